Background: an optimization exercise with open tools, aiming at a short achievable clock period and few clock cycles. Do not read the settings as production practice. Where RTL was checked, it was by simulation tests only, not by an equivalence proof against the original. Runs are listed by start time; runs that overlapped did not see each other's results, and the first one shown may already differ from the original design. The series may have gaps, and a smaller design here may also do less where the tests do not look. The RTL of runs 2 and 3 was laid out without a check of its function. Power figures rest on the tool's default switching activity, not on a simulated workload.

<file path="flow/design.v">
`timescale 1ns / 1ps
module ALU_OP(clk,rst,en,aluopcode,immed,data_A,data_B,data_result,shldBranch);
	input en,clk,rst;
	input      [15:0]data_A,data_B;       
	input      [8:0] immed;
	input      [4:0] aluopcode;
	output reg shldBranch;
	output     [17:0]data_result;         
	wire [3:0]opcode;
	reg  [17:0]result;                    
	wire op_lsb;                          
	assign opcode = aluopcode[4:1];
	assign op_lsb = aluopcode[0];
	localparam ADD = 0, 
	           OR = 1, 
	           AND = 2, 
	           XOR = 3, 
	           NOT = 4, 
	           RDMem = 5, 
	           WRMem = 6, 
	           LOAD = 8, 
	           COMP = 9, 
	           ShftL = 10, 
	           ShftR = 11, 
	           JumpA = 12, 
	           JumpR = 13;
	always @(posedge clk)                                  
		begin
			if(rst) begin
				result     <= 0;
				shldBranch <= 0;
			end
			else if(en) begin
				case(opcode)
					ADD : begin
					   result <= (op_lsb ? ($signed(data_A)+$signed(data_B)) : (data_A + data_B));
					   shldBranch <= 0;
					end
					OR  : begin
					   result <= data_A | data_B;
					   shldBranch <=0;
					end
					AND : begin
					   result <= data_A & data_B;
					   shldBranch <= 0;
					end
					XOR : begin
					   result <= data_A ^ data_B;
					   shldBranch <= 0;
					end
					NOT : begin
					   result <= ~data_A;
					   shldBranch <= 0;
					end
					LOAD: begin
					   result <= (op_lsb ? ({immed, 8'h00}) : ({8'h00, immed}));
					   shldBranch <= 0;
					end
					COMP: begin
						if(op_lsb)begin
							result[0] <= ($signed(data_A) == $signed(data_B)) ? 1 : 0;
							result[1] <= ($signed(data_A) == 0)               ? 1 : 0;
							result[2] <= ($signed(data_B) == 0)               ? 1 : 0;
							result[3] <= ($signed(data_A) > $signed(data_B))  ? 1 : 0;
							result[4] <= ($signed(data_A) < $signed(data_B))  ? 1 : 0;
						end
						else begin
							result[0] <= (data_A == data_B) ? 1 : 0;
							result[1] <= (data_A == 0)      ? 1 : 0;
							result[2] <= (data_B == 0)      ? 1 : 0;
							result[3] <= (data_A > data_B)  ? 1 : 0;
							result[4] <= (data_A < data_B)  ? 1 : 0;
						end
					end
					ShftL : result <= data_A << (data_B[2:0]);
					ShftR : result <= data_B >> (data_B[2:0]);
					JumpA : begin
						result     <= (op_lsb ? data_A : immed);
						shldBranch <= 1;
					end
					JumpR : begin
						result     <= data_A;
						shldBranch <= data_B [{op_lsb, immed[1:0]}];
					end
				endcase
			end 
		end
	assign data_result = result;
endmodule
`timescale 1ns / 1ps
module Control_Unit(clk, rst,enfetch,endecode,enregrd,enregwr,enalu,enmem);
	input clk,rst;
	output enfetch,endecode,enregrd,enregwr,enalu,enmem;
	reg [2:0] state;
	parameter FETCH  = 3'b000,
		      DECODE = 3'b001,
			  REGRD  = 3'b010,
			  ALU    = 3'b011,
			  REGWR  = 3'b100,
			  MEM    = 3'b101;
	always @(posedge clk)
		begin
			if (rst)
				state <= FETCH;
			else begin
				case(state)
					FETCH : state <= DECODE;
					DECODE: state <= REGRD;
					REGRD : state <= ALU;
					ALU   : state <= REGWR;
					REGWR : state <= MEM;
					MEM   : state <= FETCH;
				endcase
			end
		end
	assign enfetch  = (state == FETCH);
	assign endecode = (state == DECODE);
	assign enregrd  = (state == REGRD | state == REGWR);
	assign enregwr  = (state == REGWR);
	assign enalu    = (state == ALU);
	assign enmem    = (state == MEM);
endmodule
`timescale 1ns / 1ps
module Instruction_decode(clk,rst,en,instr,readreg1,readreg2,writereg,regen,aluopcode,imme);
	input en,clk,rst;
	input      [15:0]instr;
	output reg [2:0]readreg1, readreg2;
	output reg [2:0]writereg;
	output reg [4:0]aluopcode;
	output reg [8:0] imme;
	output reg regen;
	always @(posedge clk)
		begin
			if(rst) begin
				readreg1 <= 0;
				readreg2 <= 0;
				writereg <= 0;
				regen    <= 0;
				imme     <= 0;
				aluopcode<= 0;
			end
			else if(en) begin
				readreg1 <= instr[4:2];
				readreg2 <= instr[7:5];
				aluopcode<= instr[15:11];
				imme     <= instr[7:0];
				writereg <= instr[10:8];
				case(instr[15:12])            
					4'b0111: regen <= 0;
					4'b1100: regen <= 0;
					4'b1101: regen <= 0;
					default: regen <= 1;
				endcase
			end
		end
endmodule
`timescale 1ns / 1ps
module PC_unit(clk, counter, pc_in, pc_out);
	input             clk;
	input      [1:0]  counter;
	input      [15:0] pc_in;
	output reg [15:0] pc_out;
	always@(posedge clk)
		begin
			case(counter)
				2'b00 : pc_out <= pc_out;
				2'b01 : pc_out <= pc_out + 1;     
				2'b10 : pc_out <= pc_in;          
				2'b11 : pc_out <= 0;
			endcase
		end
endmodule
`timescale 1ns / 1ps
module Reg_File(clk,rst,en,regen,readreg1,readreg2, writereg, data_A, data_B, data_result);
	input            clk,rst,en,regen;
	input      [2:0] readreg1,readreg2,writereg;
	input      [15:0] data_result;
	output reg [15:0]data_A, data_B;
	reg [15:0] registers [7:0];
	integer i;                      
	always @(posedge clk) 
		begin
			if(rst) begin
				data_A <= 0;
				data_B <= 0;
				for (i=0; i<8; i=i+1)
					registers[i] <= 0;                   
			end
			else if(en) begin
				data_A <= registers[readreg1];             
				data_B <= registers[readreg2];             
				if(regen)
					registers[writereg] <= data_result;    
			end
		end
endmodule
`timescale 1ns / 1ps
module risc16(clk, rst, imem_addr, imem_data, wb_en, wb_reg, wb_data);
	input         clk, rst;
	output [15:0] imem_addr;
	input  [15:0] imem_data;
	output        wb_en;
	output [2:0]  wb_reg;
	output [15:0] wb_data;
	wire [2:0] readreg1;
	wire [2:0] readreg2;
	wire [2:0] writereg;
	wire [4:0] aluopcode;
	wire [8:0] imme;
	wire [15:0]data_A;
	wire [15:0]data_B;
	wire [17:0]data_result;
	wire [1:0] counter;
	wire [15:0]pc_out;
	wire enfetch,endecode,enregrd,enregwr,enalu,enmem;
	wire shldBranch;
	wire update;
	wire regen;
	Instruction_decode main_instr (clk,rst,endecode,imem_data,readreg1,readreg2,writereg,regen,aluopcode,imme);    
	Control_Unit main_ctrl (clk, rst,enfetch,endecode,enregrd,update,enalu,enmem);
	ALU_OP main_alu (clk,rst,enalu,aluopcode,imme,data_A,data_B,data_result,shldBranch);
	PC_unit main_PC (clk, counter, data_result[15:0], pc_out);
	Reg_File main_reg (clk,rst,enregrd,enregwr,readreg1,readreg2, writereg, data_A, data_B, data_result[15:0]);
	assign enregwr = regen & update ;
	assign counter = (rst) ? 2'b11 : ((shldBranch) ? 2'b10 : ((update) ? 2'b01 : 2'b00));       
	assign imem_addr = pc_out;
	assign wb_en     = enregwr;
	assign wb_reg    = writereg;
	assign wb_data   = data_result[15:0];
endmodule
</file>
<file path="flow/run.sh">
#!/bin/bash
# synth_recipe.tcl (not shown) runs the flow's synth.tcl, then flattens the netlist and writes it again
# the make line also repeats each setting of config.mk as NAME=value (left out here)
make -C /OpenROAD-flow-scripts/flow DESIGN_CONFIG=/design/flow/config.mk WORK_HOME=/design/flow/orfs CLKGATE_MAP_FILE= SYNTH_SCRIPT=/design/flow/synth_recipe.tcl finish
</file>
<file path="flow/config.mk">
export PLATFORM = sky130hd
export DESIGN_NAME = risc16
export DESIGN_NICKNAME = risc16
export VERILOG_FILES = /design/flow/design.v
export SDC_FILE = /design/flow/constraint.sdc
export NUM_CORES = 4
export LEC_CHECK = 0
export CAP_MARGIN = 20
export CORE_MARGIN = 2
export CORE_UTILIZATION = 40
export SLEW_MARGIN = 20
</file>
<file path="flow/constraint.sdc">
create_clock -name core_clock -period 8.0 [get_ports {clk}]
set_input_delay 1.6000 -clock core_clock [delete_from_list [all_inputs] [get_ports {clk}]]
set_output_delay 1.6000 -clock core_clock [all_outputs]
set_load 0.01 [all_outputs]
</file>
==> results.yml, run 1 <==
detailed_routing:
  routedWlPerCell_um: 24.2
  via_per_inst: 5.97
  postRouteAntennaNets: 0
  drt_iter0_markers: 1185
  dr.pass1.iters: 6
  wirelength_um: 42800
  vias: 10600
  drc: 0
layout:
  syn_to_final_growth_pct: 12.3
  layout-drive-gt1-share_pct: 13.4
  layout_commonest_cell: "edfxtp_1"
  final_nets: 1376
  diodes: 0
  fillers: 3116
  mostFrequentLayoutCells: "edfxtp_1, and2_1, nor2_1, nand2_1, a21oi_1"
floorplanning:
  io-pin-count: 54
  die-height_um: 189
  initial_core_util_pct: 40.7
  design.die.area_mm2: 0.0357
  die_x_um: 189
  rows: 67
  core_area_mm2: 0.0336
pwr:
  peakVddDrop_v: 0.000134
  netSwitchingPower_mw: 1.27
  p_leak_nw: 5.24
  pwr-share-clk_pct: 29.7
  combPwrFrac_pct: 31.0
  internal_power_mw: 2.38
  seqPwrFrac_pct: 39.3
  p_sw_share_pct: 34.9
  powerDensity_mw_per_mm2: 238
yosys:
  yosys_warnings: 5
  ys_seq_area_share_pct: 41.7
  synth_seq_cells: 213
  synth_edf_count: 144
  ys.flop_type: "edfxtp_1"
  syn_nets: 1367
  synth_area_per_cell_um2: 10.5
  syn_area_mm2: 0.0137
  syn_inst: 1297
  ys_types: 73
  synthArstFlopShare_pct: 0
clock_tree:
  clock-root-buffer: "clkbuf_16"
  clockBufferDepth: 3
  cts_sinks: 213
  cts.clk_slew.worst_paths_ns: 0.06
  cts_made_buffers: 22
  cts.htree.levels: 1
  cts_resized: 0
  cts_setup_buffers: 0
  cts_tree: "built"
  clock_latency_ns: 0.51
  holdBufCountCts: 0
timing:
  fmax_ghz: 0.270
  skew_ns: 0.00982
  worstMarginPinSlew_ns: 1.06
  setup_violations: 0
  rsz0062_at_grt: "no"
  fin_crit_ns: 3.70
  fin_hold_ws_ns: 0.456
  slew_headroom_pct: 29.3
  fin_setup_tns_ns: 0
  hold_viol: 0
  fin_crit_sh_pct: 46.2
  drv_slew: 0
grt:
  gr-usage-all-layers_pct: 23.9
  grt_pass1_wl_um: 64900
  grt_pass1_vias: 10400
  antenna_found_initial: 0
  globalRouteOverflowTotal: 0
  grt_max_degree: 65
worst_setup_path:
  crit_chain: "buf_2 -> inv_1 -> nand3_1 -> nor2_1 -> and2_1"
  arrival_ns: 4.07
  cp_slowest_cell: "nor2_1"
  worstPathMaxFanout: 31
  slowest_delay_ns: 0.90
  crit_required_ns: 8.37
  cp-start-kind: "primary input"
  path_class: "in -> reg"
  crit_path_end_kind: "register"
flow_run:
  maxCapViolCount: 0
worst_hold_path:
  hold_path.class: "reg -> reg"
placement:
  gp_congestion: 0.938
  dp_hpwl_um: 29400
  io_buffers: 53
outcome:
  status: "finished clean"
registers in the layout, indices dropped and copies added, names as in the netlist:
register and count:
main_instr.writereg 3, main_reg.data_A 16, main_instr.aluopcode 5, main_PC.pc_out 16, main_instr.regen 1, main_reg.registers 128
main_instr.imme 4, main_ctrl.state 3, main_instr.readreg2 2, main_reg.data_B 16, main_alu.shldBranch 1, main_alu.result 16
main_instr.readreg1 2
synth_stat cells (all sizes together), types with 9 or more instances:
library cell / n / share of area [%]
o21ai: 47 / 1.7
buf: 38 / 1.4
clkbuf: 59 / 1.6
a32oi: 12 / 0.77
a21oi: 83 / 3.0
nand3: 21 / 0.77
edfxtp: 144 / 32
and3: 9 / 0.41
a31oi: 9 / 0.41
a22oi: 10 / 0.55
dfxtp: 69 / 10
xnor2: 17 / 1.1
mux4: 81 / 13
nor2: 126 / 3.5
nand2: 92 / 2.5
mux2i: 57 / 4.2
ha: 51 / 4.7
a211oi: 39 / 2.2
inv: 46 / 1.3
nand2b: 9 / 0.41
and2: 126 / 5.8
xor2: 9 / 0.58
nor3: 21 / 0.77
nor4: 15 / 0.73
cells by family after synthesis:
logic type / after synthesis / synth area share [%]
AND/OR/NAND/NOR: 453 / 16.8
AO/OA/AOI/OAI: 265 / 12.7
flip-flops: 213 / 41.7
buffers and inverters: 144 / 4.28
multiplexers: 144 / 18.0
adder cells (fa/ha/maj): 52 / 4.81
XOR/XNOR: 26 / 1.67
per-stage QoR:
| stage | setup slack (ns) | power, mW | instances | utilization [%] | area [um^2] |
|---|---|---|---|---|---|
| after floorplan | 4.04 | 2.17 | 1297 | - | 13700 |
| final | 4.30 | 3.65 | 1770 | 45.7 | 15400 |
| after global routing | 4.02 | 3.81 | 1770 | 45.7 | 15400 |
| after global placement | 3.87 | 2.56 | 1729 | 43.4 | 14600 |
| after CTS | 4.31 | 3.65 | 1769 | 45.7 | 15400 |
| after detailed placement | 3.78 | 2.56 | 1729 | 43.4 | 14600 |
critical path: cells and delay by family:
kind / cells / cell delay (ns)
buffers and inverters: 2 / 0.86
AND/OR/NAND/NOR: 3 / 1.60
cell type report:
type	instances	area, um^2	share of cell area (%)
tap	448	561	3.65
clock inverter	9	121	0.790
inverter	47	176	1.15
timing repair buffer	82	743	4.84
clock buffer	31	652	4.24
sequential	213	5710	37.2
multi-input combinational	940	7400	48.2
power groups by stage:
stage	combinational (mW)	clock (mW)	sequential, mW
after floorplan	0.804	0	1.36
after global placement	1.11	0	1.45
after detailed placement	1.11	0	1.46
after CTS	1.11	1.10	1.43
after global routing	1.22	1.14	1.45
final	1.13	1.08	1.44
path summary, 6_finish.rpt:
check	startpoint	to	slack (ns)	depth (start not counted)
worst max register to register	main_reg.data_A[4]$_SDFFE_PP0P_	main_alu.result[15]$_SDFFE_PP0P_	4.76	9
worst max-delay path	rst	main_reg.registers[3][6]$_SDFFCE_PN0P_	4.30	5
worst min-delay path	main_instr.aluopcode[3]$_SDFFE_PP0P_	main_instr.aluopcode[3]$_SDFFE_PP0P_	0.46	2
worst min register to register	main_instr.aluopcode[3]$_SDFFE_PP0P_	main_instr.aluopcode[3]$_SDFFE_PP0P_	0.46	2
metal layers:
| layer | share of wire (%) | vias up | track usage, % |
|---|---|---|---|
| met1 | 44 | 5203 | 33.7 |
| met4 | 3.3 | 0 | 8.68 |
| li1 | - | 4850 | - |
| met5 | 0 | - | 0 |
| met3 | 6.5 | 81 | 2.61 |
| met2 | 47 | 439 | 38.2 |
Testbench counts, summed over its fixed seeds: cycles 79,624.
==> run 2, diff against run 1 <==
==> flow/design.v (replaced) <==
`timescale 1ns / 1ps
module risc16(clk, rst, imem_addr, imem_data, wb_en, wb_reg, wb_data);
	input         clk, rst;
	output [15:0] imem_addr;
	input  [15:0] imem_data;
	output        wb_en;
	output [2:0]  wb_reg;
	output [15:0] wb_data;
	localparam NBTB = 16;
	reg [15:0] R [0:7];
	reg [15:0] res_q;
	reg        br_q;
	reg [15:0] fpc_q;
	reg        btb_v   [0:NBTB-1];
	reg [15:0] btb_tag [0:NBTB-1];
	reg [15:0] btb_tgt [0:NBTB-1];
	reg [3:0]  btb_ptr;
	wire [15:0] fpc_inc = fpc_q + 16'd1;
	reg  [15:0] btb_pred;
	reg         btb_hit;
	integer i;
	always @(*) begin
		btb_pred = 16'd0;
		btb_hit  = 1'b0;
		for (i = 0; i < NBTB; i = i + 1)
			if (btb_v[i] && btb_tag[i] == fpc_q) begin
				btb_pred = btb_pred | btb_tgt[i];
				btb_hit  = 1'b1;
			end
	end
	wire [15:0] pred_next = btb_hit ? btb_pred : fpc_inc;
	reg        f2_v;
	reg [15:0] f2_pc1;            
	reg [15:0] f2_pred;           
	reg        f2_seq;            
	reg        ex_v;
	reg [15:0] ex_ir;
	reg [15:0] ex_pc1;
	reg [15:0] ex_pred;
	reg        ex_seq;
	reg [15:0] ex_a, ex_b;        
	reg        ex_fa, ex_fb;      
	wire [3:0]  op  = ex_ir[15:12];
	wire        L   = ex_ir[11];
	wire [2:0]  wr  = ex_ir[10:8];
	wire [7:0]  imm = ex_ir[7:0];
	wire [15:0] A   = ex_fa ? res_q : ex_a;
	wire [15:0] B   = ex_fb ? res_q : ex_b;
	wire writes = ~(op == 4'd7 || op == 4'd12 || op == 4'd13);
	wire        a_eq_b = (A == B);
	wire        a_lt_u = (A < B);
	wire        a_gt_u = (A > B);
	wire        a_lt_s = ($signed(A) < $signed(B));
	wire        a_gt_s = ($signed(A) > $signed(B));
	wire [4:0]  cmp = {L ? a_lt_s : a_lt_u, L ? a_gt_s : a_gt_u,
	                   (B == 16'd0), (A == 16'd0), a_eq_b};
	reg [15:0] res_n;
	reg        br_n;
	always @(*) begin
		res_n = res_q;
		br_n  = br_q;
		case (op)
			4'd0:  begin res_n = A + B; br_n = 1'b0; end
			4'd1:  begin res_n = A | B; br_n = 1'b0; end
			4'd2:  begin res_n = A & B; br_n = 1'b0; end
			4'd3:  begin res_n = A ^ B; br_n = 1'b0; end
			4'd4:  begin res_n = ~A;    br_n = 1'b0; end
			4'd8:  begin res_n = L ? {imm, 8'h00} : {8'h00, imm}; br_n = 1'b0; end
			4'd9:  res_n = {res_q[15:5], cmp};
			4'd10: res_n = A << B[2:0];
			4'd11: res_n = B >> B[2:0];
			4'd12: begin res_n = L ? A : {8'h00, imm}; br_n = 1'b1; end
			4'd13: begin res_n = A; br_n = B[{L, ex_ir[1:0]}]; end
			default: ;
		endcase
	end
	wire [15:0] next_pc = br_n ? res_n : ex_pc1;
	wire        mispred = ex_v & (br_n ? (res_n != ex_pred) : ~ex_seq);
	reg        up_v;
	reg [15:0] up_pc;             
	reg [15:0] up_tgt;
	reg        up_seq;
	wire [15:0] up_pcm1 = up_pc - 16'd1;
	reg         up_hit;
	reg  [NBTB-1:0] up_match;
	always @(*) begin
		up_hit = 1'b0;
		for (i = 0; i < NBTB; i = i + 1) begin
			up_match[i] = btb_v[i] && btb_tag[i] == up_pcm1;
			if (up_match[i]) up_hit = 1'b1;
		end
	end
	always @(posedge clk) begin
		if (rst) begin
			fpc_q <= 16'd0;
			f2_v  <= 1'b0;
			ex_v  <= 1'b0;
			up_v  <= 1'b0;
			btb_ptr <= 4'd0;
			for (i = 0; i < NBTB; i = i + 1) btb_v[i] <= 1'b0;
		end else begin
			fpc_q   <= mispred ? next_pc : pred_next;
			f2_v    <= ~mispred;
			f2_pc1  <= fpc_inc;
			f2_pred <= pred_next;
			f2_seq  <= ~btb_hit;
			ex_v    <= f2_v & ~mispred;
			up_v    <= ex_v;
			up_pc   <= ex_pc1;
			up_tgt  <= next_pc;
			up_seq  <= ~br_n | (res_n == ex_pc1);
			if (up_v) begin
				if (up_hit) begin
					for (i = 0; i < NBTB; i = i + 1)
						if (up_match[i]) begin
							btb_tgt[i] <= up_tgt;
							if (up_seq) btb_v[i] <= 1'b0;
						end
				end else if (!up_seq) begin
					btb_v[btb_ptr]   <= 1'b1;
					btb_tag[btb_ptr] <= up_pcm1;
					btb_tgt[btb_ptr] <= up_tgt;
					btb_ptr <= btb_ptr + 4'd1;
				end
			end
		end
	end
	always @(posedge clk) begin
		ex_ir   <= imem_data;
		ex_pc1  <= f2_pc1;
		ex_pred <= f2_pred;
		ex_seq  <= f2_seq;
		ex_a    <= R[imem_data[4:2]];
		ex_b    <= R[imem_data[7:5]];
		ex_fa   <= ex_v & writes & (wr == imem_data[4:2]);
		ex_fb   <= ex_v & writes & (wr == imem_data[7:5]);
	end
	reg        wb_en_q;
	reg [2:0]  wb_reg_q;
	reg [15:0] wb_data_q;
	always @(posedge clk) begin
		if (rst) begin
			res_q   <= 16'd0;
			br_q    <= 1'b0;
			wb_en_q <= 1'b0;
			for (i = 0; i < 8; i = i + 1) R[i] <= 16'd0;
		end else begin
			wb_en_q <= ex_v & writes;
			if (ex_v) begin
				res_q <= res_n;
				br_q  <= br_n;
				if (writes) R[wr] <= res_n;
			end
		end
		wb_reg_q  <= wr;
		wb_data_q <= res_n;
	end
	assign imem_addr = fpc_q;
	assign wb_en     = wb_en_q;
	assign wb_reg    = wb_reg_q;
	assign wb_data   = wb_data_q;
endmodule
==> results.yml, run 2 <==
clock_tree:
  clock-root-buffer: "clkbuf_16"
  cts_resized: 0
  clockBufferDepth: 3
  clock_latency_ns: 0.70
  cts_sinks: 865
  cts_made_buffers: 94
  cts.htree.levels: 3
  cts_tree: "built"
  cts_setup_buffers: 0
  cts.clk_slew.worst_paths_ns: 0.06
  holdBufCountCts: 0
detailed_routing:
  drt_iter0_markers: 4024
  wirelength_um: 153000
  drc: 0
  vias: 30400
  via_per_inst: 6.19
  routedWlPerCell_um: 31.1
  postRouteAntennaNets: 0
  dr.pass1.iters: 6
yosys:
  synth_top_area_cell: "edfxtp_1"
  syn_inst: 3345
  syn_nets: 3419
  yosys_warnings: 1
  yosysMostFrequentCell: "edfxtp_1"
  ys_types: 95
  synth_area_leaders: "edfxtp_1, dfxtp_1, xnor2_1"
  synth_edf_count: 706
  synthArstFlopShare_pct: 0
  ys.flop_type: "edfxtp_1"
  yosys-top-cells-count: "edfxtp_1, xnor2_1, xor2_1, nor2_1, dfxtp_1"
  syn_area_mm2: 0.0431
  yosysTopAreaCellShare_pct: 49.2
  synth_area_per_cell_um2: 12.9
  ys_seq_area_share_pct: 56.6
  synth_seq_cells: 865
layout:
  final_nets: 3499
  layout-drive-gt1-share_pct: 14.9
  layout_commonest_cell: "edfxtp_1"
  reg_top3: "btb_tag (256), btb_tgt (256), R (128)"
  mostFrequentLayoutCells: "edfxtp_1, xnor2_1, xor2_1, nor2_1, dfxtp_1"
  syn_to_final_growth_pct: 13.8
worst_setup_path:
  crit_path_start: "ex_fb$_DFF_P_"
  slowest_delay_ns: 0.86
  cp_slowest_cell: "clkinv_1"
  timing.rr.start: "ex_fb$_DFF_P_"
  arrival_ns: 7.18
  worstPathMaxFanout: 27
  crit_path_end_kind: "register"
  crit_family: "compound AO/OA/AOI/OAI gates"
  crit_chain: "buf_4 -> mux2i_2 -> buf_4 -> clkinv_1 -> ha_1 -> a211o_1 -> a211oi_1 -> nor2_1 -> mux2i_1 -> or4_1 -> o21ai_2 -> inv_2 -> a222oi_1 -> and4_1 -> nand4b_1 -> a21oi_1 -> nor3_1"
  path_class: "reg -> reg"
  cpMostUsedCell: "buf_4"
  cp-start-kind: "register"
  critPathBufInv: 4
  crit_required_ns: 8.52
grt:
  grt_pass1_vias: 29100
  grt_max_degree: 50
  globalRouteOverflowTotal: 0
  grt_pass1_wl_um: 216000
  antenna_found_initial: 5
  gr-usage-all-layers_pct: 27.1
timing:
  hold_viol: 0
  fin_crit_sh_pct: 83.3
  setup_violations: 0
  fin_crit_ns: 6.66
  fin_setup_tns_ns: 0
  skew_ns: 0.0523
  worstMarginPinSlew_ns: 1.23
  drv_slew: 0
  fmax_ghz: 0.150
  slew_headroom_pct: 18.1
  rsz0062_at_grt: "no"
  setup_slack_ns: 1.34
pwr:
  seqPwrFrac_pct: 47.8
  powerDensity_mw_per_mm2: 219
  p_leak_nw: 16.9
  combPwrFrac_pct: 12.0
  power_mw: 10.7
  pwr-share-clk_pct: 40.2
  internal_power_mw: 7.89
  netSwitchingPower_mw: 2.86
  peakVddDrop_v: 0.000171
  p_sw_share_pct: 26.6
flow_run:
  maxCapViolCount: 0
floorplanning:
  die-height_um: 332
  design.die.area_mm2: 0.110
  die_x_um: 332
  initial_core_util_pct: 40.3
  core_area_mm2: 0.107
  io-pin-count: 54
  rows: 120
outcome:
  status: "finished clean"
placement:
  dp_slack_ns: 1.47
  gp_congestion: 0.981
  dp_hpwl_um: 97900
  io_buffers: 53
worst_hold_path:
  holdCritStartpoint: "f2_pc1[5]$_DFFE_PN_"
  hold_path.class: "reg -> reg"
==> run 2: metal layers <==
layer	part of all wire, %	track usage, %
met4	4.6	11.2
met2	46	42.8
met3	9.3	4.66
met5	0.018	0
met1	40	36.9
==> run 2: metrics by stage <==
stage / instance area, um^2 / utilization (%) / instances / hold WS [ns]
3_3_place_gp: 45800 / 42.9 / 4729 / 0.325
2_1_floorplan: 43100 / - / 3345 / 0.323
3_5_place_dp: 45900 / 42.9 / 4731 / 0.327
6_report: 49000 / 45.9 / 4910 / 0.341
5_1_grt: 49000 / 45.9 / 4908 / 0.343
4_1_cts: 49000 / 45.8 / 4907 / 0.340
==> run 2: power by group through the flow <==
stage          Sequential [mW]  Clock, mW  Combinational (mW)
6_report                  5.14       4.32                1.29
5_1_grt                   5.14       4.53                1.35
4_1_cts                   5.13       4.36                1.26
3_5_place_dp              5.23          0                1.25
3_3_place_gp              5.23          0                1.25
2_1_floorplan             5.15          0               0.773
==> run 2: worst paths after layout <==
kind | depth (start not counted) | slack, ns | end
worst max-delay path | 17 | 1.34 | fpc_q[2]$_SDFF_PP0_
worst min-delay path | 0 | 0.34 | ex_pc1[5]$_DFF_P_
worst max register to register | 17 | 1.34 | fpc_q[2]$_SDFF_PP0_
worst min register to register | 0 | 0.34 | ex_pc1[5]$_DFF_P_
==> run 2: logic make-up after synthesis <==
kind of cell	Yosys count	share of synthesized area, %
muxes	237	7.68
DFF	865	56.6
xor gates and xnor gates	571	12.8
buffers and inverters	312	2.91
adders and majority gates	56	1.64
and+or+nand+nor	823	10.2
AOI/OAI and AO/OA	481	8.21
==> run 2: cell type report <==
| type | instances | area, um^2 |
|---|---|---|
| fillers | 9602 | 57900 |
| flip-flops and latches | 865 | 24400 |
| multi-input cells | 2168 | 17800 |
| clock buffers | 128 | 2580 |
| well taps | 1403 | 1760 |
| repair buffers | 191 | 1570 |
| clock inverters | 48 | 484 |
| inverters | 105 | 397 |
| diodes | 2 | 5.00 |
==> run 3, diff against run 2 <==
--- a/flow/config.mk
+++ b/flow/config.mk
@@ -6,6 +6,8 @@
 export NUM_CORES = 4
 export LEC_CHECK = 0
+export ABC_CLOCK_PERIOD_IN_PS = 2500
 export CAP_MARGIN = 20
 export CORE_MARGIN = 2
 export CORE_UTILIZATION = 40
+export SETUP_SLACK_MARGIN = 5
 export SLEW_MARGIN = 20
==> results.yml, run 3 <==
yosys:
  synth_edf_count: 706
  synth_area_leaders: "edfxtp_1, dfxtp_1, xnor2_1"
  ys.flop_type: "edfxtp_1"
  ys_types: 95
  syn_inst: 3345
  synth_area_per_cell_um2: 12.9
  syn_nets: 3419
  ys_seq_area_share_pct: 56.6
  yosysMostFrequentCell: "edfxtp_1"
  synthArstFlopShare_pct: 0
  syn_area_mm2: 0.0431
  synth_top_area_cell: "edfxtp_1"
  yosys-top-cells-count: "edfxtp_1, xnor2_1, xor2_1, nor2_1, dfxtp_1"
  yosysTopAreaCellShare_pct: 49.2
  synth_seq_cells: 865
  yosys_warnings: 1
grt:
  globalRouteOverflowTotal: 0
  grt_pass1_vias: 32500
  grt_pass1_wl_um: 247000
  antenna_found_initial: 9
  met1_usage_pct: 40.6
  gr-usage-all-layers_pct: 31.3
  grt_use_met3_pct: 7.88
  grt_util_met2_pct: 48.5
  grt_busiest_layer: "met2"
  grt_max_degree: 62
detailed_routing:
  dr.pass1.iters: 6
  wirelength_um: 180000
  postRouteAntennaNets: 0
  via_per_inst: 6.31
  vias: 34200
  drt_iter0_markers: 4656
  routedWlPerCell_um: 33.3
  drc: 0
floorplanning:
  core_area_mm2: 0.107
  rows: 120
  die-height_um: 332
  initial_core_util_pct: 40.3
  die_x_um: 332
  design.die.area_mm2: 0.110
  io-pin-count: 54
worst_hold_path:
  hold_path.class: "reg -> reg"
  whs_path_depth: 0
  holdCritStartpoint: "f2_seq$_DFFE_PN_"
  min_to: "ex_seq$_DFF_P_"
clock_tree:
  cts.clk_slew.worst_paths_ns: 0.06
  cts_made_buffers: 93
  cts_tree: "built"
  clockBufferDepth: 3
  cts.htree.levels: 3
  cts_sinks: 865
  clock-root-buffer: "clkbuf_16"
  clock_latency_ns: 0.70
timing:
  fin_crit_sh_pct: 56.7
  hold_viol: 0
  worstMarginPinSlew_ns: 1.39
  rsz0062_at_grt: "yes"
  fin_crit_ns: 4.54
  drv_slew: 0
  fin_hold_ws_ns: 0.332
  fmax_ghz: 0.220
  skew_ns: 0.0486
  setup_violations: 0
  fin_setup_tns_ns: 0
  slew_headroom_pct: 7.51
pwr:
  combPwrFrac_pct: 17.1
  internal_power_mw: 8.31
  p_leak_nw: 21.2
  powerDensity_mw_per_mm2: 193
  peakVddDrop_v: 0.000173
  p_sw_share_pct: 27.3
  pwr-share-clk_pct: 38.0
  seqPwrFrac_pct: 45.0
  netSwitchingPower_mw: 3.12
worst_setup_path:
  crit_required_ns: 8.44
  r2r_slack_ns: 3.46
  path_class: "reg -> reg"
  crit_path_end_kind: "register"
  worstPathMaxFanout: 13
  timing.rr.start: "up_pc[0]$_DFFE_PN_"
  arrival_ns: 4.98
  cp-start-kind: "register"
  rr_worst_depth: 18
  r2r-end: "btb_tgt[11][12]$_DFFE_PP_"
flow_run:
  maxCapViolCount: 0
placement:
  dp_hpwl_um: 99400
  gp_congestion: 0.953
  io_buffers: 53
  dpl-instance-area_mm2: 0.0466
  placedCellCount: 4694
layout:
  instances_no_fill: 5419
  layout-drive-gt1-share_pct: 35.8
  syn_to_final_growth_pct: 37.5
  fillers: 8455
  final_nets: 4014
  layout_commonest_cell: "edfxtp_1"
  final-seq-area_mm2: 0.0245
  multi_input_area_mm2: 0.0209
  mostFrequentLayoutCells: "edfxtp_1, buf_4, xnor2_1, xor2_1, nor2_1"
  reg_top3: "btb_tag (256), btb_tgt (256), R (128)"
  fin_area_mm2: 0.0592
  final_util_pct: 55.4
outcome:
  status: "finished clean"
[run 3: kinds of logic after synthesis]
kind of cell,share of synthesized area (%)
AND/OR/NAND/NOR,10.2
buffers and inverters,2.91
flip-flops,56.6
XOR/XNOR,12.8
adder cells (fa/ha/maj),1.64
multiplexers,7.68
AO/OA/AOI/OAI,8.21
[run 3: power groups by stage]
stage	logic, mW	clock network, mW	registers [mW]
after floorplan	0.879	0	5.15
final	1.95	4.34	5.14
after CTS	1.76	4.37	5.13
after global placement	1.30	0	5.23
after global routing	2.00	4.55	5.14
after detailed placement	1.30	0	5.24
[run 3: layer usage]
| layer | part of all wire, % | vias to the layer above |
|---|---|---|
| met5 | 0.015 | - |
| met4 | 7.0 | 4 |
| met3 | 12 | 683 |
| met2 | 44 | 2531 |
| met1 | 37 | 17100 |
| li1 | - | 13900 |
[run 3: worst max-delay path, stage by stage, from the launching register on]
cell and delay [ns]:
edfxtp_1 0.38, buf_6 0.17, inv_12 0.08, ha_4 0.13, or4b_4 0.58, nor2_1 0.13, buf_4 0.18, xnor2_2 0.13
buf_6 0.32, xor2_1 0.28, nand3_1 0.14, or4_4 0.57, o31ai_1 0.12, and4bb_4 0.30, buf_6 0.15, nand3_4 0.13
buf_8 0.16, o22ai_4 0.12, buf_16 0.22
[run 3: how the worst max path moves through the flow]
| stage | startpoint | end | slack [ns] | depth (start not counted) |
|---|---|---|---|---|
| final | up_pc[0]$_DFFE_PN_ | btb_tgt[11][12]$_DFFE_PP_ | 3.46 | 18 |
| after global routing | up_pc[0]$_DFFE_PN_ | btb_tgt[7][12]$_DFFE_PP_ | 3.47 | 19 |
| after CTS | up_pc[0]$_DFFE_PN_ | btb_tgt[1][13]$_DFFE_PP_ | 3.63 | 20 |
| after detailed placement | ex_fb$_DFF_P_ | fpc_q[4]$_SDFF_PP0_ | 1.67 | 16 |
| after global placement | ex_fb$_DFF_P_ | fpc_q[4]$_SDFF_PP0_ | 1.73 | 16 |
| after floorplan | up_pc[0]$_DFFE_PN_ | btb_tgt[13][0]$_DFFE_PP_ | 3.70 | 17 |
[run 3: per-stage QoR]
| step | power (mW) | setup slack [ns] |
|---|---|---|
| 2_1_floorplan | 6.03 | 3.70 |
| 4_1_cts | 11.3 | 3.63 |
| 3_5_place_dp | 6.54 | 1.67 |
| 3_3_place_gp | 6.54 | 1.73 |
| 5_1_grt | 11.7 | 3.47 |
| 6_report | 11.4 | 3.46 |
[run 3: timing repair]
item | in CTS | in global routing
gates resized for setup | 660 | 266
gates cloned | 37 | 11
pin swaps | 148 | 124
buffers inserted | 378 | 127
endpoints found under the setup margin | 1147 | 912
hold buffers | 0 | 0
[run 3: final cells by class]
class / count / area share, %
flip-flops and latches: 865 / 41.3
clock inverters: 40 / 0.818
repair inverters: 1 / 0.0275
repair buffers: 701 / 14.4
inverters: 105 / 0.947
well taps: 1403 / 2.97
clock buffers: 128 / 4.29
multi-input cells: 2173 / 35.3
diodes: 3 / 0.0127
==> run 4, diff against run 3 <==
==> flow/design.v (replaced) <==
`timescale 1ns / 1ps
module risc16(clk, rst, imem_addr, imem_data, wb_en, wb_reg, wb_data);
	input         clk, rst;
	output [15:0] imem_addr;
	input  [15:0] imem_data;
	output        wb_en;
	output [2:0]  wb_reg;
	output [15:0] wb_data;
	localparam NB = 16;    
	localparam PW = 4;     
	integer i;
	function [17:0] exec1;
		input [15:0] ins;
		input [15:0] A, B;
		input [15:0] rin;
		input        bin;
		reg   [15:0] r;
		reg          b;
		reg   [4:0]  cmp;
		reg          l;
		begin
			l   = ins[11];
			cmp = {l ? ($signed(A) < $signed(B)) : (A < B),
			       l ? ($signed(A) > $signed(B)) : (A > B),
			       (B == 16'd0), (A == 16'd0), (A == B)};
			r = rin;
			b = bin;
			case (ins[15:12])
				4'd0:  begin r = A + B; b = 1'b0; end
				4'd1:  begin r = A | B; b = 1'b0; end
				4'd2:  begin r = A & B; b = 1'b0; end
				4'd3:  begin r = A ^ B; b = 1'b0; end
				4'd4:  begin r = ~A;    b = 1'b0; end
				4'd8:  begin r = l ? {ins[7:0], 8'h00} : {8'h00, ins[7:0]}; b = 1'b0; end
				4'd9:  r = {rin[15:5], cmp};
				4'd10: r = A << B[2:0];
				4'd11: r = B >> B[2:0];
				4'd12: begin r = l ? A : {8'h00, ins[7:0]}; b = 1'b1; end
				4'd13: begin r = A; b = B[{l, ins[1:0]}]; end
				default: ;
			endcase
			exec1 = {~(ins[15:12] == 4'd7 || ins[15:12] == 4'd12 || ins[15:12] == 4'd13), b, r};
		end
	endfunction
	function [16:0] jump1;
		input [15:0] ins;
		input [15:0] A, B;
		input [15:0] rin;
		input        bin;
		reg   [15:0] r;
		reg          b;
		reg   [4:0]  cmp;
		reg          l;
		begin
			l   = ins[11];
			cmp = {l ? ($signed(A) < $signed(B)) : (A < B),
			       l ? ($signed(A) > $signed(B)) : (A > B),
			       (B == 16'd0), (A == 16'd0), (A == B)};
			r = rin;
			b = bin;
			case (ins[15:12])
				4'd0, 4'd1, 4'd2, 4'd3, 4'd4, 4'd8: b = 1'b0;
				4'd9:  r = {rin[15:5], cmp};
				4'd10: r = A << B[2:0];
				4'd11: r = B >> B[2:0];
				4'd12: begin r = l ? A : {8'h00, ins[7:0]}; b = 1'b1; end
				4'd13: begin r = A; b = B[{l, ins[1:0]}]; end
				default: ;
			endcase
			jump1 = {b, r};
		end
	endfunction
	reg [15:0] R [0:7];
	reg [15:0] res_q;
	reg        br_q;
	reg        bv   [0:NB-1];    
	reg [15:0] btag [0:NB-1];    
	reg [15:0] btgt [0:NB-1];    
	reg        bfz  [0:NB-1];    
	reg [15:0] bwin [0:NB-1];    
	reg [15:0] bwpc [0:NB-1];    
	reg [PW-1:0] bptr;
	reg  [15:0] fpc_q;
	wire [15:0] fpc_inc = fpc_q + 16'd1;
	reg  [15:0] l_tgt, l_win, l_wpc;
	reg         l_hit, l_fz;
	always @(*) begin
		l_tgt = 16'd0; l_win = 16'd0; l_wpc = 16'd0;
		l_hit = 1'b0;  l_fz = 1'b0;
		for (i = 0; i < NB; i = i + 1)
			if (bv[i] && btag[i] == fpc_q) begin
				l_tgt = l_tgt | btgt[i];
				l_win = l_win | bwin[i];
				l_wpc = l_wpc | bwpc[i];
				l_fz  = l_fz  | bfz[i];
				l_hit = 1'b1;
			end
	end
	wire [15:0] pred_next = l_hit ? l_tgt : fpc_inc;
	reg        f2_v;
	reg [15:0] f2_pc, f2_pc1, f2_pred;
	reg        f2_fz;
	reg [15:0] f2_win, f2_wpc;
	wire [15:0] f2_wpc1 = f2_wpc + 16'd1;
	reg        ex_v;
	reg [15:0] ex_ir, ex_pc, ex_pc1, ex_pred;
	reg        ex_seq0, ex_seq1;    
	reg        ex_fz;
	reg        ex_pc1_is_wpc;
	reg [15:0] ex_win, ex_wpc, ex_wpc1;
	reg [15:0] ex_a0, ex_b0, ex_a1, ex_b1;
	reg        ex_fa0, ex_fb0, ex_fa1, ex_fb1;
	wire [15:0] A0 = ex_fa0 ? res_q : ex_a0;
	wire [15:0] B0 = ex_fb0 ? res_q : ex_b0;
	wire [15:0] A1 = ex_fa1 ? res_q : ex_a1;
	wire [15:0] B1 = ex_fb1 ? res_q : ex_b1;
	wire [17:0] x0 = exec1(ex_ir, A0, B0, res_q, br_q);
	wire        w0 = x0[17];
	wire [15:0] res0 = x0[15:0];
	wire [3:0]  op0 = ex_ir[15:12];
	wire [15:0] imm0 = {8'h00, ex_ir[7:0]};
	wire [15:0] res0j = (op0 == 4'd12) ? (ex_ir[11] ? A0 : imm0) :
	                    (op0 == 4'd13) ? A0 : res_q;
	wire        br0j  = (op0 == 4'd12) ? 1'b1 :
	                    (op0 == 4'd13) ? B0[{ex_ir[11], ex_ir[1:0]}] : br_q;
	wire [17:0] x1 = exec1(ex_win, A1, B1, res0j, br0j);
	wire        w1 = x1[17];
	wire [15:0] res1 = x1[15:0];
	wire [16:0] j0 = jump1(ex_ir, A0, B0, res_q, br_q);
	wire [16:0] j1 = jump1(ex_win, A1, B1, res0j, br0j);
	wire        br0 = j0[16], br1 = j1[16];
	wire [15:0] next0 = br0 ? j0[15:0] : ex_pc1;
	wire [15:0] next1 = br1 ? j1[15:0] : ex_wpc1;
	wire        use1 = ex_fz & ~w0 & (br0j ? (res0j == ex_wpc) : ex_pc1_is_wpc);
	wire [15:0] res_f  = use1 ? res1 : res0;
	wire        br_f   = use1 ? br1 : br0;
	wire        wen_f  = ex_v & (use1 ? w1 : w0);
	wire [2:0]  wreg_f = use1 ? ex_win[10:8] : ex_ir[10:8];
	wire [15:0] next_f = use1 ? next1 : next0;
	wire m0 = br0 ? (j0[15:0] != ex_pred) : ~ex_seq0;
	wire m1 = br1 ? (j1[15:0] != ex_pred) : ~ex_seq1;
	wire mispred = ex_v & (use1 ? m1 : m0);
	reg        lj_v;
	reg [15:0] lj_pc;
	reg        ua_v;
	reg [15:0] ua_key, ua_win, ua_wpc, ua_tgt;
	reg        ub_v;
	reg [15:0] ub_key, ub_tgt, ub_lpc1;
	reg        ub_fz;       
	reg        ub_jfail;    
	reg [NB-1:0] ma, mb;
	reg          ha, hb, hb_fz;
	always @(*) begin
		ha = 1'b0; hb = 1'b0; hb_fz = 1'b0;
		for (i = 0; i < NB; i = i + 1) begin
			ma[i] = bv[i] && btag[i] == ua_key;
			mb[i] = bv[i] && btag[i] == ub_key;
			if (ma[i]) ha = 1'b1;
			if (mb[i]) begin hb = 1'b1; hb_fz = hb_fz | bfz[i]; end
		end
	end
	wire ub_seq  = (ub_tgt == ub_lpc1);
	wire a_do    = ua_v;
	wire b_do    = ub_v & ~(ua_v && ua_key == ub_key);
	wire a_alloc = a_do & ~ha;
	wire b_skip  = ~ub_fz & ~ub_jfail & hb & hb_fz;
	wire b_alloc = b_do & ~hb & ~ub_seq;
	wire [PW-1:0] pa = bptr;
	wire [PW-1:0] pb = a_alloc ? bptr + 1'b1 : bptr;
	always @(posedge clk) begin
		if (rst) begin
			fpc_q <= 16'd0;
			f2_v  <= 1'b0;
			ex_v  <= 1'b0;
			ua_v  <= 1'b0;
			ub_v  <= 1'b0;
			lj_v  <= 1'b0;
			bptr  <= {PW{1'b0}};
			for (i = 0; i < NB; i = i + 1) bv[i] <= 1'b0;
		end else begin
			fpc_q   <= mispred ? next_f : pred_next;
			f2_v    <= ~mispred;
			ex_v    <= f2_v & ~mispred;
			if (ex_v) begin
				lj_v  <= use1 ? ~w1 : ~w0;
				lj_pc <= use1 ? ex_wpc : ex_pc;
			end
			ua_v <= ex_v & lj_v & ~ex_fz;
			ub_v <= ex_v;
			for (i = 0; i < NB; i = i + 1) begin
				if ((a_do && ma[i]) || (a_alloc && pa == i)) begin
					bv[i]   <= 1'b1;
					btag[i] <= ua_key;
					bfz[i]  <= 1'b1;
					bwin[i] <= ua_win;
					bwpc[i] <= ua_wpc;
					btgt[i] <= ua_tgt;
				end else if (b_do && mb[i] && !b_skip) begin
					btgt[i] <= ub_tgt;
					if (!ub_fz) begin
						bfz[i] <= 1'b0;
						if (ub_seq) bv[i] <= 1'b0;
					end
				end else if (b_alloc && pb == i) begin
					bv[i]   <= 1'b1;
					btag[i] <= ub_key;
					bfz[i]  <= 1'b0;
					btgt[i] <= ub_tgt;
				end
			end
			bptr <= bptr + a_alloc + b_alloc;
		end
	end
	always @(posedge clk) begin
		f2_pc   <= fpc_q;
		f2_pc1  <= fpc_inc;
		f2_pred <= pred_next;
		f2_fz   <= l_hit & l_fz;
		f2_win  <= l_win;
		f2_wpc  <= l_wpc;
		ex_ir   <= imem_data;
		ex_pc   <= f2_pc;
		ex_pc1  <= f2_pc1;
		ex_pred <= f2_pred;
		ex_seq0 <= (f2_pc1 == f2_pred);
		ex_seq1 <= (f2_wpc1 == f2_pred);
		ex_fz   <= f2_fz;
		ex_win  <= f2_win;
		ex_wpc  <= f2_wpc;
		ex_wpc1 <= f2_wpc1;
		ex_pc1_is_wpc <= (f2_pc1 == f2_wpc);
		ex_a0   <= R[imem_data[4:2]];
		ex_b0   <= R[imem_data[7:5]];
		ex_a1   <= R[f2_win[4:2]];
		ex_b1   <= R[f2_win[7:5]];
		ex_fa0  <= wen_f & (wreg_f == imem_data[4:2]);
		ex_fb0  <= wen_f & (wreg_f == imem_data[7:5]);
		ex_fa1  <= wen_f & (wreg_f == f2_win[4:2]);
		ex_fb1  <= wen_f & (wreg_f == f2_win[7:5]);
		ua_key  <= lj_pc;
		ua_win  <= ex_ir;
		ua_wpc  <= ex_pc;
		ua_tgt  <= next0;
		ub_key  <= ex_pc;
		ub_tgt  <= next_f;
		ub_lpc1 <= use1 ? ex_wpc1 : ex_pc1;
		ub_fz   <= use1;
		ub_jfail <= ex_fz & ~use1;
	end
	reg        wb_en_q;
	reg [2:0]  wb_reg_q;
	reg [15:0] wb_data_q;
	always @(posedge clk) begin
		if (rst) begin
			res_q   <= 16'd0;
			br_q    <= 1'b0;
			wb_en_q <= 1'b0;
			for (i = 0; i < 8; i = i + 1) R[i] <= 16'd0;
		end else begin
			wb_en_q <= wen_f;
			if (ex_v) begin
				res_q <= res_f;
				br_q  <= br_f;
			end
			if (wen_f) R[wreg_f] <= res_f;
		end
		wb_reg_q  <= wreg_f;
		wb_data_q <= res_f;
	end
	assign imem_addr = fpc_q;
	assign wb_en     = wb_en_q;
	assign wb_reg    = wb_reg_q;
	assign wb_data   = wb_data_q;
endmodule
--- a/flow/config.mk
+++ b/flow/config.mk
@@ -6,8 +6,9 @@
 export NUM_CORES = 4
 export LEC_CHECK = 0
-export ABC_CLOCK_PERIOD_IN_PS = 2500
+export ABC_CLOCK_PERIOD_IN_PS = 2000
 export CAP_MARGIN = 20
 export CORE_MARGIN = 2
-export CORE_UTILIZATION = 40
+export CORE_UTILIZATION = 60
+export CTS_CLUSTER_SIZE = 30
 export SETUP_SLACK_MARGIN = 5
 export SLEW_MARGIN = 20
==> results.yml, run 4 <==
grt:
  gr-usage-all-layers_pct: 72.0
  globalRouteOverflowTotal: 106
  grt_max_degree: 82
yosys:
  synth_edf_count: 1184
  yosys-top-cells-count: "edfxtp_1, mux2_2, xnor2_1, dfxtp_1, xor2_1"
  ys_types: 104
  synthArstFlopShare_pct: 0
  syn_inst: 6712
  synth_top_area_cell: "edfxtp_1"
  syn_nets: 6838
  yosysTopAreaCellShare_pct: 42.3
  syn_area_mm2: 0.0840
  synth_seq_cells: 1625
  synth_area_leaders: "edfxtp_1, dfxtp_1, mux2_2"
  ys.flop_type: "edfxtp_1"
  yosysMostFrequentCell: "edfxtp_1"
  yosys_warnings: 7
  ys_seq_area_share_pct: 52.8
  synth_area_per_cell_um2: 12.5
clock_tree:
  cts.htree.levels: 4
  holdBufCountCts: 0
  clockBufferDepth: 3
  cts_made_buffers: 167
  cts_sinks: 1625
  clock-root-buffer: "clkbuf_16"
placement:
  gp_congestion: 1.05
  dpl-instance-area_mm2: 0.0886
  io_buffers: 53
  dp_hpwl_um: 202000
outcome:
  haltStage: "5_1_grt"
  stop_error: "[ERROR GRT-0232] Routing congestion too high. Check the congestion heatmap in the GUI."
  status: "did not finish"
floorplanning:
  rows: 137
  initial_core_util_pct: 60.4
  io-pin-count: 54
  die_x_um: 378
  die-height_um: 378
==> run 4: what timing repair did <==
item / CTS
gates resized for setup: 1341
buffers inserted: 749
endpoints found under the setup margin: 2071
endpoints found under the hold margin: 0
cloned: 158
pin swaps: 262
==> run 4: logic make-up after synthesis <==
kind of cell / count (synthesis) / synth area share, %
AO/OA/AOI/OAI: 1046 / 9.45
XOR/XNOR: 940 / 9.80
adder cells (fa/ha/maj): 108 / 1.63
buffers and inverters: 707 / 3.59
flip-flops: 1625 / 52.8
multiplexers: 972 / 14.7
AND/OR/NAND/NOR: 1314 / 7.98
==> run 4: per-layer routing <==
metal / global-route usage, % / GRT overflow
met4: 62.5 / 39
met1: 77.0 / 7
met3: 54.7 / 4
met5: 34.3 / 0
met2: 87.6 / 56
==> run 4: how the worst max path moves through the flow <==
stage	start	end	slack, ns	depth (start not counted)
3_5_place_dp	res_q[1]$_SDFFE_PP0P_	ex_v$_SDFF_PP0_	2.49	13
2_1_floorplan	ex_fb1$_DFF_P_	R[6][14]$_SDFFCE_PN0P_	4.21	20
3_3_place_gp	ua_key[7]$_DFF_P_	bwin[15][3]$_DFFE_PP_	2.30	13
4_1_cts	ex_fb1$_DFF_P_	fpc_q[14]$_SDFF_PP0_	3.97	15
==> run 4: stage by stage <==
step | power [mW] | instances | setup WS, ns
CTS | 20.5 | 9484 | 3.97
global placement | 11.9 | 8263 | 2.30
detailed placement | 11.9 | 8264 | 2.49
floorplan | 11.1 | 6712 | 4.21
==> run 4: power by group through the flow <==
stage | logic, mW | clock network (mW) | registers (mW)
2_1_floorplan | 1.58 | 0 | 9.56
3_3_place_gp | 2.09 | 0 | 9.83
3_5_place_dp | 2.10 | 0 | 9.84
4_1_cts | 2.94 | 7.97 | 9.55
Testbench counts for the RTL of run 4, summed over its fixed seeds: cycles 11,168.
==> run 5, diff against run 4 <==
--- a/flow/config.mk
+++ b/flow/config.mk
@@ -6,9 +6,8 @@
 export NUM_CORES = 4
 export LEC_CHECK = 0
-export ABC_CLOCK_PERIOD_IN_PS = 2000
+export ABC_CLOCK_PERIOD_IN_PS = 2500
 export CAP_MARGIN = 20
 export CORE_MARGIN = 2
-export CORE_UTILIZATION = 60
-export CTS_CLUSTER_SIZE = 30
+export CORE_UTILIZATION = 40
 export SETUP_SLACK_MARGIN = 5
 export SLEW_MARGIN = 20
==> results.yml, run 5 <==
clock_tree:
  clock-root-buffer: "clkbuf_16"
  cts.htree.levels: 4
  cts_tree: "built"
  clock_latency_ns: 0.90
  cts.clk_slew.worst_paths_ns: 0.06
  clockBufferDepth: 3
  cts_made_buffers: 174
  holdBufCountCts: 0
  cts_sinks: 1625
yosys:
  synth_top_area_cell: "edfxtp_1"
  syn_inst: 6712
  synth-simple-area-share_pct: 7.98
  synthArstFlopShare_pct: 0
  yosys_warnings: 7
  yosysMostFrequentCell: "edfxtp_1"
  synth_top_family_by_area: "multiplexers"
  synth.mux.area_fraction_pct: 14.7
  synth_area_leaders: "edfxtp_1, dfxtp_1, mux2_2"
  synth_compound_area_share_pct: 9.45
  synth_seq_cells: 1625
  synth-xor-area-share_pct: 9.80
  synth_fa_ha_area_share_pct: 1.63
  synth_area_per_cell_um2: 12.5
  ys_seq_area_share_pct: 52.8
  yosysTopAreaCellShare_pct: 42.3
  synth_edf_count: 1184
  syn_nets: 6838
  yosys-top-cells-count: "edfxtp_1, mux2_2, xnor2_1, dfxtp_1, xor2_1"
  ys_types: 104
  syn_area_mm2: 0.0840
  ys.flop_type: "edfxtp_1"
worst_setup_path:
  cp-start-kind: "register"
  r2r_slack_ns: 3.68
  r2r-end: "ex_v$_SDFF_PP0_"
  timing.rr.start: "ex_ir[13]$_DFF_P_"
  rr_worst_depth: 14
  crit_path_end_kind: "register"
  arrival_ns: 5.04
  worstPathMaxFanout: 26
  crit_required_ns: 8.73
  path_class: "reg -> reg"
outcome:
  status: "finished clean"
placement:
  dp_hpwl_um: 226000
  placedCellCount: 9229
  io_buffers: 53
  gp_congestion: 0.998
worst_hold_path:
  min_to: "ex_pc[3]$_DFF_P_"
  hold_path.class: "reg -> reg"
  holdCritStartpoint: "f2_pc[3]$_DFF_P_"
  whs_path_depth: 0
detailed_routing:
  postRouteAntennaNets: 0
  routedWlPerCell_um: 39.8
  wirelength_um: 433000
  via_per_inst: 6.69
  dr.pass1.iters: 9
  drc: 0
  drt_iter0_markers: 12600
  vias: 72800
grt:
  grt_max_degree: 46
  antenna_found_initial: 19
  grt_pass1_wl_um: 559000
  gr-usage-all-layers_pct: 37.2
  globalRouteOverflowTotal: 0
  grt_pass1_vias: 66700
layout:
  final_nets: 8032
  instances_no_fill: 10900
  mostFrequentLayoutCells: "edfxtp_1, buf_4, xnor2_1, xor2_1, buf_12"
  syn_to_final_growth_pct: 43.4
  layout_commonest_cell: "edfxtp_1"
  layout-drive-gt1-share_pct: 43.3
timing:
  slew_headroom_pct: 21.3
  fmax_ghz: 0.232
  rsz0062_at_grt: "yes"
  worstMarginPinSlew_ns: 1.18
  skew_ns: 0.0651
  setup_violations: 0
  fin_setup_tns_ns: 0
  drv_slew: 0
  hold_viol: 0
  fin_crit_sh_pct: 54.0
  fin_crit_ns: 4.32
  fin_hold_ws_ns: 0.323
floorplanning:
  design.die.area_mm2: 0.214
  core_area_mm2: 0.209
  rows: 168
  initial_core_util_pct: 40.2
  die_x_um: 462
  die-height_um: 462
  io-pin-count: 54
flow_run:
  maxCapViolCount: 0
pwr:
  p_leak_nw: 44.8
  powerDensity_mw_per_mm2: 181
  power_mw: 21.8
  peakVddDrop_v: 0.000253
-- run 5: cell counts after synthesis --
No cell type changed its count.
-- run 5: worst max-delay path by stage --
stage                            startpoint                      to  slack, ns  depth (start not counted)
after floorplan              ex_fb1$_DFF_P_  R[6][14]$_SDFFCE_PN0P_       4.21                         20
after global placement       ex_fb0$_DFF_P_         ex_v$_SDFF_PP0_       1.86                         13
after detailed placement     ex_fb0$_DFF_P_     fpc_q[4]$_SDFF_PP0_       1.98                         13
after CTS                    ex_fa0$_DFF_P_     fpc_q[0]$_SDFF_PP0_       3.92                         16
after global routing         ex_fb0$_DFF_P_         ex_v$_SDFF_PP0_       3.58                         14
final                     ex_ir[13]$_DFF_P_         ex_v$_SDFF_PP0_       3.68                         14
-- run 5: cell families after synthesis --
logic type	Yosys count
adder cells (fa/ha/maj)	108
AO/OA/AOI/OAI	1046
multiplexers	972
buffers and inverters	707
AND/OR/NAND/NOR	1314
flip-flops	1625
XOR/XNOR	940
-- run 5: worst max-delay path, cell delays in order, from the launching register on --
cell and delay (ns):
dfxtp_1 0.30, buf_4 0.37, and3b_1 0.35, nand3_2 0.23, a21boi_0 0.32, o221a_2 0.29, nand4_1 0.41, xnor2_1 0.29
nor4_2 0.41, nand4_1 0.14, buf_4 0.18, o211ai_4 0.27, buf_4 0.16, nand2_1 0.09, nor3b_1 0.29
-- run 5: power breakdown --
group | leakage, nW | total, mW | internal [mW] | switching [mW]
sequential | 14.7 | 9.59 | 9.24 | 0.353
clock | 2.96 | 8.72 | 4.91 | 3.81
combinational | 27.2 | 3.51 | 1.55 | 1.96
-- run 5: per-stage QoR --
stage	setup WS, ns	instance area (um^2)	util, %
floorplan	4.21	87800	-
global placement	1.86	90000	43.0
detailed placement	1.98	90100	43.1
CTS	3.92	114000	54.6
global route	3.58	120000	57.6
finish	3.68	121000	57.6
-- run 5: repair_timing --
| action | CTS | global route |
|---|---|---|
| gates cloned | 137 | 39 |
| pin swaps | 253 | 185 |
| gates resized for setup | 1532 | 646 |
| buffers inserted | 824 | 306 |
| endpoints found under the setup margin | 2071 | 2046 |
-- run 5: metal layers --
| layer | global-route usage (%) | vias to the layer above | routed length (um) |
|---|---|---|---|
| met5 | 0.0446 | - | 318 |
| met4 | 21.2 | 16 | 33600 |
| met3 | 11.7 | 1669 | 66200 |
| met2 | 52.8 | 6477 | 176000 |
| met1 | 50.0 | 36600 | 157000 |
| li1 | - | 28000 | - |
-- run 5: final cells by class --
class / count / area (um^2)
Clock buffer: 234 / 4830
Multi-Input combinational cell: 4416 / 44200
Sequential cell: 1625 / 44600
Timing Repair inverter: 2 / 17.5
Clock inverter: 93 / 1290
Timing Repair Buffer: 1526 / 21300
Antenna cell: 17 / 42.5
Inverter: 161 / 722
Tap cell: 2805 / 3510
Fill cell: 15700 / 88600
==> run 6, diff against run 5 <==
==> flow/design.v (replaced) <==
`timescale 1ns / 1ps
module risc16(clk, rst, imem_addr, imem_data, wb_en, wb_reg, wb_data);
	input         clk, rst;
	output [15:0] imem_addr;
	input  [15:0] imem_data;
	output        wb_en;
	output [2:0]  wb_reg;
	output [15:0] wb_data;
	localparam NB = 16;    
	localparam PW = 4;     
	localparam TW = 12;    
	integer i, il, iv, iu;    
	function [15:0] add16;
		input [15:0] a, b;
		reg   [15:0] g, p, gn, pn;
		integer k, d;
		begin
			g = a & b;
			p = a ^ b;
			for (d = 1; d < 16; d = d * 2) begin
				gn = g; pn = p;
				for (k = d; k < 16; k = k + 1) begin
					gn[k] = g[k] | (p[k] & g[k-d]);
					pn[k] = p[k] & p[k-d];
				end
				g = gn; p = pn;
			end
			add16 = (a ^ b) ^ {g[14:0], 1'b0};
		end
	endfunction
	function [15:0] inc16;
		input [15:0] a;
		reg   [15:0] c;    
		integer k;
		begin
			c[0] = 1'b1;
			for (k = 1; k < 16; k = k + 1)
				c[k] = c[k-1] & a[k-1];
			inc16 = a ^ c;
		end
	endfunction
	function lt16;
		input [15:0] a, b;
		reg   [15:0] e, l;
		integer k, d;
		begin
			e = ~(a ^ b);
			l = ~a & b;
			for (d = 1; d < 16; d = d * 2)
				for (k = 0; k + d < 16; k = k + 2 * d) begin
					l[k] = l[k+d] | (e[k+d] & l[k]);
					e[k] = e[k+d] & e[k];
				end
			lt16 = l[0];
		end
	endfunction
	function writes;
		input [15:0] ins;
		writes = ~(ins[15:12] == 4'd7 || ins[15:12] == 4'd12 || ins[15:12] == 4'd13);
	endfunction
	function [4:0] comp;
		input        l;
		input [15:0] A, B;
		comp = {lt16({A[15] ^ l, A[14:0]}, {B[15] ^ l, B[14:0]}),
		        lt16({B[15] ^ l, B[14:0]}, {A[15] ^ l, A[14:0]}),
		        (B == 16'd0), (A == 16'd0), (A == B)};
	endfunction
	function [15:0] alu;
		input [15:0] ins;
		input [15:0] A, B;
		input [15:0] rin;
		begin
			case (ins[15:12])
				4'd0:    alu = 16'd0;    
				4'd1:    alu = A | B;
				4'd2:    alu = A & B;
				4'd3:    alu = A ^ B;
				4'd4:    alu = ~A;
				4'd8:    alu = ins[11] ? {ins[7:0], 8'h00} : {8'h00, ins[7:0]};
				4'd9:    alu = {rin[15:5], comp(ins[11], A, B)};
				4'd10:   alu = A << B[2:0];
				4'd11:   alu = B >> B[2:0];
				4'd12:   alu = ins[11] ? A : {8'h00, ins[7:0]};
				4'd13:   alu = A;
				default: alu = rin;
			endcase
		end
	endfunction
	function [15:0] jval;
		input [15:0] ins;
		input [15:0] A, B;
		input [15:0] rin;
		begin
			case (ins[15:12])
				4'd9:    jval = {rin[15:5], comp(ins[11], A, B)};
				4'd10:   jval = A << B[2:0];
				4'd11:   jval = B >> B[2:0];
				4'd12:   jval = ins[11] ? A : {8'h00, ins[7:0]};
				4'd13:   jval = A;
				default: jval = rin;
			endcase
		end
	endfunction
	function jbr;
		input [15:0] ins;
		input [15:0] B;
		input        bin;
		begin
			case (ins[15:12])
				4'd0, 4'd1, 4'd2, 4'd3, 4'd4, 4'd8: jbr = 1'b0;
				4'd12:   jbr = 1'b1;
				4'd13:   jbr = B[{ins[11], ins[1:0]}];
				default: jbr = bin;
			endcase
		end
	endfunction
	reg [15:0] R [0:7];
	reg [15:0] res_q;
	reg        br_q;
	reg        wb_en_q;               
	reg [2:0]  wb_reg_q;
	reg [15:0] wb_data_q;
	reg        wi_enn_q;              
	reg [2:0]  wi_reg_q;
	reg [15:0] wi_data_q;
	reg        bv   [0:NB-1];    
	reg [TW-1:0] btag [0:NB-1];    
	reg [15:0] btgt [0:NB-1];    
	reg [1:0]  bn   [0:NB-1];    
	reg [15:0] bi1  [0:NB-1];    
	reg [15:0] bp1  [0:NB-1];
	reg [15:0] bi2  [0:NB-1];    
	reg [15:0] bp2  [0:NB-1];
	reg [PW-1:0] bptr;
	reg  [15:0] fpo_q;     
	reg  [15:0] fpcn_q;    
	wire [15:0] fpc = ~fpcn_q;
	wire [15:0] fpc_inc = inc16(fpc);
	reg  [15:0] l_tgt, l_i1, l_p1, l_i2, l_p2;
	reg  [1:0]  l_n;
	reg         l_hit;
	always @(*) begin
		l_tgt = 16'd0; l_i1 = 16'd0; l_p1 = 16'd0; l_i2 = 16'd0; l_p2 = 16'd0;
		l_n = 2'd0; l_hit = 1'b0;
		for (il = 0; il < NB; il = il + 1)
			if (bv[il] && btag[il] == fpc[TW-1:0]) begin
				l_tgt = l_tgt | btgt[il];
				l_i1  = l_i1  | bi1[il];
				l_p1  = l_p1  | bp1[il];
				l_i2  = l_i2  | bi2[il];
				l_p2  = l_p2  | bp2[il];
				l_n   = l_n   | bn[il];
				l_hit = 1'b1;
			end
	end
	wire [15:0] pred_next = l_hit ? l_tgt : fpc_inc;
	reg        f2_v;
	reg [15:0] f2_pc, f2_pc1, f2_pred;
	reg [1:0]  f2_n;
	reg [15:0] f2_i1, f2_p1, f2_i2, f2_p2;
	wire [15:0] f2_p1i = inc16(f2_p1);
	wire [15:0] f2_p2i = inc16(f2_p2);
	wire        wi_en = ~wi_enn_q;
	reg  [15:0] Rv [0:7];
	always @(*)
		for (iv = 0; iv < 8; iv = iv + 1)
			Rv[iv] = (wi_en && wi_reg_q == iv) ? wi_data_q : R[iv];
	function [15:0] rd;
		input [2:0] idx;
		rd = Rv[idx];
	endfunction
	wire [15:0] f2_a0 = rd(imem_data[4:2]), f2_b0 = rd(imem_data[7:5]);
	wire [15:0] f2_a1 = rd(f2_i1[4:2]),     f2_b1 = rd(f2_i1[7:5]);
	wire [15:0] f2_a2 = rd(f2_i2[4:2]),     f2_b2 = rd(f2_i2[7:5]);
	wire [15:0] f2_m0 = {8'h00, imem_data[7:0]};
	wire [15:0] f2_m1 = {8'h00, f2_i1[7:0]};
	wire [15:0] f2_m2 = {8'h00, f2_i2[7:0]};
	reg        ex_v;
	reg [15:0] ex_ir, ex_pc, ex_pc1, ex_pred;
	reg [1:0]  ex_n;
	reg [15:0] ex_i1, ex_p1, ex_p1i, ex_i2, ex_p2, ex_p2i;
	reg        ex_seq0, ex_seq1, ex_seq2;   
	reg        ex_s01, ex_s12;              
	reg [15:0] ex_a0, ex_b0, ex_a1, ex_b1, ex_a2, ex_b2;
	reg        ex_fa0, ex_fb0, ex_fa1, ex_fb1, ex_fa2, ex_fb2;
	reg        ex_add0, ex_add1, ex_add2;       
	reg        q_a0p1, q_i0p1, q_a0p2, q_i0p2, q_a1p2, q_i1p2;
	reg        q_a0pd, q_i0pd, q_a1pd, q_i1pd, q_a2pd, q_i2pd;
	reg        q_a0ph, q_i0ph, q_a1ph, q_i1ph;
	wire [15:0] rq = res_q;
	wire [15:0] A0 = ex_fa0 ? rq : ex_a0;
	wire [15:0] B0 = ex_fb0 ? rq : ex_b0;
	wire [15:0] A1 = ex_fa1 ? rq : ex_a1;
	wire [15:0] B1 = ex_fb1 ? rq : ex_b1;
	wire [15:0] A2 = ex_fa2 ? rq : ex_a2;
	wire [15:0] B2 = ex_fb2 ? rq : ex_b2;
	wire w0 = writes(ex_ir), w1 = writes(ex_i1), w2 = writes(ex_i2);
	wire [3:0]  op0 = ex_ir[15:12], op1 = ex_i1[15:12];
	wire [15:0] jr0 = (op0 == 4'd12) ? (ex_ir[11] ? A0 : {8'h00, ex_ir[7:0]}) :
	                  (op0 == 4'd13) ? A0 : rq;
	wire        jb0 = jbr(ex_ir, B0, br_q);
	wire [15:0] jr1 = (op1 == 4'd12) ? (ex_i1[11] ? A1 : {8'h00, ex_i1[7:0]}) :
	                  (op1 == 4'd13) ? A1 : jr0;
	wire        jb1 = jbr(ex_i1, B1, jb0);
	wire rq_p1  = (rq == ex_p1);
	wire rq_p2  = (rq == ex_p2);
	wire rq_pd  = (rq == ex_pred);
	wire rq_pdh = (rq[15:5] == ex_pred[15:5]);
	wire a0_p1 = ex_fa0 ? rq_p1 : q_a0p1;
	wire a0_p2 = ex_fa0 ? rq_p2 : q_a0p2;
	wire a0_pd = ex_fa0 ? rq_pd : q_a0pd;
	wire a0_ph = ex_fa0 ? rq_pdh : q_a0ph;
	wire a1_p2 = ex_fa1 ? rq_p2 : q_a1p2;
	wire a1_pd = ex_fa1 ? rq_pd : q_a1pd;
	wire a1_ph = ex_fa1 ? rq_pdh : q_a1ph;
	wire a2_pd = ex_fa2 ? rq_pd : q_a2pd;
	function jeq;    
		input [2:0] k;
		input ea, ei, er;
		jeq = k[2] ? (k[0] ? ea : ei) : k[1] ? ea : er;
	endfunction
	wire [2:0] k0 = {op0 == 4'd12, op0 == 4'd13, ex_ir[11]};
	wire [2:0] k1 = {op1 == 4'd12, op1 == 4'd13, ex_i1[11]};
	wire jr0_p1 = jeq(k0, a0_p1, q_i0p1, rq_p1);
	wire jr0_p2 = jeq(k0, a0_p2, q_i0p2, rq_p2);
	wire jr0_pd = jeq(k0, a0_pd, q_i0pd, rq_pd);
	wire jr0_ph = jeq(k0, a0_ph, q_i0ph, rq_pdh);
	wire jr1_p2 = jeq(k1, a1_p2, q_i1p2, jr0_p2);
	wire jr1_pd = jeq(k1, a1_pd, q_i1pd, jr0_pd);
	wire jr1_ph = jeq(k1, a1_ph, q_i1ph, jr0_ph);
	wire use1 = (ex_n != 2'd0) & ~w0 & (jb0 ? jr0_p1 : ex_s01);
	wire use2 = use1 & ex_n[1] & ~w1 & (jb1 ? jr1_p2 : ex_s12);
	wire [15:0] s0 = add16(A0, B0);
	wire [15:0] s1 = add16(A1, B1);
	wire [15:0] s2 = add16(A2, B2);
	wire [15:0] o0 = alu(ex_ir, A0, B0, rq);
	wire [15:0] o1 = alu(ex_i1, A1, B1, jr0);
	wire [15:0] o2 = alu(ex_i2, A2, B2, jr1);
	wire        br0 = jb0;
	wire        br1 = jb1;
	wire        br2 = jbr(ex_i2, B2, jb1);
	wire [15:0] j0 = jval(ex_ir, A0, B0, rq);
	wire [15:0] j1 = jval(ex_i1, A1, B1, jr0);
	wire [15:0] j2 = jval(ex_i2, A2, B2, jr1);
	wire [15:0] next0 = br0 ? j0 : ex_pc1;
	wire [15:0] next1 = br1 ? j1 : ex_p1i;
	wire [15:0] next2 = br2 ? j2 : ex_p2i;
	wire sl0 = ((A0 << B0[2:0]) == ex_pred);
	wire sl1 = ((A1 << B1[2:0]) == ex_pred);
	wire sl2 = ((A2 << B2[2:0]) == ex_pred);
	wire sr0 = ((B0 >> B0[2:0]) == ex_pred);
	wire sr1 = ((B1 >> B1[2:0]) == ex_pred);
	wire sr2 = ((B2 >> B2[2:0]) == ex_pred);
	function jvq;
		input [15:0] ins;
		input ai, ii, ri, rh;
		input [4:0] cm;
		input [4:0] p;
		input sl, sr;
		begin
			case (ins[15:12])
				4'd9:    jvq = rh & (cm == p);
				4'd10:   jvq = sl;
				4'd11:   jvq = sr;
				4'd12:   jvq = ins[11] ? ai : ii;
				4'd13:   jvq = ai;
				default: jvq = ri;
			endcase
		end
	endfunction
	wire [4:0] c0 = comp(ex_ir[11], A0, B0);
	wire [4:0] c1 = comp(ex_i1[11], A1, B1);
	wire [4:0] c2 = comp(ex_i2[11], A2, B2);
	wire m0 = br0 ? ~jvq(ex_ir, a0_pd, q_i0pd, rq_pd, rq_pdh, c0, ex_pred[4:0],
	                     sl0, sr0)
	              : ~ex_seq0;
	wire m1 = br1 ? ~jvq(ex_i1, a1_pd, q_i1pd, jr0_pd, jr0_ph, c1, ex_pred[4:0],
	                     sl1, sr1)
	              : ~ex_seq1;
	wire m2 = br2 ? ~jvq(ex_i2, a2_pd, q_i2pd, jr1_pd, jr1_ph, c2, ex_pred[4:0],
	                     sl2, sr2)
	              : ~ex_seq2;
	wire        ad0 = ~use1 & ex_add0;
	wire        ad1 = use1 & ~use2 & ex_add1;
	wire        ad2 = use2 & ex_add2;
	wire [15:0] res_f  = ({16{ad0}} & s0) | ({16{ad1}} & s1) | ({16{ad2}} & s2) |
	                     ({16{~(ad0 | ad1 | ad2)}} & (use2 ? o2 : use1 ? o1 : o0));
	wire        br_f   = use2 ? br2 : use1 ? br1 : br0;
	wire        wl_f   = use2 ? w2 : use1 ? w1 : w0;
	wire        wen_f  = ex_v & wl_f;
	wire [2:0]  wreg_f = use2 ? ex_i2[10:8] : use1 ? ex_i1[10:8] : ex_ir[10:8];
	wire [15:0] next_f = use2 ? next2 : use1 ? next1 : next0;
	wire        mispred = ex_v & (use2 ? m2 : use1 ? m1 : m0);
	reg         rd_v;
	reg  [15:0] rd_pc;
	wire [15:0] fpc_d   = rd_v ? rd_pc : pred_next;
	reg        lj_v;
	reg [15:0] lj_pc;
	reg        ua_v;
	reg [15:0] ua_key, ua_tgt, ua_i1, ua_p1, ua_i2, ua_p2;
	reg [1:0]  ua_n;
	reg        ub_v;
	reg [15:0] ub_key, ub_tgt, ub_lpc1;
	reg [1:0]  ub_n;        
	reg        ub_full;     
	reg [NB-1:0] ma, mb;
	reg          ha, hb, hb_n;
	always @(*) begin
		ha = 1'b0; hb = 1'b0; hb_n = 1'b0;
		for (iu = 0; iu < NB; iu = iu + 1) begin
			ma[iu] = bv[iu] && btag[iu] == ua_key[TW-1:0];
			mb[iu] = bv[iu] && btag[iu] == ub_key[TW-1:0];
			if (ma[iu]) ha = 1'b1;
			if (mb[iu]) begin hb = 1'b1; hb_n = hb_n | (bn[iu] != 2'd0); end
		end
	end
	wire ub_seq  = (ub_tgt == ub_lpc1);
	wire a_do    = ua_v;
	wire b_do    = ub_v & ~(ua_v && ua_key[TW-1:0] == ub_key[TW-1:0]);
	wire a_alloc = a_do & ~ha;
	wire b_skip  = (ub_n == 2'd0) & ub_full & hb_n;
	wire b_alloc = b_do & ~hb & ~ub_seq & (ub_n == 2'd0);
	wire [PW-1:0] pa = bptr;
	wire [PW-1:0] pb = a_alloc ? bptr + 1'b1 : bptr;
	always @(posedge clk) begin
		if (rst) begin
			fpo_q  <= 16'd0;
			rd_v   <= 1'b0;
			fpcn_q <= 16'hffff;
			f2_v   <= 1'b0;
			ex_v   <= 1'b0;
			ua_v   <= 1'b0;
			ub_v   <= 1'b0;
			lj_v   <= 1'b0;
			bptr   <= {PW{1'b0}};
			for (i = 0; i < NB; i = i + 1) bv[i] <= 1'b0;
		end else begin
			fpo_q   <= fpc_d;
			fpcn_q  <= ~fpc_d;
			f2_v    <= ~mispred & ~rd_v;
			rd_v    <= mispred;
			ex_v    <= f2_v & ~mispred;
			if (ex_v) begin
				lj_v  <= ~wl_f;
				lj_pc <= use2 ? ex_p2 : use1 ? ex_p1 : ex_pc;
			end
			ua_v <= ex_v & lj_v;
			ub_v <= ex_v;
			for (i = 0; i < NB; i = i + 1) begin
				if ((a_do && ma[i]) || (a_alloc && pa == i)) begin
					bv[i]   <= 1'b1;
					btag[i] <= ua_key[TW-1:0];
					btgt[i] <= ua_tgt;
					bn[i]   <= ua_n;
					bi1[i]  <= ua_i1;
					bp1[i]  <= ua_p1;
					bi2[i]  <= ua_i2;
					bp2[i]  <= ua_p2;
				end else if (b_do && mb[i] && !b_skip) begin
					btgt[i] <= ub_tgt;
					bn[i]   <= ub_n;
					if (ub_n == 2'd0 && ub_seq) bv[i] <= 1'b0;
				end else if (b_alloc && pb == i) begin
					bv[i]   <= 1'b1;
					btag[i] <= ub_key[TW-1:0];
					btgt[i] <= ub_tgt;
					bn[i]   <= 2'd0;
				end
			end
			bptr <= bptr + a_alloc + b_alloc;
		end
	end
	always @(posedge clk) begin
		f2_pc   <= fpc;
		f2_pc1  <= fpc_inc;
		f2_pred <= pred_next;
		f2_n    <= l_hit ? l_n : 2'd0;
		f2_i1   <= l_i1;
		f2_p1   <= l_p1;
		f2_i2   <= l_i2;
		f2_p2   <= l_p2;
		ex_ir   <= imem_data;
		ex_add0 <= (imem_data[15:12] == 4'd0);
		ex_add1 <= (f2_i1[15:12] == 4'd0);
		ex_add2 <= (f2_i2[15:12] == 4'd0);
		ex_pc   <= f2_pc;
		ex_pc1  <= f2_pc1;
		ex_pred <= f2_pred;
		ex_n    <= f2_n;
		ex_i1   <= f2_i1;
		ex_p1   <= f2_p1;
		ex_p1i  <= f2_p1i;
		ex_i2   <= f2_i2;
		ex_p2   <= f2_p2;
		ex_p2i  <= f2_p2i;
		ex_seq0 <= (f2_pc1 == f2_pred);
		ex_seq1 <= (f2_p1i == f2_pred);
		ex_seq2 <= (f2_p2i == f2_pred);
		ex_s01  <= (f2_pc1 == f2_p1);
		ex_s12  <= (f2_p1i == f2_p2);
		ex_a0   <= f2_a0;
		ex_b0   <= f2_b0;
		ex_a1   <= f2_a1;
		ex_b1   <= f2_b1;
		ex_a2   <= f2_a2;
		ex_b2   <= f2_b2;
		q_a0p1  <= (f2_a0 == f2_p1);
		q_i0p1  <= (f2_m0 == f2_p1);
		q_a0p2  <= (f2_a0 == f2_p2);
		q_i0p2  <= (f2_m0 == f2_p2);
		q_a1p2  <= (f2_a1 == f2_p2);
		q_i1p2  <= (f2_m1 == f2_p2);
		q_a0pd  <= (f2_a0 == f2_pred);
		q_i0pd  <= (f2_m0 == f2_pred);
		q_a1pd  <= (f2_a1 == f2_pred);
		q_i1pd  <= (f2_m1 == f2_pred);
		q_a2pd  <= (f2_a2 == f2_pred);
		q_i2pd  <= (f2_m2 == f2_pred);
		q_a0ph  <= (f2_a0[15:5] == f2_pred[15:5]);
		q_i0ph  <= (f2_m0[15:5] == f2_pred[15:5]);
		q_a1ph  <= (f2_a1[15:5] == f2_pred[15:5]);
		q_i1ph  <= (f2_m1[15:5] == f2_pred[15:5]);
		ex_fa0  <= wen_f & (wreg_f == imem_data[4:2]);
		ex_fb0  <= wen_f & (wreg_f == imem_data[7:5]);
		ex_fa1  <= wen_f & (wreg_f == f2_i1[4:2]);
		ex_fb1  <= wen_f & (wreg_f == f2_i1[7:5]);
		ex_fa2  <= wen_f & (wreg_f == f2_i2[4:2]);
		ex_fb2  <= wen_f & (wreg_f == f2_i2[7:5]);
		rd_pc   <= next_f;
		ua_key  <= lj_pc;
		ua_n    <= use1 ? 2'd2 : 2'd1;
		ua_i1   <= ex_ir;
		ua_p1   <= ex_pc;
		ua_i2   <= ex_i1;
		ua_p2   <= ex_p1;
		ua_tgt  <= use1 ? next1 : next0;
		ub_key  <= ex_pc;
		ub_tgt  <= next_f;
		ub_lpc1 <= use2 ? ex_p2i : use1 ? ex_p1i : ex_pc1;
		ub_n    <= use2 ? 2'd2 : use1 ? 2'd1 : 2'd0;
		ub_full <= use2 ? 1'b1 : use1 ? ~ex_n[1] : (ex_n == 2'd0);
	end
	always @(posedge clk) begin
		if (rst) begin
			res_q    <= 16'd0;
			br_q     <= 1'b0;
			wb_en_q  <= 1'b0;
			wi_enn_q <= 1'b1;
			for (i = 0; i < 8; i = i + 1) R[i] <= 16'd0;
		end else begin
			wb_en_q  <= wen_f;
			wi_enn_q <= ~wen_f;
			if (ex_v) begin
				res_q <= res_f;
				br_q  <= br_f;
			end
			if (wi_en) R[wi_reg_q] <= wi_data_q;
		end
		wb_reg_q  <= wreg_f;
		wb_data_q <= res_f;
		if (wen_f) begin
			wi_reg_q  <= wreg_f;
			wi_data_q <= res_f;
		end
	end
	assign imem_addr = fpo_q;
	assign wb_en     = wb_en_q;
	assign wb_reg    = wb_reg_q;
	assign wb_data   = wb_data_q;
endmodule
--- a/flow/config.mk
+++ b/flow/config.mk
@@ -6,5 +6,5 @@
 export NUM_CORES = 4
 export LEC_CHECK = 0
-export ABC_CLOCK_PERIOD_IN_PS = 2500
+export ABC_CLOCK_PERIOD_IN_PS = 2000
 export CAP_MARGIN = 20
 export CORE_MARGIN = 2
==> results.yml, run 6 <==
outcome:
  status: "finished clean"
worst_setup_path:
  cp.depth: 16
  arrival_ns: 5.04
  critPathBufInv: 7
  rr_worst_depth: 16
  crit_chain: "buf_8 -> buf_4 -> xor2_1 -> nor4_1 -> nand3_1 -> o21ai_1 -> or4_1 -> nor4_4 -> buf_6 -> buf_6 -> buf_6 -> and2_4 -> a21boi_4 -> a21oi_4 -> buf_12 -> buf_8"
  cp-start-kind: "register"
  crit_path_end_kind: "register"
  crit_path_end: "btgt[11][13]$_DFFE_PP_"
  slowest_delay_ns: 0.64
  r2r-end: "btgt[11][13]$_DFFE_PP_"
  timing.rr.start: "ua_key[4]$_DFF_P_"
  path_class: "reg -> reg"
  cpMostUsedCell: "buf_6"
  r2r_slack_ns: 3.61
  crit_required_ns: 8.65
  worstPathMaxFanout: 6
  crit_family: "simple AND/OR/NAND/NOR gates"
  crit_path_start: "ua_key[4]$_DFF_P_"
  cp_slowest_cell: "nor4_1"
layout:
  syn_to_final_growth_pct: 45.7
  layout_commonest_cell: "edfxtp_1"
  fin_area_mm2: 0.171
  mostFrequentLayoutCells: "edfxtp_1, buf_4, xnor2_1, dfxtp_1, buf_6"
  layout-drive-gt1-share_pct: 40.0
  final_nets: 11900
  fillers: 22100
clock_tree:
  cts_tree: "built"
  cts_sinks: 2290
  holdBufCountCts: 0
  cts.htree.levels: 4
  cts_made_buffers: 238
  clock_latency_ns: 1.02
  clock-root-buffer: "clkbuf_16"
  cts.clk_slew.worst_paths_ns: 0.07
  clockBufferDepth: 4
detailed_routing:
  drc: 0
  routedWlPerCell_um: 43.5
  via_per_inst: 6.96
  drt_iter0_markers: 19000
  dr.pass1.iters: 14
  postRouteAntennaNets: 0
  vias: 109000
  wirelength_um: 685000
yosys:
  ys_types: 102
  synth_area_per_cell_um2: 11.9
  yosys-top-cells-count: "edfxtp_1, xnor2_1, dfxtp_1, clkbuf_1, mux2_2"
  yosysMostFrequentCell: "edfxtp_1"
  synthArstFlopShare_pct: 0
  ys.flop_type: "edfxtp_1"
  syn_area_mm2: 0.117
  yosys_warnings: 10
  synth_seq_cells: 2290
  synth_area_leaders: "edfxtp_1, dfxtp_1, mux2_2"
  ys_seq_area_share_pct: 53.3
  syn_nets: 10200
  syn_inst: 9890
  synth_top_area_cell: "edfxtp_1"
  synth_edf_count: 1663
  yosysTopAreaCellShare_pct: 42.6
grt:
  grt_pass1_wl_um: 862000
  gr-usage-all-layers_pct: 41.8
  grt_max_degree: 53
  globalRouteOverflowTotal: 0
  grt_pass1_vias: 98200
  antenna_found_initial: 72
placement:
  gp_congestion: 1.06
  dp_hpwl_um: 365000
  io_buffers: 53
  dpl-instance-area_mm2: 0.125
pwr:
  powerDensity_mw_per_mm2: 174
  p_leak_nw: 63.1
  peakVddDrop_v: 0.000189
timing:
  fin_setup_tns_ns: 0
  skew_ns: 0.144
  rsz0062_at_grt: "yes"
  worstMarginPinSlew_ns: 1.26
  drv_slew: 0
  fin_crit_sh_pct: 54.9
  hold_viol: 0
  fmax_ghz: 0.228
  fin_crit_ns: 4.39
  setup_violations: 0
  slew_headroom_pct: 15.7
floorplanning:
  io-pin-count: 54
  die-height_um: 546
  initial_core_util_pct: 40.3
  die_x_um: 546
  core_area_mm2: 0.291
  design.die.area_mm2: 0.298
  rows: 198
flow_run:
  maxCapViolCount: 0
worst_hold_path:
  hold_path.class: "reg -> reg"
==> run 6: changes by cell type in the layout (fill, tap and decap cells not counted), moves of 143 or more <==
cell	delta
edfxtp_1	+479
buf_4	+367
nand2_1	+243
nor2_1	+195
buf_6	+162
buf_16	+143
==> run 6: cells by family (layout without fill, tap and decap cells) <==
family,Yosys count,in the layout,synth area share [%]
buffers and inverters,1055,2953,3.55
and+or+nand+nor,2041,2045,8.72
DFF,2290,2290,53.3
other,0,41,0
adders and majority gates,246,246,2.65
muxes,1057,1057,10.4
xor gates and xnor gates,1002,1002,7.48
AOI/OAI and AO/OA,2199,2199,13.9
==> run 6: area by class of cell <==
type	instances	area [um^2]	share of cell area (%)
inverter	215	965	0.564
clock inverter	122	1180	0.693
antenna	41	103	0.0600
timing repair buffer	2294	32200	18.8
timing repair inverter	7	75.1	0.0439
sequential	2290	62800	36.8
multi-input combinational	6549	62000	36.3
clock buffer	315	6680	3.91
tap	3900	4880	2.86
==> run 6: layer usage <==
metal	global-route usage [%]	up-vias	wire [um]
met2	59.8	10700	274000
li1	-	41400	-
met5	0.288	-	967
met1	53.1	54200	235000
met3	14.8	3183	107000
met4	27.6	54	68200
==> run 6: what timing repair did <==
action,CTS,global route
pin swaps,364,408
gates resized for setup,2445,1051
cloned,233,63
setup buffers,1052,538
setup endpoints to repair,2415,2321
==> run 6: how the worst min path moves through the flow <==
| stage | startpoint | to | slack [ns] | cells past startpoint |
|---|---|---|---|---|
| after floorplan | f2_i1[10]$_DFF_P_ | ex_i1[10]$_DFF_P_ | 0.31 | 0 |
| after global placement | f2_pc[0]$_DFF_P_ | ex_pc[0]$_DFF_P_ | 0.31 | 0 |
| after detailed placement | f2_pc[11]$_DFF_P_ | ex_pc[11]$_DFF_P_ | 0.31 | 0 |
| after CTS | f2_n[0]$_SDFF_PP0_ | ex_n[0]$_DFF_P_ | 0.31 | 0 |
| after global routing | f2_n[0]$_SDFF_PP0_ | ex_n[0]$_DFF_P_ | 0.32 | 0 |
| final | f2_i2[9]$_DFF_P_ | ex_i2[9]$_DFF_P_ | 0.31 | 0 |
==> run 6: metrics by stage <==
step	power, mW	setup WS (ns)	utilization [%]	cells	hold slack (ns)
after floorplan	15.3	4.26	-	9890	0.310
after global placement	16.6	1.98	42.9	13400	0.312
after detailed placement	16.7	2.06	42.9	13400	0.313
after CTS	28.7	4.08	54.8	15100	0.313
after global routing	30.0	3.75	58.6	15700	0.317
final	29.7	3.61	58.7	15700	0.308
==> run 6: power by group <==
part / leakage (nW) / internal [mW] / switching (mW) / total [mW]
Sequential: 20.6 / 12.9 / 0.451 / 13.3
Combinational: 38.6 / 2.00 / 2.74 / 4.74
Clock: 3.88 / 6.42 / 5.20 / 11.6
Total: 63.1 / 21.3 / 8.40 / 29.7
Testbench counts for the RTL of run 6, summed over its fixed seeds: cycles 10,452.
==> run 7, diff against run 6 <==
--- a/flow/design.v
+++ b/flow/design.v
@@ -321,4 +321,22 @@
 	wire b_skip  = (ub_n == 2'd0) & ub_full & hb_n;
 	wire b_alloc = b_do & ~hb & ~ub_seq & (ub_n == 2'd0);
+	reg [NB-1:0] w_a, w_b, w_c;
+	reg [TW-1:0] wa_key, wb_key;
+	reg [15:0]   wa_tgt, wa_i1, wa_p1, wa_i2, wa_p2, wb_tgt;
+	reg [1:0]    wa_n, wb_n;
+	reg          wb_inv;
+	always @(posedge clk) begin
+		wa_key <= ua_key[TW-1:0];
+		wa_tgt <= ua_tgt;
+		wa_n   <= ua_n;
+		wa_i1  <= ua_i1;
+		wa_p1  <= ua_p1;
+		wa_i2  <= ua_i2;
+		wa_p2  <= ua_p2;
+		wb_key <= ub_key[TW-1:0];
+		wb_tgt <= ub_tgt;
+		wb_n   <= ub_n;
+		wb_inv <= (ub_n == 2'd0) && ub_seq;
+	end
 	wire [PW-1:0] pa = bptr;
 	wire [PW-1:0] pb = a_alloc ? bptr + 1'b1 : bptr;
@@ -335,4 +353,7 @@
 			bptr   <= {PW{1'b0}};
 			for (i = 0; i < NB; i = i + 1) bv[i] <= 1'b0;
+			w_a <= {NB{1'b0}};
+			w_b <= {NB{1'b0}};
+			w_c <= {NB{1'b0}};
 		end else begin
 			fpo_q   <= fpc_d;
@@ -348,21 +369,26 @@
 			ub_v <= ex_v;
 			for (i = 0; i < NB; i = i + 1) begin
-				if ((a_do && ma[i]) || (a_alloc && pa == i)) begin
+				w_a[i] <= (a_do && ma[i]) || (a_alloc && pa == i);
+				w_b[i] <= b_do && mb[i] && !b_skip;
+				w_c[i] <= b_alloc && pb == i;
+			end
+			for (i = 0; i < NB; i = i + 1) begin
+				if (w_a[i]) begin
 					bv[i]   <= 1'b1;
-					btag[i] <= ua_key[TW-1:0];
-					btgt[i] <= ua_tgt;
-					bn[i]   <= ua_n;
-					bi1[i]  <= ua_i1;
-					bp1[i]  <= ua_p1;
-					bi2[i]  <= ua_i2;
-					bp2[i]  <= ua_p2;
-				end else if (b_do && mb[i] && !b_skip) begin
-					btgt[i] <= ub_tgt;
-					bn[i]   <= ub_n;
-					if (ub_n == 2'd0 && ub_seq) bv[i] <= 1'b0;
-				end else if (b_alloc && pb == i) begin
+					btag[i] <= wa_key;
+					btgt[i] <= wa_tgt;
+					bn[i]   <= wa_n;
+					bi1[i]  <= wa_i1;
+					bp1[i]  <= wa_p1;
+					bi2[i]  <= wa_i2;
+					bp2[i]  <= wa_p2;
+				end else if (w_b[i]) begin
+					btgt[i] <= wb_tgt;
+					bn[i]   <= wb_n;
+					if (wb_inv) bv[i] <= 1'b0;
+				end else if (w_c[i]) begin
 					bv[i]   <= 1'b1;
-					btag[i] <= ub_key[TW-1:0];
-					btgt[i] <= ub_tgt;
+					btag[i] <= wb_key;
+					btgt[i] <= wb_tgt;
 					bn[i]   <= 2'd0;
 				end
==> results.yml, run 7 <==
outcome:
  status: "finished clean"
timing:
  fin_crit_ns: 4.20
  rsz0062_at_grt: "yes"
  setup_violations: 0
  skew_ns: 0.0754
  fin_crit_sh_pct: 52.5
  drv_slew: 0
  fmax_ghz: 0.238
  fin_setup_tns_ns: 0
  slew_headroom_pct: 6.63
  hold_viol: 0
  worstMarginPinSlew_ns: 1.39
layout:
  syn_to_final_growth_pct: 30.5
  mostFrequentLayoutCells: "edfxtp_1, buf_4, dfxtp_1, xnor2_1, mux2_2"
  final_nets: 11200
  multi_input_area_mm2: 0.0592
  layout_commonest_cell: "edfxtp_1"
  final-seq-area_mm2: 0.0660
  instances_no_fill: 15100
  fillers: 25000
  layout-drive-gt1-share_pct: 33.8
grt:
  gr-usage-all-layers_pct: 37.6
  grt_max_degree: 58
  antenna_found_initial: 56
  grt_pass1_vias: 92500
  globalRouteOverflowTotal: 0
  grt_pass1_wl_um: 801000
worst_setup_path:
  slowest_delay_ns: 0.59
  worstPathMaxFanout: 26
  cp_slowest_cell: "nand4b_1"
  crit_chain: "buf_12 -> mux2i_4 -> buf_12 -> inv_4 -> buf_12 -> nand2_1 -> o22ai_1 -> o31ai_2 -> o32ai_1 -> nor3_1 -> and4_1 -> nand4b_1 -> o2111a_2 -> and3b_1"
  cpMostUsedCell: "buf_12"
  crit_required_ns: 8.75
  cp-start-kind: "register"
  path_class: "reg -> reg"
  crit_path_end_kind: "register"
  critPathBufInv: 4
  crit_family: "simple AND/OR/NAND/NOR gates"
  arrival_ns: 4.94
yosys:
  syn_nets: 10300
  yosysTopAreaCellShare_pct: 41.5
  synthArstFlopShare_pct: 0
  synth_seq_cells: 2451
  synth_area_per_cell_um2: 12.0
  ys.flop_type: "edfxtp_1"
  yosys_warnings: 10
  syn_inst: 10000
  ys_types: 97
  synth_edf_count: 1663
  syn_area_mm2: 0.120
  synth_area_leaders: "edfxtp_1, dfxtp_1, mux2_2"
  yosys-top-cells-count: "edfxtp_1, dfxtp_1, xnor2_1, clkbuf_1, mux2_2"
  ys_seq_area_share_pct: 54.6
  synth_top_area_cell: "edfxtp_1"
  yosysMostFrequentCell: "edfxtp_1"
detailed_routing:
  wirelength_um: 620000
  drt_iter0_markers: 18100
  via_per_inst: 6.75
  routedWlPerCell_um: 41.0
  dr.pass1.iters: 8
  drc: 0
  postRouteAntennaNets: 0
  vias: 102000
clock_tree:
  holdBufCountCts: 0
  cts_tree: "built"
  clock-root-buffer: "clkbuf_16"
  clock_latency_ns: 0.88
  cts.clk_slew.worst_paths_ns: 0.06
  cts_made_buffers: 270
  cts_sinks: 2451
  clockBufferDepth: 4
  cts.htree.levels: 5
floorplanning:
  rows: 201
  die_x_um: 553
  initial_core_util_pct: 40.2
  design.die.area_mm2: 0.305
  io-pin-count: 54
  core_area_mm2: 0.300
  die-height_um: 553
placement:
  io_buffers: 53
  placedCellCount: 13600
  gp_congestion: 1.09
  dp_hpwl_um: 367000
pwr:
  powerDensity_mw_per_mm2: 198
  peakVddDrop_v: 0.000231
  p_leak_nw: 55.7
worst_hold_path:
  hold_path.class: "reg -> reg"
flow_run:
  maxCapViolCount: 0
[run 7: power by group]
group          switching [mW]  internal, mW
logic                    2.38          1.62
registers               0.448          13.7
clock network            5.38          7.59
[run 7: through the flow]
step	setup slack, ns	instance area (um^2)	hold slack, ns	power, mW	util [%]
floorplan	4.40	123000	0.310	15.8	-
global placement	1.98	127000	0.310	17.2	42.4
detailed placement	2.31	127000	0.312	17.2	42.4
CTS	4.09	149000	0.297	30.5	49.7
global route	3.84	157000	0.300	31.6	52.4
finish	3.80	157000	0.295	31.1	52.4
[run 7: worst paths after layout]
check / depth (start not counted) / slack (ns) / start / to
max: 14 / 3.80 / ex_fb0$_DFF_P_ / rd_v$_SDFF_PP0_
min reg2reg: 0 / 0.29 / ua_i2[1]$_DFF_P_ / wa_i2[1]$_DFF_P_
min: 0 / 0.29 / ua_i2[1]$_DFF_P_ / wa_i2[1]$_DFF_P_
max reg2reg: 14 / 3.80 / ex_fb0$_DFF_P_ / rd_v$_SDFF_PP0_
[run 7: what timing repair did]
item                                    in CTS  in global routing
gates resized for setup                   1526                723
pin swaps                                  211                282
setup buffers                              536                413
endpoints found under the setup margin     890                358
gates cloned                                58                 52
[run 7: final cells by class]
class	instances	area share, %
inverter	215	0.613
antenna	28	0.0446
multi-input combinational	6552	37.7
clock inverter	123	0.961
sequential	2451	42.0
tap	3958	3.15
timing repair inverter	2	0.0159
clock buffer	362	4.80
timing repair buffer	1436	10.7
[run 7: logic make-up after synthesis]
kind of cell	share of synthesized area, %
DFF	54.6
xor gates and xnor gates	7.22
adders and majority gates	2.58
buffers and inverters	3.39
muxes	10.2
AOI/OAI and AO/OA	13.2
and+or+nand+nor	8.77
[run 7: layer usage]
layer | GRT usage (%) | share of wire [%] | vias up
met5 | 0 | 0.078 | -
met4 | 21.8 | 7.6 | 38
met3 | 13.0 | 15 | 2209
met2 | 53.9 | 41 | 8577
met1 | 49.0 | 36 | 51300
li1 | - | - | 40000
Testbench counts for the RTL of run 7, summed over its fixed seeds: cycles 10,495.
==> run 8, diff against run 7 <==
--- a/flow/design.v
+++ b/flow/design.v
@@ -188,4 +188,6 @@
 	reg        q_a0pd, q_i0pd, q_a1pd, q_i1pd, q_a2pd, q_i2pd;
 	reg        q_a0ph, q_i0ph, q_a1ph, q_i1ph;
+	reg [15:0] q_sl0, q_sl1, q_sl2;         
+	reg [15:0] q_sr0, q_sr1, q_sr2;
 	wire [15:0] rq = res_q;
 	wire [15:0] A0 = ex_fa0 ? rq : ex_a0;
@@ -246,10 +248,17 @@
 	wire [15:0] next1 = br1 ? j1 : ex_p1i;
 	wire [15:0] next2 = br2 ? j2 : ex_p2i;
-	wire sl0 = ((A0 << B0[2:0]) == ex_pred);
-	wire sl1 = ((A1 << B1[2:0]) == ex_pred);
-	wire sl2 = ((A2 << B2[2:0]) == ex_pred);
-	wire sr0 = ((B0 >> B0[2:0]) == ex_pred);
-	wire sr1 = ((B1 >> B1[2:0]) == ex_pred);
-	wire sr2 = ((B2 >> B2[2:0]) == ex_pred);
+	function shleq;
+		input        fa, fb;
+		input [15:0] a, b, r, q, pd;
+		shleq = fa ? (fb ? ((r << r[2:0]) == pd) : ((r << b[2:0]) == pd))
+		           : (fb ? ((a << r[2:0]) == pd) : (q == pd));
+	endfunction
+	wire sl0 = shleq(ex_fa0, ex_fb0, ex_a0, ex_b0, rq, q_sl0, ex_pred);
+	wire sl1 = shleq(ex_fa1, ex_fb1, ex_a1, ex_b1, rq, q_sl1, ex_pred);
+	wire sl2 = shleq(ex_fa2, ex_fb2, ex_a2, ex_b2, rq, q_sl2, ex_pred);
+	wire rq_shr = ((rq >> rq[2:0]) == ex_pred);
+	wire sr0 = ex_fb0 ? rq_shr : (q_sr0 == ex_pred);
+	wire sr1 = ex_fb1 ? rq_shr : (q_sr1 == ex_pred);
+	wire sr2 = ex_fb2 ? rq_shr : (q_sr2 == ex_pred);
 	function jvq;
 		input [15:0] ins;
@@ -269,7 +278,12 @@
 		end
 	endfunction
-	wire [4:0] c0 = comp(ex_ir[11], A0, B0);
-	wire [4:0] c1 = comp(ex_i1[11], A1, B1);
-	wire [4:0] c2 = comp(ex_i2[11], A2, B2);
+	function [4:0] comp4;
+		input        l, fa, fb;
+		input [15:0] a, b, r;
+		comp4 = fa ? (fb ? comp(l, r, r) : comp(l, r, b)) : (fb ? comp(l, a, r) : comp(l, a, b));
+	endfunction
+	wire [4:0] c0 = comp4(ex_ir[11], ex_fa0, ex_fb0, ex_a0, ex_b0, rq);
+	wire [4:0] c1 = comp4(ex_i1[11], ex_fa1, ex_fb1, ex_a1, ex_b1, rq);
+	wire [4:0] c2 = comp4(ex_i2[11], ex_fa2, ex_fb2, ex_a2, ex_b2, rq);
 	wire m0 = br0 ? ~jvq(ex_ir, a0_pd, q_i0pd, rq_pd, rq_pdh, c0, ex_pred[4:0],
 	                     sl0, sr0)
@@ -447,4 +461,10 @@
 		q_a1ph  <= (f2_a1[15:5] == f2_pred[15:5]);
 		q_i1ph  <= (f2_m1[15:5] == f2_pred[15:5]);
+		q_sl0   <= f2_a0 << f2_b0[2:0];
+		q_sl1   <= f2_a1 << f2_b1[2:0];
+		q_sl2   <= f2_a2 << f2_b2[2:0];
+		q_sr0   <= f2_b0 >> f2_b0[2:0];
+		q_sr1   <= f2_b1 >> f2_b1[2:0];
+		q_sr2   <= f2_b2 >> f2_b2[2:0];
 		ex_fa0  <= wen_f & (wreg_f == imem_data[4:2]);
 		ex_fb0  <= wen_f & (wreg_f == imem_data[7:5]);
==> results.yml, run 8 <==
timing:
  setup_violations: 0
  worstMarginPinSlew_ns: 1.33
  slew_headroom_pct: 11.4
  rsz0062_at_grt: "yes"
  setup_slack_ns: 3.92
  fin_crit_sh_pct: 51.0
  fin_setup_tns_ns: 0
  fmax_ghz: 0.245
  drv_slew: 0
  hold_viol: 0
  fin_crit_ns: 4.08
  skew_ns: 0.0722
pwr:
  p_leak_nw: 66.6
  p_sw_share_pct: 29.1
  internal_power_mw: 24.4
  netSwitchingPower_mw: 10.1
  combPwrFrac_pct: 18.2
  pwr-share-clk_pct: 39.1
  peakVddDrop_v: 0.000180
  power_mw: 34.5
  seqPwrFrac_pct: 42.7
  powerDensity_mw_per_mm2: 190
yosys:
  ys_types: 102
  syn_nets: 12500
  yosys-top-cells-count: "edfxtp_1, dfxtp_1, xnor2_1, clkbuf_1, mux2i_1"
  yosysTopAreaCellShare_pct: 36.6
  synth_top_area_cell: "edfxtp_1"
  synth_area_leaders: "edfxtp_1, dfxtp_1, mux2_2"
  synth_edf_count: 1663
  yosysMostFrequentCell: "edfxtp_1"
  ys_seq_area_share_pct: 49.6
  syn_area_mm2: 0.136
  ys.flop_type: "edfxtp_1"
  synth_area_per_cell_um2: 11.4
  syn_inst: 12000
  synthArstFlopShare_pct: 0
  synth_seq_cells: 2547
  yosys_warnings: 10
worst_setup_path:
  path_class: "reg -> reg"
  cp-start-kind: "register"
  arrival_ns: 4.83
  crit_required_ns: 8.74
  crit_path_end_kind: "register"
  worstPathMaxFanout: 7
grt:
  grt_max_degree: 74
  antenna_found_initial: 59
  grt_pass1_vias: 112000
  gr-usage-all-layers_pct: 39.3
  grt_pass1_wl_um: 949000
  globalRouteOverflowTotal: 0
detailed_routing:
  wirelength_um: 721000
  vias: 120000
  dr.pass1.iters: 10
  drt_iter0_markers: 20400
  drc: 0
  via_per_inst: 6.70
  postRouteAntennaNets: 0
  routedWlPerCell_um: 40.1
layout:
  final_util_pct: 53.5
  mostFrequentLayoutCells: "edfxtp_1, buf_4, dfxtp_1, xnor2_1, mux2_2"
  layout-drive-gt1-share_pct: 34.7
  instances_no_fill: 18000
  layout_commonest_cell: "edfxtp_1"
  syn_to_final_growth_pct: 33.2
  final_nets: 13700
placement:
  io_buffers: 53
  gp_congestion: 1.05
  placedCellCount: 16000
  dp_hpwl_um: 426000
  dp_slack_ns: 2.53
floorplanning:
  die-height_um: 588
  core_area_mm2: 0.340
  initial_core_util_pct: 40.1
  rows: 214
  design.die.area_mm2: 0.345
  die_x_um: 588
  io-pin-count: 54
clock_tree:
  cts.clk_slew.worst_paths_ns: 0.06
  cts_sinks: 2547
  holdBufCountCts: 0
  clock_latency_ns: 0.96
  clock-root-buffer: "clkbuf_16"
  clockBufferDepth: 4
  cts_tree: "built"
  cts_made_buffers: 279
  cts.htree.levels: 5
flow_run:
  maxCapViolCount: 0
worst_hold_path:
  hold_path.class: "reg -> reg"
outcome:
  status: "finished clean"
-- run 8: cell types whose count changed after synthesis, sizes merged, moves of 48 or more --
cell,delta
o21ai,+133
nand2,+86
mux2i,+212
a21oi,+143
ha,+276
clkbuf,+86
buf,+54
mux4,+51
xor2,+48
xnor2,+147
nor2,+97
dfxtp,+96
inv,+154
-- run 8: path summary, 6_finish.rpt --
kind / startpoint / endpoint / slack (ns) / cells after the start
setup / recovery: res_q[1]$_SDFFE_PP0P_ / ex_fb0$_DFF_P_ / 3.92 / 13
setup reg to reg: res_q[1]$_SDFFE_PP0P_ / ex_fb0$_DFF_P_ / 3.92 / 13
hold / removal: ua_p1[13]$_DFF_P_ / wa_p1[13]$_DFF_P_ / 0.32 / 0
hold reg to reg: ua_p1[13]$_DFF_P_ / wa_p1[13]$_DFF_P_ / 0.32 / 0
-- run 8: cells by family after synthesis --
kind of cell	count (synthesis)	share of synthesized area (%)
flops	2547	49.6
simple gates	2541	9.33
xor+xnor	1187	7.63
fa+ha+maj	522	4.81
buf+inv	1331	3.86
mux	1341	11.6
compound gates	2482	13.2
-- run 8: routing by layer --
metal  share of wire, %  GRT usage (%)  routed length [um]  vias to the layer above
met5              0.039              0                 282                        -
met2                 41           56.5              295000                    10100
li1                   -              -                   -                    47400
met4                8.4           25.2               60700                       40
met3                 14           13.2              104000                     2756
met1                 36           50.3              261000                    60000
-- run 8: critical path, stage by stage, from the launching register on --
cell,delay (ns)
dfxtp_4,0.40
buf_16,0.15
mux4_2,0.48
mux4_2,0.57
o211ai_4,0.27
a2bb2oi_4,0.14
buf_12,0.15
mux2i_4,0.25
nor2_8,0.05
buf_12,0.16
mux2i_4,0.20
o21ai_4,0.34
xnor2_1,0.18
nor4_4,0.53
-- run 8: timing repair --
item	in CTS	in global routing
cloned	111	32
buffers inserted	855	385
gates resized for setup	2258	810
pin swaps	335	323
endpoints found under the setup margin	1106	762
-- run 8: cell type report --
| class | instances | area, um^2 |
|---|---|---|
| antenna | 33 | 82.6 |
| sequential | 2547 | 67900 |
| timing repair inverter | 11 | 103 |
| inverter | 376 | 1700 |
| clock buffer | 376 | 7750 |
| fill | 28100 | 158000 |
| clock inverter | 138 | 1680 |
| multi-input combinational | 8084 | 74400 |
| tap | 4536 | 5680 |
| timing repair buffer | 1853 | 22200 |
-- run 8: metrics by stage --
stage | instance area (um^2) | hold WS, ns
6_report | 182000 | 0.317
3_5_place_dp | 144000 | 0.312
5_1_grt | 181000 | 0.328
2_1_floorplan | 140000 | 0.310
3_3_place_gp | 144000 | 0.313
4_1_cts | 174000 | 0.312
-- run 8: power by group through the flow --
stage          clock, mW  combinational [mW]  sequential [mW]
2_1_floorplan          0                2.86             14.6
3_3_place_gp           0                4.31             15.0
3_5_place_dp           0                4.33             15.0
4_1_cts             13.5                5.55             14.7
5_1_grt             14.0                6.36             14.7
6_report            13.5                6.27             14.7
Testbench counts for the RTL of run 8, summed over its fixed seeds: cycles 10,495.

-- what the ideal ports hide --
No port has a modelled driver above. Below, the same layouts with a new extraction and two added sets of constraints. Step 1 sets driving cells, clkbuf_16 on the clock port and buf_2 on the other inputs (assumed; they add their load-dependent delay and slew). Step 2, shift: input delay + t, output delay - t, t = (earliest + latest rising clock arrival at the registers) / 2. This alone moves slack from input paths to output paths. a / b / c = ideal / step 1 / step 2; a / b = the first two.
run | shift t [ns] | setup WS [ns] | hold slack, ns | latest minus earliest clock arrival (ns) | cell pins on the clock port's net
run 1 | 0.550 | 4.302 / 4.328 / 3.778 | 0.456 / 0.456 / 0.456 | 0.010 / 0.010 | 1
run 2 | 0.744 | 1.338 / 1.338 / 1.338 | 0.341 / 0.341 / 0.341 | 0.053 / 0.053 | 1
run 3 | 0.742 | 3.462 / 3.462 / 3.462 | 0.332 / 0.332 / 0.332 | 0.051 / 0.050 | 1
run 5 | 0.952 | 3.683 / 3.683 / 3.683 | 0.323 / 0.323 / 0.323 | 0.065 / 0.065 | 1
run 6 | 1.055 | 3.611 / 3.611 / 3.611 | 0.308 / 0.308 / 0.308 | 0.153 / 0.153 | 1
run 7 | 0.945 | 3.803 / 3.803 / 3.803 | 0.295 / 0.295 / 0.295 | 0.082 / 0.081 | 1
run 8 | 1.033 | 3.918 / 3.918 / 3.651 | 0.317 / 0.317 / 0.317 | 0.074 / 0.074 | 1
After both steps setup and hold are still met in every run listed. The setup slack of run 1, which loses most, moves by +0.026 ns with the drivers and by -0.524 ns with both steps.
